This design comes from an exercise in tuning for small area on the open sky130 flow, not from production work. Only simulation tests tie the RTL to the original design; equivalence was not proved. Order is by start time. A run may have started before the one above it ended, and the first run may already hold edits. The series may have gaps, and a smaller design here may also do less where the tests do not look. Power and IR drop assume default switching activity.

`flow/run.sh`:
```
#!/bin/bash
# synth_recipe.tcl (not shown) runs the flow's synth.tcl, then flattens the netlist and writes it again
# the make line also repeats each setting of config.mk as NAME=value (left out here)
make -C /OpenROAD-flow-scripts/flow DESIGN_CONFIG=/design/flow/config.mk WORK_HOME=/design/flow/orfs CLKGATE_MAP_FILE= SYNTH_SCRIPT=/design/flow/synth_recipe.tcl finish
```
`flow/constraint.sdc`:
```
create_clock -name core_clock -period 12.0 [get_ports {clk}]
set_input_delay 2.4000 -clock core_clock [delete_from_list [all_inputs] [get_ports {clk}]]
set_output_delay 2.4000 -clock core_clock [all_outputs]
set_load 0.01 [all_outputs]
```
`flow/config.mk`:
```
export PLATFORM = sky130hd
export DESIGN_NAME = cpu
export DESIGN_NICKNAME = cpu
export VERILOG_FILES = /design/flow/design.v
export SDC_FILE = /design/flow/constraint.sdc
export NUM_CORES = 4
export LEC_CHECK = 0
export CAP_MARGIN = 40
export CORE_MARGIN = 2
export CORE_UTILIZATION = 40
export SLEW_MARGIN = 20
```
`flow/design.v`:
```
module ALU(
    input  [31:0] val_A,
    input  [31:0] val_B,
    input  [2:0]  ALU_op,
    output logic [31:0] ALU_out,
    output logic [7:0]  ALU_flags
);
    logic [31:0] sum_result;
    logic [31:0] diff_result;
    logic        overflow_add, overflow_sub;
    logic        signed_ge, signed_lt, signed_gt, signed_le;
    always_comb begin
        sum_result = $signed(val_A) + $signed(val_B);
        diff_result = $signed(val_A) - $signed(val_B);
        overflow_add = (val_A[31] == val_B[31]) && (val_A[31] != sum_result[31]);
        overflow_sub = (val_A[31] != val_B[31]) && (val_A[31] != diff_result[31]);
        signed_ge = ($signed(val_A) >= $signed(val_B));
        signed_lt = ($signed(val_A) < $signed(val_B));
        signed_gt = ($signed(val_A) > $signed(val_B));
        signed_le = ($signed(val_A) <= $signed(val_B));
        case(ALU_op)
            3'b000: begin  
                ALU_out = sum_result;
                ALU_flags[4] = overflow_add;
            end
            3'b001: begin  
                ALU_out = diff_result;
                ALU_flags[4] = overflow_sub;
            end
            3'b010: begin  
                ALU_out = val_A & val_B;
                ALU_flags[4] = 1'b0;
            end
            3'b011: begin  
                ALU_out = val_A | val_B;
                ALU_flags[4] = 1'b0;
            end
            3'b100: begin  
                ALU_out = val_A ^ val_B;
                ALU_flags[4] = 1'b0;
            end
            3'b101: begin  
                ALU_out = ~val_A;
                ALU_flags[4] = 1'b0;
            end
            default: begin  
                ALU_out = 32'b0;
                ALU_flags[4] = 1'b0;
            end
        endcase
        ALU_flags[7] = ALU_out[31];                     
        ALU_flags[6] = (ALU_out == 32'b0);              
        ALU_flags[5] = 1'b0;                            
        ALU_flags[3] = signed_ge;                       
        ALU_flags[2] = signed_lt;                       
        ALU_flags[1] = signed_gt;                       
        ALU_flags[0] = signed_le;                       
    end
endmodule
module shifter(
    input  [31:0] shift_in,     
    input  [1:0]  shift_op,     
    input  [4:0]  shift_amt,    
    output logic [31:0] shift_out   
);
    logic [4:0] valid_shift_amt;
    logic [31:0] rotate_amount;
    assign valid_shift_amt = (shift_amt > 5'd31) ? 5'd31 : shift_amt;
    assign rotate_amount = 32 - valid_shift_amt;
    always_comb begin
        case (shift_op)
            2'b00: begin  
                shift_out = shift_in << valid_shift_amt;
            end
            2'b01: begin  
                shift_out = shift_in >> valid_shift_amt;
            end
            2'b10: begin  
                shift_out = $signed(shift_in) >>> valid_shift_amt;
            end
            2'b11: begin  
                if (valid_shift_amt == 5'd0) begin
                    shift_out = shift_in;   
                end else begin
                    shift_out = (shift_in >> valid_shift_amt) | 
                               (shift_in << rotate_amount);
                end
            end
            default: begin  
                shift_out = shift_in;
            end
        endcase
    end
endmodule
module status_reg_block(
    input  clk,
    input  rst_n,
    input         en_status,     
    input         status_rdy,    
    input  [31:0] status_in,     
    output logic [31:0] status_out   
);
    logic [31:0] status_reg;
    assign status_out = status_rdy ? status_in : status_reg;
    always_ff @(posedge clk or negedge rst_n) begin
        if (!rst_n) begin
            status_reg <= 32'b0;   
        end else if (en_status) begin
            status_reg <= status_in;
        end
    end
endmodule
module regfile(
    input  clk,
    input  [31:0] w_data1,
    input  [3:0]  w_addr1,
    input         w_en1,
    input  [31:0] w_data2,
    input  [3:0]  w_addr2,
    input         w_en2,
    input  [31:0] w_data_ldr,
    input  [3:0]  w_addr_ldr,
    input         w_en_ldr,
    input  [3:0]  A_addr,
    input  [3:0]  B_addr,
    input  [3:0]  shift_addr,
    input  [3:0]  str_addr,
    input  [3:0]  reg_addr,
    input  [1:0]  sel_pc,
    input         load_pc,
    input  [10:0] start_pc,
    input  [10:0] dp_pc,
    output logic [31:0] A_data,
    output logic [31:0] B_data,
    output logic [31:0] shift_data,
    output logic [31:0] str_data,
    output logic [10:0] pc_out,
    output logic [31:0] reg_output
);
    logic [31:0] registers[1:15];   
    logic [10:0] pc_in;
    assign A_data      = (A_addr == 4'd0)     ? 32'b0 : registers[A_addr];
    assign B_data      = (B_addr == 4'd0)     ? 32'b0 : registers[B_addr];
    assign shift_data  = (shift_addr == 4'd0) ? 32'b0 : registers[shift_addr];
    assign str_data    = (str_addr == 4'd0)   ? 32'b0 : registers[str_addr];
    assign reg_output  = (reg_addr == 4'd0)   ? 32'b0 : registers[reg_addr];
    assign pc_out      = registers[4'd15][10:0];   
    assign pc_in       = pc_out + 1'b1;
    always_ff @(posedge clk) begin
        if (w_en1 && w_addr1 != 4'd0) begin
            registers[w_addr1] <= w_data1;
        end else if (w_en2 && w_addr2 != 4'd0) begin
            registers[w_addr2] <= w_data2;
        end else if (w_en_ldr && w_addr_ldr != 4'd0) begin
            registers[w_addr_ldr] <= w_data_ldr;
        end
        if (load_pc) begin
            case (sel_pc)
                2'b01: registers[4'd15] <= {21'b0, start_pc};
                2'b11: registers[4'd15] <= {21'b0, dp_pc};
                default: registers[4'd15] <= {21'b0, pc_in};
            endcase
        end
    end
endmodule
module idecoder(
    input  [31:0] instr,      
    output logic [3:0]  cond,       
    output logic [6:0]  opcode,     
    output logic        en_status,  
    output logic [3:0]  rn,         
    output logic [3:0]  rd,         
    output logic [3:0]  rs,         
    output logic [3:0]  rm,         
    output logic [1:0]  shift_op,   
    output logic [4:0]  imm5,       
    output logic [11:0] imm12,      
    output logic [23:0] imm24,      
    output logic        P,          
    output logic        U,          
    output logic        W           
);
    logic type_I;    
    logic type_RS;   
    assign cond = instr[31:28];       
    assign type_I = instr[25];        
    assign P = instr[24];             
    assign U = instr[23];             
    assign W = instr[21];             
    assign en_status = instr[20];     
    assign rn = instr[19:16];         
    assign rd = instr[15:12];         
    assign rs = instr[11:8];          
    assign rm = instr[3:0];           
    assign shift_op = instr[6:5];     
    assign imm5 = instr[11:7];        
    assign imm12 = instr[11:0];       
    assign imm24 = instr[23:0];       
    assign type_RS = ~type_I & (instr[4] == 1'b1);
    always_comb begin
        case (instr[27:26])
            2'b00: begin  
                if (instr[27:21] == 7'b0011001) begin  
                    opcode = 7'b0000000;
                end else if (instr[27:21] == 7'b0001000) begin  
                    opcode = 7'b0000001;
                end else if (instr[27:21] == 7'b0001001) begin  
                    if (instr[5] == 1'b0) begin   
                        opcode = 7'b1001001;
                    end else begin               
                        opcode = 7'b1001101;
                    end
                end else begin
                    if (type_I) begin
                        case (instr[24:21])
                            4'b0100: opcode = 7'b0000100;  
                            4'b0010: opcode = 7'b0001001;  
                            4'b1010: opcode = 7'b0001010;  
                            4'b0000: opcode = 7'b0001011;  
                            4'b1100: opcode = 7'b0001100;  
                            4'b0001: opcode = 7'b0001101;  
                            4'b1101: opcode = 7'b0000000;  
                            default: opcode = 7'b0000001;  
                        endcase
                    end else if (type_RS) begin
                        case (instr[24:21])
                            4'b0100: opcode = 7'b0111000;  
                            4'b0010: opcode = 7'b0111001;  
                            4'b1010: opcode = 7'b0111010;  
                            4'b0000: opcode = 7'b0111011;  
                            4'b1100: opcode = 7'b0111100;  
                            4'b0001: opcode = 7'b0111101;  
                            4'b1101: opcode = 7'b0110000;  
                            default: opcode = 7'b0000001;  
                        endcase
                    end else begin
                        case (instr[24:21])
                            4'b0100: opcode = 7'b0011000;  
                            4'b0010: opcode = 7'b0011001;  
                            4'b1010: opcode = 7'b0011010;  
                            4'b0000: opcode = 7'b0011011;  
                            4'b1100: opcode = 7'b0011100;  
                            4'b0001: opcode = 7'b0011101;  
                            4'b1101: opcode = 7'b0010000;  
                            default: opcode = 7'b0000001;  
                        endcase
                    end
                end
            end
            2'b01: begin  
                if (instr[20] == 1'b1) begin  
                    if (instr[25] == 1'b0) begin  
                        if (instr[19:16] == 4'b1111) begin  
                            opcode = 7'b1000000;
                        end else begin  
                            opcode = 7'b1100000;
                        end
                    end else begin  
                        opcode = 7'b1101000;
                    end
                end else begin  
                    if (instr[25] == 1'b0) begin  
                        opcode = 7'b1110000;
                    end else begin  
                        opcode = 7'b1111000;
                    end
                end
            end
            2'b10: begin  
                if (instr[25:24] == 2'b10) begin  
                    opcode = 7'b1001000;
                end else begin  
                    opcode = 7'b1001100;
                end
            end
            default: begin  
                opcode = 7'b0000001;  
            end
        endcase
    end
endmodule
module controller(
    input  clk,
    input  rst_n,
    input  [6:0]  opcode,
    input  [31:0] status_reg,
    input  [3:0]  cond,
    input         P,
    input         U,
    input         W,
    input         en_status_decode,
    output logic         waiting,
    output logic         w_en1,
    output logic         w_en2,
    output logic         w_en_ldr,
    output logic         sel_load_LR,
    output logic [1:0]   sel_A_in,
    output logic [1:0]   sel_B_in,
    output logic [1:0]   sel_shift_in,
    output logic         en_A,
    output logic         en_B,
    output logic         en_C,
    output logic         en_S,
    output logic         sel_A,
    output logic         sel_B,
    output logic         sel_post_indexing,
    output logic [2:0]   ALU_op,
    output logic         en_status,
    output logic         status_rdy,
    output logic         load_ir,
    output logic         load_pc,
    output logic [1:0]   sel_pc,
    output logic         ram_w_en1,
    output logic         ram_w_en2
);
    localparam [3:0] RESET = 4'd0;
    localparam [3:0] FETCH = 4'd1;
    localparam [3:0] FETCH_WAIT = 4'd2;
    localparam [3:0] DECODE = 4'd3;
    localparam [3:0] EXECUTE = 4'd4;
    localparam [3:0] MEMORY_INCREMENT_PC = 4'd5;
    localparam [3:0] MEMORY_WAIT = 4'd6;
    localparam [3:0] WRITE_BACK = 4'd7;
    localparam [3:0] LOAD_PC_START = 4'd8;
    localparam [6:0] NOP = 7'b0000000;
    localparam [6:0] HLT = 7'b0000001;
    localparam [6:0] MOV_I = 7'b0001000;
    localparam [3:0] CMP = 4'b1010;
    localparam [2:0] ALU_ADD = 3'b000;
    localparam [2:0] ALU_SUB = 3'b001;
    localparam [2:0] ALU_AND = 3'b010;
    localparam [2:0] ALU_ORR = 3'b011;
    localparam [2:0] ALU_XOR = 3'b100;
    logic N, Z, C, V;
    assign N = status_reg[31];
    assign Z = status_reg[30];
    assign C = status_reg[29];
    assign V = status_reg[28];
    logic [3:0] state;
    always_ff @(posedge clk or negedge rst_n) begin
        if (!rst_n) begin
            state <= RESET;
        end else begin
            case (state)
                RESET: begin
                    state <= LOAD_PC_START;
                end
                LOAD_PC_START: begin
                    state <= FETCH;
                end
                FETCH: begin
                    state <= FETCH_WAIT;
                end
                FETCH_WAIT: begin
                    state <= DECODE;
                end
                DECODE: begin
                    state <= EXECUTE;
                end
                EXECUTE: begin
                    state <= MEMORY_INCREMENT_PC;
                end
                MEMORY_INCREMENT_PC: begin
                    state <= MEMORY_WAIT;
                end
                MEMORY_WAIT: begin
                    state <= WRITE_BACK;
                end
                WRITE_BACK: begin
                    state <= FETCH;
                end
                default: begin
                    state <= RESET;
                end
            endcase
        end
    end
    always_comb begin
        waiting = 1'b1;
        w_en1 = 1'b0;
        w_en2 = 1'b0;
        w_en_ldr = 1'b0;
        sel_load_LR = 1'b0;
        sel_A_in = 2'b00;
        sel_B_in = 2'b00;
        sel_shift_in = 2'b00;
        en_A = 1'b0;
        en_B = 1'b0;
        en_C = 1'b0;
        en_S = 1'b0;
        sel_A = 1'b0;
        sel_B = 1'b0;
        sel_post_indexing = 1'b0;
        ALU_op = ALU_ADD;
        en_status = 1'b0;
        status_rdy = 1'b0;
        load_ir = 1'b0;
        load_pc = 1'b0;
        sel_pc = 2'b00;
        ram_w_en1 = 1'b0;
        ram_w_en2 = 1'b0;
        case (state)
            RESET: begin
                waiting = 1'b1;
            end
            LOAD_PC_START: begin
                waiting = 1'b1;
                load_pc = 1'b1;
                sel_pc = 2'b01;
            end
            FETCH: begin
                waiting = 1'b1;
            end
            FETCH_WAIT: begin
                waiting = 1'b1;
            end
            DECODE: begin
                waiting = 1'b1;
                load_ir = 1'b1;
            end
            EXECUTE: begin
                waiting = 1'b1;
                if (opcode[6] == 1'b0 && cond != 4'b1111) begin
                    if (opcode[3]) begin
                        en_A = 1'b1;
                    end
                    if (opcode[4]) begin
                        en_B = 1'b1;
                    end
                    en_S = 1'b1;
                    if (opcode[4]) begin
                        sel_shift_in = 2'b00;
                    end else begin
                        sel_shift_in = 2'b00;
                    end
                end 
                else if (opcode[6:5] == 2'b11 || opcode[6:3] == 4'b1000) begin
                    if (opcode[3] == 1'b0) begin
                        if (opcode[6:4] == 3'b100) begin  
                            sel_A_in = 2'b11;  
                        end
                        sel_B_in = 2'b00;  
                        en_A = 1'b1;
                        en_B = 1'b0;
                        en_S = 1'b0;
                        sel_shift_in = 2'b00;
                    end 
                    else begin
                        sel_A_in = 2'b00;  
                        sel_B_in = 2'b00;  
                        en_A = 1'b1;
                        en_B = 1'b1;
                        en_S = 1'b1;
                        sel_shift_in = 2'b00;
                    end
                end 
                else if (opcode[6:3] == 4'b1001) begin
                    en_A = 1'b0;
                    if (opcode[1]) begin
                        en_B = 1'b1;
                    end
                    en_S = 1'b1;
                    sel_shift_in = 2'b11;
                end
            end
            MEMORY_INCREMENT_PC: begin
                waiting = 1'b1;
                en_C = 1'b1;
                if (opcode[6] == 1'b0 && cond != 4'b1111) begin
                    sel_pc = 2'b00;
                    load_pc = 1'b1;
                    case (opcode[2:0])
                        3'b000: ALU_op = ALU_ADD;
                        3'b001: ALU_op = ALU_SUB;
                        3'b010: ALU_op = ALU_AND;
                        3'b011: ALU_op = ALU_ORR;
                        3'b100: ALU_op = ALU_XOR;
                        default: ALU_op = ALU_ADD;
                    endcase
                    if (opcode[3] == 1'b0) begin
                        sel_A = 1'b1;
                    end
                    if (opcode[4] == 1'b0) begin
                        sel_B = 1'b1;
                    end
                    sel_post_indexing = 1'b0;
                    sel_load_LR = 1'b0;
                    en_status = en_status_decode;
                    if (opcode[3:0] != CMP) begin
                        w_en1 = 1'b1;
                    end
                    ram_w_en2 = 1'b0;
                end 
                else if (opcode[6:5] == 2'b11 || opcode[6:3] == 4'b1000) begin
                    sel_pc = 2'b00;
                    load_pc = 1'b1;
                    if (U == 1'b0) begin
                        ALU_op = ALU_SUB;
                    end else begin
                        ALU_op = ALU_ADD;
                    end
                    sel_A = 1'b0;  
                    sel_post_indexing = ~P;
                    if (opcode[3] == 1'b1) begin
                        sel_B = 1'b0;  
                    end else begin
                        sel_B = 1'b1;  
                    end
                    sel_load_LR = 1'b0;
                    en_status = en_status_decode;
                    w_en1 = 1'b0;
                    w_en2 = ~P | W;
                    if (opcode[4] == 1'b1) begin  
                        ram_w_en2 = 1'b1;
                    end else begin  
                        ram_w_en2 = 1'b0;
                    end
                end 
                else if (opcode[6:3] == 4'b1001) begin
                    if ((cond == 4'b0000 && Z) || 
                        (cond == 4'b0001 && ~Z) || 
                        (cond == 4'b0010 && C) || 
                        (cond == 4'b0011 && ~C) || 
                        (cond == 4'b0100 && N) || 
                        (cond == 4'b0101 && ~N) || 
                        (cond == 4'b0110 && V) || 
                        (cond == 4'b0111 && ~V) || 
                        (cond == 4'b1000 && C && ~Z) || 
                        (cond == 4'b1001 && (~C || Z)) || 
                        (cond == 4'b1010 && (N == V)) || 
                        (cond == 4'b1011 && (N != V)) || 
                        (cond == 4'b1100 && (~Z && (N == V))) || 
                        (cond == 4'b1101 && (Z || (N != V))) || 
                        (cond == 4'b1110)) begin
                        sel_pc = 2'b11;
                        load_pc = 1'b1;
                    end else begin
                        sel_pc = 2'b00;
                        load_pc = 1'b1;
                    end
                    if (opcode[2] == 1'b1) begin
                        w_en1 = 1'b1;
                        sel_load_LR = 1'b0;
                    end
                    ALU_op = ALU_ADD;
                    sel_A = 1'b1;
                    if (opcode[1] == 1'b1) begin
                        sel_B = 1'b0;
                    end else begin
                        sel_B = 1'b1;
                    end
                    sel_post_indexing = 1'b0;
                    en_status = 1'b0;
                end
            end
            MEMORY_WAIT: begin
                waiting = 1'b1;
                status_rdy = 1'b1;
            end
            WRITE_BACK: begin
                waiting = 1'b1;
                if (opcode[6:4] == 3'b110 || opcode[6:3] == 4'b1000) begin
                    w_en_ldr = 1'b1;
                end
            end
            default: begin
                waiting = 1'b1;
            end
        endcase
    end
endmodule
module datapath(
    input  clk,
    input  rst_n,
    input  [3:0]  w_addr1,
    input         w_en1,
    input  [3:0]  w_addr2,
    input         w_en2,
    input  [3:0]  w_addr_ldr,
    input         w_en_ldr,
    input  [31:0] w_data_ldr,
    input  [3:0]  A_addr,
    input  [3:0]  B_addr,
    input  [3:0]  shift_addr,
    input  [3:0]  str_addr,
    input  [3:0]  reg_addr,       
    input  [1:0]  sel_pc,
    input         load_pc,
    input  [10:0] start_pc,
    input  [1:0]  sel_A_in,
    input  [1:0]  sel_B_in,
    input  [1:0]  sel_shift_in,
    input         en_A,
    input         en_B,
    input         en_S,
    input  [31:0] shift_imme,
    input         sel_shift,
    input  [1:0]  shift_op,
    input         sel_A,
    input         sel_B,
    input         sel_post_indexing,
    input  [31:0] imme_data,
    input  [2:0]  ALU_op,
    input         en_status,
    input         status_rdy,
    input  [31:0] LR_in,
    input         sel_load_LR,
    output logic [31:0] datapath_out,
    output logic [31:0] status_out,
    output logic [31:0] str_data,
    output logic [10:0] PC,
    output logic [31:0] reg_output
);  
    logic [31:0] A_data, B_data, shift_data, str_data_rf;
    logic [10:0] pc_out;
    logic [31:0] reg_output_rf;
    logic [31:0] shift_out;
    logic [31:0] val_A, val_B, ALU_out, shift_amt, status_in;
    logic [7:0]  ALU_flags;
    logic [31:0] A_in, B_in, shift_in;
    logic [31:0] A_reg, B_reg, S_reg, status_out_reg;
    logic [31:0] w_data1;
    logic [3:0]  w_addr1_in;
    assign PC = pc_out;
    assign reg_output = reg_output_rf;
    assign status_out = status_out_reg;
    assign str_data = str_data_rf;
    regfile regfile(
        .clk(clk),
        .w_data1(w_data1),
        .w_addr1(w_addr1_in),
        .w_en1(w_en1),
        .w_data2(ALU_out),
        .w_addr2(w_addr2),
        .w_en2(w_en2),
        .w_data_ldr(w_data_ldr),
        .w_addr_ldr(w_addr_ldr),
        .w_en_ldr(w_en_ldr),
        .sel_pc(sel_pc),
        .load_pc(load_pc),
        .start_pc(start_pc),
        .dp_pc(ALU_out[10:0]),
        .A_addr(A_addr),
        .B_addr(B_addr),
        .shift_addr(shift_addr),
        .str_addr(str_addr),
        .A_data(A_data),
        .B_data(B_data),
        .shift_data(shift_data),
        .str_data(str_data_rf),
        .pc_out(pc_out),
        .reg_output(reg_output_rf),
        .reg_addr(reg_addr)
    );
    shifter shifter(
        .shift_in(B_reg),
        .shift_op(shift_op),
        .shift_amt(S_reg[4:0]),
        .shift_out(shift_out)
    );
    ALU alu(
        .val_A(val_A),
        .val_B(val_B),
        .ALU_op(ALU_op),
        .ALU_out(ALU_out),
        .ALU_flags(ALU_flags)
    );
    status_reg_block status_reg(
        .clk(clk),
        .rst_n(rst_n),
        .en_status(en_status),
        .status_rdy(status_rdy),
        .status_in(status_in),
        .status_out(status_out_reg)
    );
    assign status_in = {24'b0, ALU_flags};
    assign datapath_out = sel_post_indexing ? val_A : ALU_out;
    assign w_data1 = sel_load_LR ? LR_in : ALU_out;
    assign w_addr1_in = sel_load_LR ? 4'd14 : w_addr1;   
    assign val_A = sel_A ? 32'b0 : A_reg;
    assign val_B = sel_B ? imme_data : shift_out; 
    assign shift_amt = sel_shift ? shift_in : shift_imme;
    always_comb begin
        case (sel_A_in)
            2'b00: A_in = A_data;         
            2'b01: A_in = ALU_out;        
            2'b11: A_in = {21'b0, pc_out};  
            default: A_in = A_data;
        endcase
    end
    always_comb begin
        case (sel_B_in)
            2'b00: B_in = B_data;         
            2'b01: B_in = ALU_out;        
            2'b11: B_in = val_B;          
            default: B_in = B_data;
        endcase
    end
    always_comb begin
        case (sel_shift_in)
            2'b00: shift_in = shift_data;  
            2'b01: shift_in = ALU_out;     
            2'b11: shift_in = 32'b0;       
            default: shift_in = shift_data;
        endcase
    end
    always_ff @(posedge clk or negedge rst_n) begin
        if (!rst_n) begin
            A_reg <= 32'b0;
        end else if (en_A) begin
            A_reg <= A_in;
        end
    end
    always_ff @(posedge clk or negedge rst_n) begin
        if (!rst_n) begin
            B_reg <= 32'b0;
        end else if (en_B) begin
            B_reg <= B_in;
        end
    end
    always_ff @(posedge clk or negedge rst_n) begin
        if (!rst_n) begin
            S_reg <= 32'b0;
        end else if (en_S) begin
            S_reg <= shift_amt;
        end
    end
endmodule
module cpu (
    input  clk,
    input  rst_n,
    input  [31:0] instr,
    input  [31:0] ram_data2,
    input  [10:0] start_pc,
    input  [3:0]  reg_addr,   
    output logic         waiting,
    output logic         ram_w_en1,
    output logic         ram_w_en2,
    output logic [10:0]  ram_addr2,
    output logic [31:0]  ram_in2,
    output logic [31:0]  status_out,
    output logic [31:0]  datapath_out,
    output logic [10:0]  pc_out,
    output logic [31:0]  reg_output
);
    logic [31:0] instr_reg;
    logic [3:0]  cond;            
    logic [6:0]  opcode;          
    logic        en_status_decode;  
    logic [3:0]  rn, rd, rs, rm;  
    logic [1:0]  shift_op;        
    logic [4:0]  imm5;            
    logic [11:0] imm12;           
    logic [23:0] imm24;           
    logic        P, U, W;         
    logic [3:0] rt;
    assign rt = rd;
    logic [31:0] status_out_dp;
    logic [31:0] datapath_out_dp;
    logic [31:0] str_data_dp;
    logic [10:0] pc_out_dp;
    logic [31:0] reg_output_dp;
    logic        waiting_ctrl;
    logic        w_en1, w_en2, w_en_ldr, sel_load_LR;
    logic [1:0]  sel_A_in, sel_B_in, sel_shift_in;
    logic        en_A, en_B, en_C, en_S;
    logic        sel_A, sel_B, sel_post_indexing;
    logic [2:0]  ALU_op;
    logic        en_status, status_rdy_ctrl;
    logic        load_ir, load_pc_ctrl;
    logic [1:0]  sel_pc_ctrl;
    logic        ram_w_en1_ctrl, ram_w_en2_ctrl;
    assign waiting = waiting_ctrl;
    assign status_out = status_out_dp;
    assign datapath_out = datapath_out_dp;
    assign pc_out = pc_out_dp;
    assign reg_output = reg_output_dp;
    assign ram_addr2 = datapath_out_dp[10:0];
    assign ram_in2 = str_data_dp;
    assign ram_w_en1 = ram_w_en1_ctrl;
    assign ram_w_en2 = ram_w_en2_ctrl;
    idecoder idecoder(
        .instr(instr_reg),
        .cond(cond),
        .opcode(opcode),
        .en_status(en_status_decode),
        .rn(rn),
        .rd(rd),
        .rs(rs),
        .rm(rm),
        .shift_op(shift_op),
        .imm5(imm5),
        .imm12(imm12),
        .imm24(imm24),
        .P(P),
        .U(U),
        .W(W)
    );
    datapath datapath(
        .clk(clk),
        .rst_n(rst_n),
        .LR_in(ram_data2),
        .sel_load_LR(sel_load_LR),
        .w_addr1(rd),
        .w_en1(w_en1),
        .w_addr2(rn),
        .w_en2(w_en2),
        .w_addr_ldr(rt),            
        .w_en_ldr(w_en_ldr),
        .w_data_ldr(ram_data2),     
        .A_addr(rn),
        .B_addr(rm),
        .shift_addr(rs),
        .str_addr(rt),
        .reg_addr(reg_addr),        
        .sel_pc(sel_pc_ctrl),
        .load_pc(load_pc_ctrl),
        .start_pc(start_pc),
        .sel_A_in(sel_A_in),
        .sel_B_in(sel_B_in),
        .sel_shift_in(sel_shift_in),
        .en_A(en_A),
        .en_B(en_B),
        .en_S(en_S),
        .shift_imme({27'd0, imm5}),
        .sel_shift(1'b0),           
        .shift_op(shift_op),
        .sel_A(sel_A),
        .sel_B(sel_B),
        .sel_post_indexing(sel_post_indexing),
        .imme_data({20'd0, imm12}),
        .ALU_op(ALU_op),
        .en_status(en_status),
        .status_rdy(status_rdy_ctrl),
        .datapath_out(datapath_out_dp),
        .status_out(status_out_dp),
        .str_data(str_data_dp),
        .PC(pc_out_dp),
        .reg_output(reg_output_dp)
    );
    controller controller(
        .clk(clk),
        .rst_n(rst_n),
        .opcode(opcode),
        .status_reg(status_out_dp),
        .cond(cond),
        .P(P),
        .U(U),
        .W(W),
        .en_status_decode(en_status_decode),
        .waiting(waiting_ctrl),
        .w_en1(w_en1),
        .w_en2(w_en2),
        .w_en_ldr(w_en_ldr),
        .sel_load_LR(sel_load_LR),
        .sel_A_in(sel_A_in),
        .sel_B_in(sel_B_in),
        .sel_shift_in(sel_shift_in),
        .en_A(en_A),
        .en_B(en_B),
        .en_C(en_C),
        .en_S(en_S),
        .sel_A(sel_A),
        .sel_B(sel_B),
        .sel_post_indexing(sel_post_indexing),
        .ALU_op(ALU_op),
        .en_status(en_status),
        .status_rdy(status_rdy_ctrl),
        .load_ir(load_ir),
        .load_pc(load_pc_ctrl),
        .sel_pc(sel_pc_ctrl),
        .ram_w_en1(ram_w_en1_ctrl),
        .ram_w_en2(ram_w_en2_ctrl)
    );
    always_ff @(posedge clk or negedge rst_n) begin
        if (!rst_n) begin
            instr_reg <= 32'b0;
        end else if (load_ir) begin
            instr_reg <= instr;
        end
    end
endmodule
```
==> results of run 1 <==
## Yosys cell counts, drive strengths merged (11+ instances only)
| library cell | number |
|---|---|
| inv | 107 |
| or3 | 13 |
| a31oi | 37 |
| o21a | 20 |
| nand3 | 58 |
| nor2b | 24 |
| and2 | 14 |
| nand2b | 30 |
| o211ai | 80 |
| a22oi | 81 |
| nor4 | 18 |
| clkbuf | 304 |
| a21oi | 297 |
| a2111oi | 40 |
| dfxtp | 21 |
| a221oi | 16 |
| nor2 | 400 |
| dfrtp | 112 |
| o311ai | 20 |
| ha | 115 |
| o221ai | 25 |
| mux4 | 417 |
| a21o | 53 |
| xor2 | 11 |
| o31ai | 24 |
| edfxtp | 459 |
| a211oi | 172 |
| nand2 | 427 |
| o21bai | 23 |
| buf | 154 |
| nor3 | 44 |
| mux2 | 147 |
| xnor2 | 26 |
| o22ai | 25 |
| or2 | 20 |
| o21ai | 256 |
| mux2i | 247 |
## stage by stage
step / hold WS (ps) / util / setup WS, ps / power [mW] / cell area, um2
floorplan: 450 / - / 2890 / 5.76 / 48100
CTS: 484 / 0.458 / 83.5 / 10.2 / 54700
finish: 481 / 0.459 / 344 / 10.4 / 54800
global route: 503 / 0.459 / 47.0 / 10.8 / 54800
detailed placement: 470 / 0.437 / 779 / 7.91 / 52200
global placement: 462 / 0.433 / 964 / 7.86 / 51800
## power groups by stage
stage | combinational [mW] | sequential, mW | clock [mW]
detailed placement | 4.83 | 3.08 | 0
floorplan | 2.82 | 2.94 | 0
global placement | 4.77 | 3.09 | 0
finish | 5.01 | 3.06 | 2.32
CTS | 4.85 | 3.04 | 2.34
global route | 5.27 | 3.07 | 2.43
## cell type report
cell class,instances,area [um2]
multi-input cells,3361,29000
well taps,1612,2020
repair buffers,414,3840
fillers,11000,64700
clock buffers,95,1990
diodes,3,7.51
inverters,110,413
clock inverters,35,472
flip-flops and latches,592,17100
## path summary, 6_finish.rpt
check                                    from                           endpoint  slack [ps]  depth (start not counted)
max                         datapath.S_reg[1]                      status_out[6]         340                         26
min                        datapath.A_reg[20]                 datapath.A_reg[20]         480                          2
max reg2reg                 datapath.S_reg[1]  datapath.regfile.registers[8][31]        3940                         25
min reg2reg                datapath.A_reg[20]                 datapath.A_reg[20]         480                          2
max in group asynchronous               rst_n                      instr_reg[12]        9170                          3
min in group asynchronous               rst_n  datapath.status_reg.status_reg[3]        1730                          1
## cells in the final DEF, fill, tap and decap left out, types with 22 or more instances in the layout
cell type        netlist  final
edfxtp_1             459    459
nand2_1              425    425
mux4_2               417    417
nor2_1               399    382
a21oi_1              296    292
o21ai_0              248    247
mux2i_1              247    247
clkdlybuf4s50_1        0    201
buf_4                 59    171
a211oi_1             170    170
mux2_2               147    147
ha_1                 115    115
inv_1                104    103
dfrtp_1              112     97
o211ai_1              80     80
a22oi_1               80     80
clkbuf_16              0     74
nand3_1               56     56
a21o_1                52     51
nor3_1                43     40
a31oi_1               35     34
nand2b_1              29     29
conb_1                 2     27
o22ai_1               25     25
xnor2_1               26     25
a2111oi_0             35     24
o221ai_1              24     24
nor2b_1               24     22
o31ai_1               22     22
o21bai_1              23     22
## per-layer routing
layer,global-route usage,vias up,wire [um],share of wire
met1,0.439,21200,77800,0.37
met2,0.506,3014,91700,0.44
li1,-,17600,-,-
met4,0.183,12,13400,0.064
met3,0.0833,610,25300,0.12
met5,0,-,82,0.00039
## kinds of logic after synthesis
kind of cell,synth area share
compound gates,0.176
simple gates,0.100
mux,0.281
flops,0.354
buf+inv,0.0502
fa+ha+maj,0.0310
xor+xnor,0.00675
other cells,0.000156
## repair_timing
action / CTS / global route
setup buffers: 0 / 0
resized for setup: 0 / 5
endpoints found under the setup margin: 0 / 4
## worst register-to-register path, delay by kind of cell, from the launching register on
family / cells / cell delay [ps]
adder cells (fa/ha/maj): 2 / 650
AND/OR/NAND/NOR: 6 / 1930
flip-flops: 1 / 670
buffers and inverters: 4 / 830
AO/OA/AOI/OAI: 13 / 3700
==> run summary, run 1 <==
- Status: complete, no violations
- Synth area leaders: edfxtp_1, mux4_2, dfrtp_1
- Hold Vio Cnt, Final: 0
- Clock root cell: clkbuf_16
- Yosys reg bits: between 500 and 600
- Clock tree buffer depth: 3
- Clock Skews: 31.1 ps
- Setup_tns: 0 ps
- Routed WL: about 210 mm
- Critical Path AT: between 9000 and 10,000 ps
- DP HPWL: between 100 and 150 mm
- # setup viols final: 0
- Top reg by flops: datapath.regfile.registers
- FP Rows: 127
- Yosys warns: 8
- Die ar.: 123,000 um2
- Layout cells sized above 1: 0.218
- Crit Path Class: reg2out
- Combinational power share: 0.482
- CTS Buf Count: about 70
- Tcrit/Tclk final: 0.971
- CP Max Fanout: 37
- Buffers on Ports: 206
- Total track usage: 0.334
- Synth top area share: 0.287
- MaxCap Viol Count: 0
- Dominant cell type by area after synthesis: edfxtp_1
- Total gr overflow: 0
- Synth Flop Type: edfxtp_1
- Critical path startpoint category: flip-flop
- Die span in x: around 350 um
- Worst path top cell family by delay: compound AO/OA/AOI/OAI gates
- Worst VDD drop: between 0.1 and 0.15 mV
- Post-DR vias/cell: roughly 6.8
- Avg Cell Area, Syn: ~11 um2
- H-tree depth: 3
- Die Span Y: roughly 350 um
- Post-synth cell types: approximately 120
- Clk Latency, worst-skew pair: 670 ps
- Area added between synthesis and finish: 14.1%
- Final Critical Period: 11,660 ps
- Critical path buffer and inverter count: 4
- Drt pass-1 iters: 7
- Global-route wire length before repair: approximately 300 mm
- Initial antenna violation count: 11
- F_max: 0.0858 GHz
- Nets: around 4,700
- I/O pin cnt: between 200 and 250
- DR WL/cell: roughly 33 um
- CTS Hold Bufs: 0
- Initial Utilization: 0.402
- Sw frac: 0.428
- Slew headroom: 0.307
- Cell Pwr Density: 190 nW/um2
- Worst Max-Slew Pin Slew: slightly above 1000 ps
- Iter 0 DRT Violations: about 6,300
- Clock power frac: 0.223
- Core area: between 100,000 and 150,000 um2
- Post-synth ARST share: 0.189
- Placed Cells: roughly 6,100
- Mapped Area: 48,000 um2
- Non-filler instance count after layout: ~6,200
- NetSw: around 4.5 mW
- Clock-pin transition on the worst setup and hold timing paths: around 60 ps
- Post-Synthesis Cells: between 4,000 and 5,000
- Post-synth EDFFs: approximately 460
- Seq pwr share: 0.294
- RSZ-0062 raised after global routing: no
- DR DRC count: 0
- Largest net degree at the start of global routing: around 120
- LEAKAGE: approximately 20 nW
- GPL Wtd Cong: 1.06
- Sink Count: 592
- Vias: between 40,000 and 50,000
- CTS tree: yes
- Slowest cell on crit path: dfrtp_4
- CP peak stage delay: 670 ps
- Post-route ant nets: 0
- Pint: just under 6 mW
- Max FFs per register: 480
- Hold Crit Class: reg2reg
- CP required: 9600 ps
- Critical path's most frequent cell: o31ai_1
- Setup crit end kind: primary output
- Slew Limit Fails: 0
- Seq/Total Area, Yosys: 0.354
- Number of global-route vias before repair: between 40,000 and 50,000
==> run 2, diff against run 1 <==
==> flow/design.v (replaced) <==
module ALU(
    input  [31:0] val_A,
    input  [31:0] val_B,
    input  [2:0]  ALU_op,
    output logic [31:0] ALU_out,
    output logic [7:0]  ALU_flags
);
    logic        sub, arith;
    logic [31:0] d, p, s;
    logic [32:0] c;
    assign sub   = (ALU_op == 3'b001);
    assign arith = (ALU_op[2:1] == 2'b00);
    assign d     = val_A ^ val_B;
    assign p     = d ^ {32{sub}};           
    always_comb begin
        c[0] = sub;
        for (int b = 0; b < 8; b++) begin
            logic r;
            r = c[4*b];
            for (int i = 4*b; i < 4*b + 4; i++) begin
                r = p[i] ? r : val_A[i];
                if (i < 4*b + 3) c[i+1] = r;
            end
            c[4*b+4] = (&p[4*b +: 4]) ? c[4*b] : r;
        end
    end
    assign s = p ^ c[31:0];
    always_comb begin
        case (ALU_op)
            3'b010:  ALU_out = val_A & ~d;      
            3'b011:  ALU_out = val_A | d;       
            3'b100:  ALU_out = d;               
            default: ALU_out = s;
        endcase
    end
    logic [31:0] l;
    always_comb begin
        l = val_B;
        l[31] = val_A[31];
    end
    logic [31:0] td [0:5];
    logic [31:0] tl [0:5];
    always_comb begin
        td[0] = d;
        tl[0] = l;
        for (int k = 1; k < 6; k++) begin
            td[k] = 32'd0;
            tl[k] = 32'd0;
            for (int j = 0; j < (32 >> k); j++) begin
                td[k][j] = td[k-1][2*j+1] | td[k-1][2*j];
                tl[k][j] = td[k-1][2*j+1] ? tl[k-1][2*j+1] : tl[k-1][2*j];
            end
        end
    end
    logic lt, gt;
    assign lt = td[5][0] & tl[5][0];
    assign gt = td[5][0] & ~tl[5][0];
    assign ALU_flags[7] = ALU_out[31];
    assign ALU_flags[6] = ~|ALU_out;
    assign ALU_flags[5] = 1'b0;
    assign ALU_flags[4] = arith & ~p[31] & (s[31] != val_A[31]);
    assign ALU_flags[3] = ~lt;
    assign ALU_flags[2] = lt;
    assign ALU_flags[1] = gt;
    assign ALU_flags[0] = ~gt;
endmodule
module shifter(
    input  [31:0] shift_in,
    input  [1:0]  shift_op,
    input  [4:0]  shift_amt,
    input         zero,
    output logic [31:0] shift_out
);
    logic lsl, ror, fill, in_rev, in_fwd;
    assign lsl    = (shift_op == 2'b00);
    assign ror    = (shift_op == 2'b11);
    assign fill   = (shift_op == 2'b10) & shift_in[31] & ~zero;
    assign in_rev = lsl & ~zero;
    assign in_fwd = ~lsl & ~zero;
    logic [31:0] x [0:5];
    always_comb begin
        for (int j = 0; j < 32; j++)
            x[0][j] = (in_rev & shift_in[31-j]) | (in_fwd & shift_in[j]);
        for (int k = 0; k < 5; k++) begin
            for (int j = 0; j < 32; j++) begin
                if (j + (1 << k) < 32)
                    x[k+1][j] = shift_amt[k] ? x[k][j + (1 << k)] : x[k][j];
                else
                    x[k+1][j] = shift_amt[k] ? ((ror & x[k][j + (1 << k) - 32]) | fill) : x[k][j];
            end
        end
        for (int j = 0; j < 32; j++)
            shift_out[j] = lsl ? x[5][31-j] : x[5][j];
    end
endmodule
module cpu (
    input  clk,
    input  rst_n,
    input  [31:0] instr,
    input  [31:0] ram_data2,
    input  [10:0] start_pc,
    input  [3:0]  reg_addr,
    output logic         waiting,
    output logic         ram_w_en1,
    output logic         ram_w_en2,
    output logic [10:0]  ram_addr2,
    output logic [31:0]  ram_in2,
    output logic [31:0]  status_out,
    output logic [31:0]  datapath_out,
    output logic [10:0]  pc_out,
    output logic [31:0]  reg_output
);
    localparam [3:0] RESET = 4'd0, FETCH = 4'd1, FETCH_WAIT = 4'd2, DECODE = 4'd3,
                     EXECUTE = 4'd4, MEM_INC_PC = 4'd5, MEM_WAIT = 4'd6,
                     WRITE_BACK = 4'd7, LOAD_PC_START = 4'd8;
    logic [3:0] state;
    always_ff @(posedge clk or negedge rst_n) begin
        if (!rst_n) state <= RESET;
        else case (state)
            RESET:         state <= LOAD_PC_START;
            LOAD_PC_START: state <= FETCH;
            FETCH:         state <= FETCH_WAIT;
            FETCH_WAIT:    state <= DECODE;
            DECODE:        state <= EXECUTE;
            EXECUTE:       state <= MEM_INC_PC;
            MEM_INC_PC:    state <= MEM_WAIT;
            MEM_WAIT:      state <= WRITE_BACK;
            WRITE_BACK:    state <= FETCH;
            default:       state <= RESET;
        endcase
    end
    logic st_dec, st_exe, st_mem, st_mwait, st_wb, st_ldpc;
    assign st_dec   = (state == DECODE);
    assign st_exe   = (state == EXECUTE);
    assign st_mem   = (state == MEM_INC_PC);
    assign st_mwait = (state == MEM_WAIT);
    assign st_wb    = (state == WRITE_BACK);
    assign st_ldpc  = (state == LOAD_PC_START);
    logic [31:0] ir;
    always_ff @(posedge clk) if (st_dec) ir <= instr;
    logic [6:0] opcode;
    always_comb begin
        case (ir[27:26])
            2'b00: begin
                if (ir[27:21] == 7'b0011001)      opcode = 7'b0000000;
                else if (ir[27:21] == 7'b0001000) opcode = 7'b0000001;
                else if (ir[27:21] == 7'b0001001) opcode = ir[5] ? 7'b1001101 : 7'b1001001;
                else if (ir[25]) begin
                    case (ir[24:21])
                        4'b0100: opcode = 7'b0000100;
                        4'b0010: opcode = 7'b0001001;
                        4'b1010: opcode = 7'b0001010;
                        4'b0000: opcode = 7'b0001011;
                        4'b1100: opcode = 7'b0001100;
                        4'b0001: opcode = 7'b0001101;
                        4'b1101: opcode = 7'b0000000;
                        default: opcode = 7'b0000001;
                    endcase
                end else if (ir[4]) begin
                    case (ir[24:21])
                        4'b0100: opcode = 7'b0111000;
                        4'b0010: opcode = 7'b0111001;
                        4'b1010: opcode = 7'b0111010;
                        4'b0000: opcode = 7'b0111011;
                        4'b1100: opcode = 7'b0111100;
                        4'b0001: opcode = 7'b0111101;
                        4'b1101: opcode = 7'b0110000;
                        default: opcode = 7'b0000001;
                    endcase
                end else begin
                    case (ir[24:21])
                        4'b0100: opcode = 7'b0011000;
                        4'b0010: opcode = 7'b0011001;
                        4'b1010: opcode = 7'b0011010;
                        4'b0000: opcode = 7'b0011011;
                        4'b1100: opcode = 7'b0011100;
                        4'b0001: opcode = 7'b0011101;
                        4'b1101: opcode = 7'b0010000;
                        default: opcode = 7'b0000001;
                    endcase
                end
            end
            2'b01: begin
                if (ir[20]) begin
                    if (!ir[25]) opcode = (ir[19:16] == 4'b1111) ? 7'b1000000 : 7'b1100000;
                    else         opcode = 7'b1101000;
                end else         opcode = ir[25] ? 7'b1111000 : 7'b1110000;
            end
            2'b10:   opcode = (ir[25:24] == 2'b10) ? 7'b1001000 : 7'b1001100;
            default: opcode = 7'b0000001;
        endcase
    end
    logic [3:0] cond;
    logic is_dp, is_mem, is_br, is_lit, is_ldr, is_str, taken;
    assign cond   = ir[31:28];
    assign is_dp  = ~opcode[6] & (cond != 4'b1111);
    assign is_mem = (opcode[6:5] == 2'b11) | (opcode[6:3] == 4'b1000);
    assign is_br  = (opcode[6:3] == 4'b1001);
    assign is_lit = (opcode == 7'b1000000);
    assign is_ldr = is_mem & ~opcode[4];
    assign is_str = is_mem & opcode[4];
    assign taken  = cond[3] ? (cond[2:0] == 3'b001 || cond[2:0] == 3'b010 ||
                               cond[2:0] == 3'b100 || cond[2:0] == 3'b110)
                            : cond[0];
    logic en_A, en_B, en_S;
    assign en_A = st_exe & ((is_dp & opcode[3]) | is_mem);
    assign en_B = st_exe & ((is_dp & opcode[4]) | (is_mem & opcode[3]));
    assign en_S = st_exe & (is_dp | (is_mem & opcode[3]) | is_br);
    logic [2:0] alu_op;
    logic sel_A, sel_B, post_idx, en_status, load_pc, wen;
    always_comb begin
        alu_op = 3'b000;
        sel_A = 1'b0;
        sel_B = 1'b0;
        if (st_mem) begin
            if (is_dp) begin
                case (opcode[2:0])
                    3'b001: alu_op = 3'b001;
                    3'b010: alu_op = 3'b010;
                    3'b011: alu_op = 3'b011;
                    3'b100: alu_op = 3'b100;
                    default: alu_op = 3'b000;
                endcase
                sel_A = ~opcode[3];
                sel_B = ~opcode[4];
            end else if (is_mem) begin
                alu_op = ir[23] ? 3'b000 : 3'b001;
                sel_B = ~opcode[3];
            end else if (is_br) begin
                sel_A = 1'b1;
                sel_B = 1'b1;
            end
        end
    end
    assign post_idx  = st_mem & is_mem & ~ir[24];
    assign en_status = st_mem & (is_dp | is_mem) & ir[20];
    assign load_pc   = st_ldpc | (st_mem & (is_dp | is_mem | is_br));
    assign wen       = (st_mem & ((is_dp & (opcode[3:0] != 4'b1010)) |
                                  (is_br & opcode[2]) |
                                  (is_mem & (~ir[24] | ir[21])))) |
                       (st_wb & is_ldr);
    logic [31:0] rf [1:14];
    logic [31:0] r15;
    logic [3:0]  waddr;
    logic [31:0] wdata;
    logic [31:0] alu_out;
    assign waddr = (st_mem & is_mem) ? ir[19:16] : ir[15:12];
    assign wdata = st_wb ? ram_data2 : alu_out;
    always_ff @(posedge clk) begin
        for (int i = 1; i < 15; i++)
            if (wen && waddr == i[3:0]) rf[i] <= wdata;
    end
    always_ff @(posedge clk) begin
        if (load_pc) begin
            if (st_ldpc)               r15 <= {21'd0, start_pc};
            else if (is_br && taken)   r15 <= {21'd0, ir[10:0]};
            else                       r15 <= {21'd0, r15[10:0] + 11'd1};
        end else if (st_wb && is_ldr && ir[15:12] == 4'd15) begin
            r15 <= ram_data2;
        end
    end
    function automatic logic [31:0] rd_reg(input logic [3:0] a);
        if (a == 4'd0)       rd_reg = 32'd0;
        else if (a == 4'd15) rd_reg = r15;
        else                 rd_reg = rf[a];
    endfunction
    logic [3:0]  paddr;
    logic [31:0] pdata;
    assign paddr = st_dec ? instr[3:0] : st_exe ? ir[19:16] : ir[15:12];
    assign pdata = rd_reg(paddr);
    assign reg_output = rd_reg(reg_addr);
    assign ram_in2    = pdata;
    assign pc_out     = r15[10:0];
    logic [31:0] t_reg, A_reg, B_reg;
    logic [4:0]  S_reg;
    logic        ldA, ldB;
    always_ff @(posedge clk) t_reg <= pdata;
    always_ff @(posedge clk) begin
        if (en_A) A_reg <= is_lit ? {21'd0, pdata[10:0]} : pdata;
        if (en_B) B_reg <= t_reg;
        if (en_S) S_reg <= ir[11:7];
    end
    always_ff @(posedge clk or negedge rst_n) begin
        if (!rst_n) begin
            ldA <= 1'b0;
            ldB <= 1'b0;
        end else begin
            if (en_A) ldA <= 1'b1;
            if (en_B) ldB <= 1'b1;
        end
    end
    logic [31:0] shift_out, val_A, val_B;
    logic [7:0]  flags;
    shifter shifter(.shift_in(B_reg), .shift_op(ir[6:5]), .shift_amt(S_reg), .zero(~ldB), .shift_out(shift_out));
    assign val_A = (sel_A | ~ldA) ? 32'd0 : A_reg;
    assign val_B = sel_B ? {20'd0, ir[11:0]} : shift_out;
    ALU alu(.val_A(val_A), .val_B(val_B), .ALU_op(alu_op), .ALU_out(alu_out), .ALU_flags(flags));
    assign datapath_out = post_idx ? val_A : alu_out;
    assign ram_addr2    = datapath_out[10:0];
    logic [7:0] status_reg;
    always_ff @(posedge clk or negedge rst_n) begin
        if (!rst_n) status_reg <= 8'd0;
        else if (en_status) status_reg <= flags;
    end
    assign status_out = {24'd0, st_mwait ? flags : status_reg};
    assign waiting   = 1'b1;
    assign ram_w_en1 = 1'b0;
    assign ram_w_en2 = st_mem & is_str;
endmodule
--- a/flow/config.mk
+++ b/flow/config.mk
@@ -5,6 +5,7 @@
 export SDC_FILE = /design/flow/constraint.sdc
 export NUM_CORES = 4
 export LEC_CHECK = 0
+export ABC_AREA = 1
 export CAP_MARGIN = 40
 export CORE_MARGIN = 2
 export CORE_UTILIZATION = 40
==> run 2 against run 1 <==
  * Total power down 49%
  * Count of clock-buffer cells in the layout unchanged
  * Die area down 27%
  * Global-route usage down 1.7 points
  * Final cell count down 15%
  * Synthesized area down 27%
  * Sequential power down 21%
  * Critical path depth up 52
  * Via count down 26%
  * Sequential cell count up 34
  * Critical path type unchanged
  * Highest routed layer unchanged
==> run summary, run 2 <==
- Sink Count: about 630
- Slew headroom: 0.334
- Avg Cell Area, Syn: ~9 um2
- Post-synth ARST share: 0.0208
- Post-Synthesis Cells: about 3,800
- Crit Path Class: reg2out
- Worst Max-Slew Pin Slew: approximately 970 ps
- Top-count cell post-synth: nand2_1
- Buffers on Ports: 206
- Initial Utilization: 0.403
- Combinational power share: 0.102
- Routed WL: approximately 150 mm
- Post-synth cell types: 64
- DP HPWL: between 100 and 150 mm
- Critical Path AT: roughly 9000 ps
- FP Rows: 108
- Cell Pwr Density: ~130 nW/um2
- Layout cells sized above 1: 0.112
- Global-route wire length before repair: 205 mm
- CP Max Fanout: 13
- Seq. cell area: around 18,000 um2
- I/O pin cnt: approximately 230
- Sw frac: 0.253
- GPL Wtd Cong: approximately 1
- Top cells by count, synth: nand2_1, edfxtp_1, inv_1
- Critical path's most frequent cell: nand2_2
- Pint: a little under 4 mW
- Setup crit end kind: primary output
- # fillers: 8,191
- Drt pass-1 iters: 6
- Core area: slightly below 90,000 um2
- Hold Vio Cnt, Final: 0
- Hold Crit Class: reg2reg
- Nets: between 4,000 and 5,000
- Status: complete, no violations
- Worst VDD drop: just over 0.09 mV
- Die span in x: roughly 300 um
- Slew Limit Fails: 0
- Area of the multi-input gates: ~13,000 um2
- Area added between synthesis and finish: 18.9%
- Critical path startpoint category: flip-flop
- Setup_tns: 0 ps
- Clock root cell: clkbuf_16
- Synth Flop Type: edfxtp_1
- Total gr overflow: 0
- Yosys reg bits: about 630
- Dominant cell type by area after synthesis: edfxtp_1
- Clock Skews: approximately 60 ps
- Mapped Area: 34,800 um2
- Commonest non-fill, non-tap cell in the layout: nand2_1
- LEAKAGE: ~17 nW
- Pre-CTS setup slack: 782 ps
- Number of global-route vias before repair: a little under 30,000
- Seq pwr share: 0.463
- Seq/Total Area, Yosys: 0.529
- Top reg by flops: rf
- Iter 0 DRT Violations: 4,331
- Clk Latency, worst-skew pair: roughly 660 ps
- Yosys warns: 39
- Die Span Y: around 300 um
- Total track usage: 0.317
- Post-DR vias/cell: ~6.0
- CP required: around 9600 ps
- Post-route ant nets: 0
- Clock-pin transition on the worst setup and hold timing paths: 60 ps
- Most frequent cells in the layout: nand2_1, edfxtp_1, inv_1, nand3_1, o21ai_0
- Largest net degree at the start of global routing: 65
- F_max: between 0.08 and 0.09 GHz
- Final worst slack: around 720 ps
- CTS Buf Count: 73
- NetSw: 1.33 mW
- H-tree depth: 3
- Vias: ~31,000
- Die ar.: slightly below 90,000 um2
- CTS tree: yes
- Slowest cell on crit path: clkdlybuf4s50_1
- Placed Instance Area: around 39,000 um2
- Final Total Pwr: around 5.3 mW
- MaxCap Viol Count: 0
- Synth area leaders: edfxtp_1, nand2_1, inv_1
- Synth top area share: 0.501
- Clock tree buffer depth: 3
- Clock power frac: 0.434
- Initial antenna violation count: 7
- DR WL/cell: about 28 um
- RSZ-0062 raised after global routing: no
- Final Critical Period: 11,280 ps
- Tcrit/Tclk final: 0.940
- # setup viols final: 0
- DR DRC count: 0
- CP peak stage delay: 570 ps
- Post-synth EDFFs: between 500 and 600
- Max FFs per register: 448
- Final Instance Area: between 40,000 and 50,000 um2
run 2: cell types whose count changed in the layout (fill, tap and decap cells not counted), sizes merged, moves of 55 or more:
| cell | change |
|---|---|
| nand4 | +55 |
| mux2 | -147 |
| a21oi | -177 |
| inv | +461 |
| mux2i | -241 |
| nand3 | +289 |
| nand2 | +299 |
| dfrtp | -99 |
| mux4 | -417 |
| o22ai | +180 |
| edfxtp | +122 |
| nor2 | -201 |
| a211oi | -140 |
| a22oi | -79 |
run 2: power by group through the flow:
stage | Clock [mW] | Sequential, mW | Combinational (mW)
after floorplan | 0 | 2.48 | 0.261
after global placement | 0 | 2.48 | 0.516
after detailed placement | 0 | 2.48 | 0.519
after CTS | 2.30 | 2.43 | 0.522
after global routing | 2.38 | 2.43 | 0.570
final | 2.28 | 2.43 | 0.538
run 2: worst max-delay path: cells and delay by family (launching register included):
family	cells	cell delay [ps]
compound gates	8	1510
xor+xnor	1	250
buf+inv	2	740
simple gates	66	4820
flops	1	480
fa+ha+maj	1	400
run 2: worst paths after layout:
| check | start | slack (ps) | to | cells after the start |
|---|---|---|---|---|
| setup / recovery | ir[5] | 720 | datapath_out[29] | 78 |
| hold / removal | t_reg[13] | 400 | B_reg[13] | 0 |
| setup reg to reg | ir[5] | 3580 | rf[4][31] | 82 |
| hold reg to reg | t_reg[13] | 400 | B_reg[13] | 0 |
| max in group asynchronous | rst_n | 9490 | status_reg[6] | 2 |
| min in group asynchronous | rst_n | 2070 | state[2] | 1 |
run 2: area by class of cell:
cell class              instances  share of cell area
flip-flops and latches        626               0.445
clock inverters                38              0.0116
well taps                    1155              0.0349
repair buffers                371              0.0834
inverters                     580              0.0526
multi-input cells            2412               0.325
clock buffers                  95              0.0476
diodes                          2            0.000121
run 2: through the flow:
stage                     hold WS [ps]  cells   util
after floorplan                    386   3849      -
after global placement             386   5124  0.446
after detailed placement           389   5136  0.449
after CTS                          399   5269  0.477
after global routing               405   5278  0.479
final                              400   5279  0.479
run 2: what timing repair did:
| action | 4_1_cts | 5_1_grt |
|---|---|---|
| hold buffers | 0 | 0 |
| endpoints found under the setup margin | 0 | 10 |
| buffers inserted | 0 | 6 |
| hold endpoints to repair | 0 | 0 |
| gates resized for setup | 0 | 37 |
run 2: cells by family (layout without fill, tap and decap cells):
family | after synthesis | in the layout | synth area share
compound gates | 833 | 833 | 0.151
xor+xnor | 38 | 38 | 0.00955
fa+ha+maj | 75 | 75 | 0.0269
buf+inv | 812 | 1084 | 0.0948
flops | 626 | 626 | 0.529
mux | 6 | 6 | 0.00172
other cells | 2 | 29 | 0.000216
simple gates | 1432 | 1433 | 0.187
run 2: metal layers:
| layer | GRT usage | share of wire | wire [um] | vias to the layer above |
|---|---|---|---|---|
| li1 | - | - | - | 13900 |
| met1 | 0.407 | 0.37 | 54500 | 15000 |
| met2 | 0.495 | 0.45 | 64900 | 2116 |
| met3 | 0.0794 | 0.12 | 17400 | 482 |
| met4 | 0.165 | 0.061 | 8820 | 10 |
| met5 | 0 | 0.00047 | 68 | - |
==> run 3, diff against run 2 <==
--- a/flow/design.v
+++ b/flow/design.v
@@ -1,98 +1,3 @@
-module ALU(
-    input  [31:0] val_A,
-    input  [31:0] val_B,
-    input  [2:0]  ALU_op,
-    output logic [31:0] ALU_out,
-    output logic [7:0]  ALU_flags
-);
-    logic        sub, arith;
-    logic [31:0] d, p, s;
-    logic [32:0] c;
-    assign sub   = (ALU_op == 3'b001);
-    assign arith = (ALU_op[2:1] == 2'b00);
-    assign d     = val_A ^ val_B;
-    assign p     = d ^ {32{sub}};           
-    always_comb begin
-        c[0] = sub;
-        for (int b = 0; b < 8; b++) begin
-            logic r;
-            r = c[4*b];
-            for (int i = 4*b; i < 4*b + 4; i++) begin
-                r = p[i] ? r : val_A[i];
-                if (i < 4*b + 3) c[i+1] = r;
-            end
-            c[4*b+4] = (&p[4*b +: 4]) ? c[4*b] : r;
-        end
-    end
-    assign s = p ^ c[31:0];
-    always_comb begin
-        case (ALU_op)
-            3'b010:  ALU_out = val_A & ~d;      
-            3'b011:  ALU_out = val_A | d;       
-            3'b100:  ALU_out = d;               
-            default: ALU_out = s;
-        endcase
-    end
-    logic [31:0] l;
-    always_comb begin
-        l = val_B;
-        l[31] = val_A[31];
-    end
-    logic [31:0] td [0:5];
-    logic [31:0] tl [0:5];
-    always_comb begin
-        td[0] = d;
-        tl[0] = l;
-        for (int k = 1; k < 6; k++) begin
-            td[k] = 32'd0;
-            tl[k] = 32'd0;
-            for (int j = 0; j < (32 >> k); j++) begin
-                td[k][j] = td[k-1][2*j+1] | td[k-1][2*j];
-                tl[k][j] = td[k-1][2*j+1] ? tl[k-1][2*j+1] : tl[k-1][2*j];
-            end
-        end
-    end
-    logic lt, gt;
-    assign lt = td[5][0] & tl[5][0];
-    assign gt = td[5][0] & ~tl[5][0];
-    assign ALU_flags[7] = ALU_out[31];
-    assign ALU_flags[6] = ~|ALU_out;
-    assign ALU_flags[5] = 1'b0;
-    assign ALU_flags[4] = arith & ~p[31] & (s[31] != val_A[31]);
-    assign ALU_flags[3] = ~lt;
-    assign ALU_flags[2] = lt;
-    assign ALU_flags[1] = gt;
-    assign ALU_flags[0] = ~gt;
-endmodule
-module shifter(
-    input  [31:0] shift_in,
-    input  [1:0]  shift_op,
-    input  [4:0]  shift_amt,
-    input         zero,
-    output logic [31:0] shift_out
-);
-    logic lsl, ror, fill, in_rev, in_fwd;
-    assign lsl    = (shift_op == 2'b00);
-    assign ror    = (shift_op == 2'b11);
-    assign fill   = (shift_op == 2'b10) & shift_in[31] & ~zero;
-    assign in_rev = lsl & ~zero;
-    assign in_fwd = ~lsl & ~zero;
-    logic [31:0] x [0:5];
-    always_comb begin
-        for (int j = 0; j < 32; j++)
-            x[0][j] = (in_rev & shift_in[31-j]) | (in_fwd & shift_in[j]);
-        for (int k = 0; k < 5; k++) begin
-            for (int j = 0; j < 32; j++) begin
-                if (j + (1 << k) < 32)
-                    x[k+1][j] = shift_amt[k] ? x[k][j + (1 << k)] : x[k][j];
-                else
-                    x[k+1][j] = shift_amt[k] ? ((ror & x[k][j + (1 << k) - 32]) | fill) : x[k][j];
-            end
-        end
-        for (int j = 0; j < 32; j++)
-            shift_out[j] = lsl ? x[5][31-j] : x[5][j];
-    end
-endmodule
 module cpu (
     input  clk,
     input  rst_n,
@@ -291,10 +196,90 @@
     end
     logic [31:0] shift_out, val_A, val_B;
     logic [7:0]  flags;
-    shifter shifter(.shift_in(B_reg), .shift_op(ir[6:5]), .shift_amt(S_reg), .zero(~ldB), .shift_out(shift_out));
+    logic [1:0]  sh_op;
+    logic [4:0]  sh_n, sh_r;
+    logic        sh_lsl, sh_ror, sh_fill;
+    logic [31:0] sh_ge, sh_valid;
+    logic [31:0] rot [0:5];
+    assign sh_op   = ir[6:5];
+    assign sh_n    = S_reg;
+    assign sh_lsl  = (sh_op == 2'b00);
+    assign sh_ror  = (sh_op == 2'b11);
+    assign sh_r    = sh_lsl ? (5'd0 - sh_n) : sh_n;
+    assign sh_fill = ldB & (sh_op == 2'b10) & B_reg[31];
+    always_comb begin
+        rot[0] = B_reg;
+        for (int k = 0; k < 5; k++)
+            for (int j = 0; j < 32; j++)
+                rot[k+1][j] = sh_r[k] ? rot[k][(j + (1 << k)) % 32] : rot[k][j];
+        for (int j = 0; j < 32; j++)
+            sh_ge[j] = (j[4:0] >= sh_n);
+        for (int j = 0; j < 32; j++)
+            sh_valid[j] = ldB & (sh_ror | (sh_lsl ? sh_ge[j] : sh_ge[31 - j]));
+        for (int j = 0; j < 32; j++)
+            shift_out[j] = sh_valid[j] ? rot[5][j] : sh_fill;
+    end
     assign val_A = (sel_A | ~ldA) ? 32'd0 : A_reg;
     assign val_B = sel_B ? {20'd0, ir[11:0]} : shift_out;
-    ALU alu(.val_A(val_A), .val_B(val_B), .ALU_op(alu_op), .ALU_out(alu_out), .ALU_flags(flags));
+    logic        sub, arith;
+    logic [31:0] d, p, g, s;
+    logic [32:0] c;
+    logic [7:0]  bg, bp;
+    assign sub   = (alu_op == 3'b001);
+    assign arith = (alu_op[2:1] == 2'b00);
+    assign d     = val_A ^ val_B;
+    assign p     = d ^ {32{sub}};           
+    assign g     = val_A & ~p;              
+    always_comb begin
+        for (int b = 0; b < 8; b++) begin
+            bg[b] = g[4*b+3] | (p[4*b+3] & (g[4*b+2] | (p[4*b+2] & (g[4*b+1] | (p[4*b+1] & g[4*b])))));
+            bp[b] = &p[4*b +: 4];
+        end
+        c[0] = sub;
+        for (int b = 0; b < 8; b++) begin
+            c[4*b+1] = g[4*b]   | (p[4*b]   & c[4*b]);
+            c[4*b+2] = g[4*b+1] | (p[4*b+1] & c[4*b+1]);
+            c[4*b+3] = g[4*b+2] | (p[4*b+2] & c[4*b+2]);
+            c[4*b+4] = bg[b] | (bp[b] & c[4*b]);
+        end
+    end
+    assign s = p ^ c[31:0];
+    always_comb begin
+        case (alu_op)
+            3'b010:  alu_out = val_A & ~d;      
+            3'b011:  alu_out = val_A | d;       
+            3'b100:  alu_out = d;               
+            default: alu_out = s;
+        endcase
+    end
+    logic [31:0] cl;
+    logic [31:0] td [0:5];
+    logic [31:0] tl [0:5];
+    logic        lt, gt;
+    always_comb begin
+        cl = val_B;
+        cl[31] = val_A[31];
+        td[0] = d;
+        tl[0] = cl;
+        for (int k = 1; k < 6; k++) begin
+            td[k] = 32'd0;
+            tl[k] = 32'd0;
+            for (int j = 0; j < (32 >> k); j++) begin
+                td[k][j] = td[k-1][2*j+1] | td[k-1][2*j];
+                tl[k][j] = td[k-1][2*j+1] ? tl[k-1][2*j+1] : tl[k-1][2*j];
+            end
+        end
+    end
+    assign lt = td[5][0] & tl[5][0];
+    assign gt = td[5][0] & ~tl[5][0];
+    assign flags[7] = alu_out[31];
+    assign flags[6] = ~|alu_out;
+    assign flags[5] = 1'b0;
+    assign flags[4] = arith & ~p[31] & (s[31] != val_A[31]);
+    assign flags[3] = ~lt;
+    assign flags[2] = lt;
+    assign flags[1] = gt;
+    assign flags[0] = ~gt;
     assign datapath_out = post_idx ? val_A : alu_out;
     assign ram_addr2    = datapath_out[10:0];
     logic [7:0] status_reg;
--- a/flow/config.mk
+++ b/flow/config.mk
@@ -9,4 +9,7 @@
 export CAP_MARGIN = 40
 export CORE_MARGIN = 2
 export CORE_UTILIZATION = 40
+export CTS_BUF_LIST = sky130_fd_sc_hd__clkbuf_8
+export CTS_CLUSTER_DIAMETER = 60
+export CTS_CLUSTER_SIZE = 14
 export SLEW_MARGIN = 20
==> run 3 against run 2 <==
  * Combinational power rose by 93%
  * Highest routed layer unchanged
  * Clock power down 41%
  * Still clean on timing, DRC and antenna
  * Sequential power increased by 5%
  * Non-clock buffer count fell by 34
  * Clock skew shrank 29 ps
  * Maximum frequency up 8.1%
  * Register-to-register slack better by 1300 ps
==> run summary, run 3 <==
- Clk Latency, worst-skew pair: between 700 and 800 ps
- Clock-pin transition on the worst setup and hold timing paths: ~90 ps
- # setup viols final: 0
- Core area: between 80,000 and 90,000 um2
- Dominant cell type by area after synthesis: edfxtp_1
- I/O pin cnt: around 230
- Synth Flop Type: edfxtp_1
- Status: complete, no violations
- Seq/Total Area, Yosys: 0.522
- Avg Cell Area, Syn: slightly below 9 um2
- Clock root cell: clkbuf_8
- Routed WL: ~140 mm
- Slew Limit Fails: 0
- Critical Path AT: between 8000 and 9000 ps
- CP Max Fanout: 28
- Most frequent cells in the layout: nand2_1, inv_1, edfxtp_1, o21ai_0, nor2_1
- Post-synth cell types: 64
- Total track usage: 0.309
- Vias: ~32,000
- Nets: about 4,400
- # fillers: between 8,000 and 9,000
- Commonest non-fill, non-tap cell in the layout: nand2_1
- Yosys reg bits: roughly 630
- DR WL/cell: between 20 and 30 um
- Clock Skews: 30.8 ps
- DR DRC count: 0
- H-tree depth: 2
- Hold Vio Cnt, Final: 0
- Post-CTS sizing: 0
- Worst VDD drop: between 0.08 and 0.09 mV
- Hold Crit Class: reg2reg
- RSZ-0062 raised after global routing: no
- Buffers on Ports: between 200 and 250
- Final Critical Period: approximately 10,000 ps
- LEAKAGE: roughly 16 nW
- CP peak stage delay: roughly 530 ps
- Die Span Y: 301 um
- Critical Path Start: S_reg[0]
- Slowest cell on crit path: clkdlybuf4s50_1
- Post-DR vias/cell: about 6
- Setup_tns: 0 ps
- Total gr overflow: 0
- Top-count cell post-synth: nand2_1
- CTS Hold Bufs: 0
- Area added between synthesis and finish: 14.6%
- Max FFs per register: between 400 and 500
- HP Start: t_reg[19]
- CTS tree: yes
- Initial Utilization: 0.405
- Die ar.: 90,600 um2
- Drt pass-1 iters: 6
- CP required: 9600 ps
- Post-Synthesis Cells: 4,002
- Layout cells sized above 1: 0.0800
- Die span in x: 301 um
- Yosys warns: 37
- Largest net degree at the start of global routing: between 60 and 70
- Slew headroom: 0.403
- Global-route wire length before repair: 202 mm
- Critical register-to-register path startpoint: ir[5]
- Critical path's most frequent cell: nand2_1
- Synth area leaders: edfxtp_1, nand2_1, inv_1
- Mapped Area: between 30,000 and 40,000 um2
- FP Rows: around 110
- Cell Pwr Density: between 100 and 150 nW/um2
- Crit Path Class: reg2out
- Final Total Pwr: around 4.9 mW
- F_max: between 0.09 and 0.1 GHz
- Iter 0 DRT Violations: roughly 4,200
- Sink Count: 626
- Post-synth EDFFs: 581
- MaxCap Viol Count: 0
- Critical path startpoint category: flip-flop
- Tcrit/Tclk final: 0.869
- Top reg by flops: rf
- Post-route ant nets: 0
- Post-synth ARST share: 0.0208
- Number of global-route vias before repair: approximately 29,000
- Synth top area share: 0.494
- GPL Wtd Cong: 1.01
- Top cells by count, synth: nand2_1, inv_1, edfxtp_1
- Post-CTS setup buffers: 0
- Initial antenna violation count: 3
- Worst Max-Slew Pin Slew: ~890 ps
- CTS Buf Count: 60
- Clock tree buffer depth: 3
- DP HPWL: roughly 100 mm
- Setup crit end kind: primary output
==> run 3: cell count changes after synthesis, sizes merged, moves of 11 or more <==
cell     change
a31oi       +11
nor2        +43
o21ai       +97
nand2      +165
inv         +59
a211oi      -21
nand3      -191
o2111ai     +11
buf         -20
o22ai       -29
a21oi       +13
==> run 3: worst max-delay path, delay by kind of cell (launching register included) <==
family                   cells  cell delay (ps)
AO/OA/AOI/OAI                4              830
XOR/XNOR                     1              170
adder cells (fa/ha/maj)      2              710
buffers and inverters        8             2150
flip-flops                   1              360
AND/OR/NAND/NOR             28             3060
==> run 3: report_power, final <==
part	internal, mW	leakage [nW]	switching [mW]	total, mW
clock	0.532	0.577	0.811	1.34
sequential	2.54	5.68	0.0139	2.56
combinational	0.353	10.0	0.683	1.04
==> run 3: layer usage <==
metal / track usage / share of wire / up-vias
met2: 0.492 / 0.45 / 1942
li1: - / - / 14200
met4: 0.150 / 0.056 / 2
met1: 0.404 / 0.39 / 15100
met3: 0.0578 / 0.10 / 436
met5: 0 / 0.000091 / -
==> run 3: layout make-up <==
class / count / area, um2 / area share
Sequential cell: 626 / 18400 / 0.456
Multi-Input combinational cell: 2536 / 13700 / 0.339
Timing Repair Buffer: 337 / 3300 / 0.0816
Inverter: 644 / 2420 / 0.0598
Tap cell: 1155 / 1450 / 0.0358
Clock buffer: 61 / 840 / 0.0208
Clock inverter: 31 / 284 / 0.00703
Antenna cell: 3 / 7.51 / 0.000186
==> run 3: per-stage QoR <==
step | hold WS [ps] | cell area, um2 | setup slack (ps) | utilization | instances
after global placement | 387 | 38800 | 2200 | 0.446 | 5271
after CTS | 407 | 40300 | 1570 | 0.462 | 5384
after floorplan | 386 | 35400 | 4370 | - | 4027
after detailed placement | 389 | 39200 | 2440 | 0.450 | 5292
final | 407 | 40400 | 1570 | 0.464 | 5393
after global routing | 415 | 40400 | 809 | 0.464 | 5391
==> run 3: final timing paths <==
| kind | to | slack, ps | cells past startpoint |
|---|---|---|---|
| hold / removal | B_reg[19] | 410 | 0 |
| min in group asynchronous | state[2] | 1860 | 1 |
| setup reg to reg | rf[12][30] | 4850 | 42 |
| setup / recovery | status_out[6] | 1570 | 43 |
| hold reg to reg | B_reg[19] | 410 | 0 |
| max in group asynchronous | status_reg[2] | 9720 | 2 |
==> run 3: kinds of logic after synthesis <==
logic type                 after synthesis  share of synthesized area
buffers and inverters                  865                     0.0983
muxes                                    6                    0.00170
xor gates and xnor gates                37                     0.0100
adders and majority gates               79                     0.0280
AOI/OAI and AO/OA                      946                      0.166
and+or+nand+nor                       1441                      0.174
other                                    2                   0.000213
DFF                                    626                      0.522
==> run 4, diff against run 3 <==
--- a/flow/design.v
+++ b/flow/design.v
@@ -165,14 +165,20 @@
         end
     end
     function automatic logic [31:0] rd_reg(input logic [3:0] a);
-        if (a == 4'd0)       rd_reg = 32'd0;
-        else if (a == 4'd15) rd_reg = r15;
-        else                 rd_reg = rf[a];
+        rd_reg = {32{a == 4'd15}} & r15;
+        for (int i = 1; i < 15; i++)
+            rd_reg = rd_reg | ({32{a == i[3:0]}} & rf[i]);
     endfunction
     logic [3:0]  paddr;
     logic [31:0] pdata;
-    assign paddr = st_dec ? instr[3:0] : st_exe ? ir[19:16] : ir[15:12];
-    assign pdata = rd_reg(paddr);
+    logic        p15_hi;
+    assign paddr  = st_dec ? instr[3:0] : st_exe ? ir[19:16] : ir[15:12];
+    assign p15_hi = (paddr == 4'd15) & ~(st_exe & is_lit);
+    always_comb begin
+        pdata = {{21{p15_hi}} & r15[31:11], {11{paddr == 4'd15}} & r15[10:0]};
+        for (int i = 1; i < 15; i++)
+            pdata = pdata | ({32{paddr == i[3:0]}} & rf[i]);
+    end
     assign reg_output = rd_reg(reg_addr);
     assign ram_in2    = pdata;
     assign pc_out     = r15[10:0];
@@ -181,7 +187,7 @@
     logic        ldA, ldB;
     always_ff @(posedge clk) t_reg <= pdata;
     always_ff @(posedge clk) begin
-        if (en_A) A_reg <= is_lit ? {21'd0, pdata[10:0]} : pdata;
+        if (en_A) A_reg <= pdata;
         if (en_B) B_reg <= t_reg;
         if (en_S) S_reg <= ir[11:7];
     end
==> flow/flow/run.sh (new file) <==
#!/bin/bash
# Own layout flow: the standard synthesis, then the combinational logic
# (never the registers) is mapped again with ABC's &nf mapper, then the standard flow's
# standard layout on that netlist with small port buffers and a leaner
# clock tree.  Each tool's output goes to a log file in this folder.
set -euo pipefail
W=$(pwd)
R=$W/orfs/results/$FLOW_PLATFORM/cpu/base
LIB=$FLOW_HOME/platforms/$FLOW_PLATFORM/lib/sky130_fd_sc_hd__tt_025C_1v80.lib

# 1. standard synthesis
bash standard.sh synth > synth.log 2>&1

# 2. map the logic between the registers again
cp $R/1_2_yosys.v $W/std_1_2_yosys.v
python3 flow/gen_cells.py $LIB > $W/cells_comb.v 2> gen_cells.log
DU=$(grep -o -- "-dont_use [A-Za-z0-9_]*" $W/orfs/logs/$FLOW_PLATFORM/cpu/base/1_2_yosys.log | sort -u | tr '\n' ' ')
printf 'set_driving_cell sky130_fd_sc_hd__buf_1\nset_load 5\n' > $W/abc.constr
cat > $W/remap.ys <<EOS
read_verilog $W/cells_comb.v
read_liberty -lib -ignore_redef $LIB
read_verilog $W/std_1_2_yosys.v
hierarchy -top $FLOW_TOP
flatten
simplemap
opt -purge
abc -script $W/flow/remap.abc -liberty $LIB $DU -constr $W/abc.constr -D ${ABC_D:-12000}
opt_clean -purge
hilomap -singleton -hicell sky130_fd_sc_hd__conb_1 HI -locell sky130_fd_sc_hd__conb_1 LO
splitnets
opt_clean -purge
tee -o $W/remap_stat.txt stat -liberty $LIB
write_verilog -noattr -noexpr -nohex -nodec $W/remap.v
EOS
YOSYS=$(command -v yosys || echo $FLOW_HOME/../tools/install/yosys/bin/yosys)
$YOSYS -s $W/remap.ys > remap.log 2>&1
cp $W/remap.v $R/1_2_yosys.v
rm -f $R/1_synth.odb $R/1_synth.sdc

# 3. standard layout from the new netlist
bash standard.sh \
  "BUFFER_PORTS_ARGS=-buffer_cell sky130_fd_sc_hd__buf_1" \
  "CTS_ARGS=-sink_clustering_enable -repair_clock_nets -buf_list sky130_fd_sc_hd__clkbuf_8 -dont_use_dummy_load -sink_clustering_size 14 -sink_clustering_max_diameter 60" \
  finish > layout.log 2>&1
==> flow/flow/gen_cells.py (new file) <==
#!/usr/bin/env python3
"""Write Verilog models of the combinational cells of a Liberty file (one
assign per output pin, from its function), so Yosys can flatten a mapped
netlist's logic back into gates and map it again."""
import re, sys

def conv(f):
    f = f.strip().strip('"')
    f = re.sub(r'([A-Za-z_][A-Za-z0-9_]*)\s*\'', r'(!\1)', f)   # postfix '
    f = f.replace('!', '~').replace('+', '|').replace('*', '&')
    # juxtaposition means AND: "A B" -> "A & B"
    f = re.sub(r'([A-Za-z0-9_)])\s+(?=[A-Za-z_(~])', r'\1 & ', f)
    return f

text = open(sys.argv[1]).read()
out = []
for m in re.finditer(r'\n\s*cell\s*\(\s*"?([A-Za-z0-9_]+)"?\s*\)\s*\{', text):
    name = m.group(1)
    start = m.end()
    depth, i = 1, start
    while depth:
        c = text[i]
        if c == '{': depth += 1
        elif c == '}': depth -= 1
        i += 1
    body = text[start:i]
    if re.search(r'\b(ff|latch|statetable)\s*\(', body):
        continue
    pins = []
    for pm in re.finditer(r'\n\s*pin\s*\(\s*"?([A-Za-z0-9_]+)"?\s*\)\s*\{', body):
        ps = pm.end(); d, j = 1, ps
        while d:
            c = body[j]
            if c == '{': d += 1
            elif c == '}': d -= 1
            j += 1
        pb = body[ps:j]
        dm = re.search(r'direction\s*:\s*"?(\w+)"?', pb)
        fm = re.search(r'\bfunction\s*:\s*"([^"]*)"', pb)
        pins.append((pm.group(1), dm.group(1) if dm else None, fm.group(1) if fm else None))
    outs = [p for p in pins if p[1] == 'output']
    if not outs or any(p[2] is None for p in outs):
        continue
    ins = [p for p in pins if p[1] == 'input']
    ports = [p[0] for p in ins] + [p[0] for p in outs]
    lines = [f'module {name}({", ".join(ports)});']
    lines += [f'  input {p[0]};' for p in ins]
    lines += [f'  output {p[0]};' for p in outs]
    lines += [f'  assign {p[0]} = {conv(p[2])};' for p in outs]
    lines.append('endmodule')
    out.append('\n'.join(lines))
print('\n'.join(out))
==> flow/flow/remap.abc (new file) <==
&get -n
&st
&dch
&nf
&put
==> flow/standard.sh (new file) <==
#!/bin/bash
# synth_recipe.tcl (not shown) runs the flow's synth.tcl, then flattens the netlist and writes it again
# the make line also repeats each setting of config.mk as NAME=value (left out here)
make -C /OpenROAD-flow-scripts/flow DESIGN_CONFIG=/design/flow/config.mk WORK_HOME=/design/flow/orfs CLKGATE_MAP_FILE= SYNTH_SCRIPT=/design/flow/synth_recipe.tcl "${@:-finish}"
removed: flow/run.sh
==> run 4 against run 3 <==
  * Still clean
  * Synthesized area fell by 11%
  * Non-clock buffer count rose by 8
  * Count of clock-buffer cells in the layout fell by 1
  * Routed wire length fell by 0.89%
  * Total power fell by 17%
  * Maximum frequency fell by 9.2%
  * Setup slack got worse by 1100 ps
  * Register-to-register slack got worse by 1100 ps
  * Utilization fell by 0.17 points
  * Via count fell by 8.4%
  * Critical path type unchanged
==> run summary, run 4 <==
- Status: complete, no violations
- Yosys warns: 5
- Total gr overflow: 0
- Number of global-route vias before repair: between 20,000 and 30,000
- Die Span Y: roughly 280 um
- Setup_tns: 0 ps
- Commonest non-fill, non-tap cell in the layout: edfxtp_1
- GPL Wtd Cong: 0.989
- Crit Path Class: reg2out
- Post-Synthesis Cells: between 2,000 and 3,000
- Post-DR vias/cell: ~7.1
- Sink Count: between 600 and 700
- Worst VDD drop: 0.0875 mV
- Drt pass-1 iters: 9
- Area added between synthesis and finish: 14.2%
- Clock root cell: clkbuf_8
- Top reg by flops: rf
- Worst setup path end: status_out[6]
- CTS Hold Bufs: 0
- Critical path, cell by cell: nor2_2 > nand3_1 > nand2_1 > mux2_1 > a211o_1 > a31oi_1 > mux2i_1 > xor2_1 > a2111oi_0 > a32oi_1 > a21oi_1 > o21ai_0 > a21oi_1 > o21ai_0 > a211oi_1 > o21ai_0 > a21oi_1 > xor2_1 > o211ai_1 > nor4bb_1 > nand4_1 > o31ai_1 > buf_1
- Pre-CTS setup slack: just over 1000 ps
- RSZ-0062 raised after global routing: no
- DP HPWL: approximately 90 mm
- CP peak stage delay: 670 ps
- Clock-pin transition on the worst setup and hold timing paths: roughly 80 ps
- Clock tree buffer depth: 3
- CP required: 9600 ps
- Global-route wire length before repair: roughly 200 mm
- R2R Setup Slk: about 3700 ps
- Slew Limit Fails: 0
- Buffers on Ports: 206
- CP Max Fanout: 14
- Post-route ant nets: 0
- Nets: roughly 3,100
- Critical Path AT: between 9000 and 10,000 ps
- Critical register-to-register path startpoint: ir[5]
- Final Critical Period: 11,480 ps
- Hold Vio Cnt, Final: 0
- Initial antenna violation count: 9
- Worst r2r dst: rf[12][31]
- # setup viols final: 0
- Critical Path Start: ir[5]
- FP Rows: just over 100
- Tcrit/Tclk final: 0.957
- Mapped Area: about 31,000 um2
- Iter 0 DRT Violations: just under 5,000
- LEAKAGE: between 10 and 15 nW
- Initial Utilization: 0.405
- Cell Pwr Density: 115 nW/um2
- Routed WL: between 100 and 150 mm
- CTS Buf Count: 60
- Setup crit end kind: primary output
- MaxCap Viol Count: 0
- Critical path startpoint category: flip-flop
- # fillers: around 7,100
- I/O pin cnt: around 230
- Largest net degree at the start of global routing: roughly 80
- Layout cells sized above 1: 0.0858
- Die ar.: just over 80,000 um2
- Vias: about 29,000
- Worst Max-Slew Pin Slew: just under 1000 ps
- DR DRC count: 0
- Clock Skews: 159 ps
- Avg Cell Area, Syn: about 12 um2
- Hold Crit Class: reg2reg
- DR WL/cell: about 35 um
- Die span in x: 284 um
- Slew headroom: 0.333
- Slowest cell on crit path: edfxtp_1
- Reg2reg path depth: 24
- H-tree depth: 2
- F_max: around 0.087 GHz
- Core area: around 77,000 um2
- Total track usage: 0.340
- Max FFs per register: approximately 450
- CTS tree: yes
- Final worst slack: between 500 and 600 ps
- Most frequent cells in the layout: edfxtp_1, nand2_1, buf_1, a21oi_1, o21ai_0
- Clk Latency, worst-skew pair: a little under 800 ps
==> run 4: layout make-up <==
cell class,count,area (um2),area share
sequential,626,18400,0.514
multi-input combinational,2001,13300,0.372
timing repair buffer,345,1850,0.0517
tap,1040,1300,0.0364
clock buffer,60,826,0.0231
inverter,20,75.1,0.00210
antenna,10,25.0,0.000699
==> run 4: worst min path at each step <==
stage / start / endpoint / slack, ps / depth (start not counted)
after global placement: t_reg[9] / B_reg[9] / 390 / 0
final: t_reg[22] / B_reg[22] / 400 / 0
after global routing: t_reg[24] / B_reg[24] / 400 / 0
after CTS: t_reg[24] / B_reg[24] / 400 / 0
after detailed placement: t_reg[10] / B_reg[10] / 390 / 0
after floorplan: t_reg[0] / B_reg[0] / 390 / 0
==> run 4: repair_timing <==
| action | 4_1_cts | 5_1_grt |
|---|---|---|
| setup endpoints to repair | 0 | 4 |
| setup buffers | 0 | 6 |
| gates resized for setup | 0 | 4 |
==> run 4: critical path, delay by kind of cell (launching register included) <==
kind	cells	cell delay, ps
multiplexers	2	650
flip-flops	1	670
XOR/XNOR	2	440
AO/OA/AOI/OAI	13	4000
buffers and inverters	1	200
AND/OR/NAND/NOR	5	2440
==> run 4: stage by stage <==
step | hold WS, ps | util | std cells | cell area (um2) | total power [mW]
global route | 401 | 0.462 | 4094 | 35800 | 4.23
CTS | 402 | 0.460 | 4075 | 35600 | 4.10
floorplan | 386 | - | 2647 | 31400 | 2.77
finish | 403 | 0.462 | 4102 | 35800 | 4.11
global placement | 387 | 0.446 | 3989 | 34600 | 2.97
detailed placement | 389 | 0.449 | 4015 | 34800 | 2.99
==> run 4: power by group <==
group          internal [mW]  switching, mW
Combinational          0.148          0.354
Sequential              2.45         0.0131
Clock                  0.441          0.706
==> run 4: metal layers <==
metal	share of wire	vias up	track usage
li1	-	11900	-
met2	0.45	2435	0.542
met4	0.059	6	0.170
met5	0.00024	-	0
met3	0.13	548	0.0860
met1	0.36	14100	0.430
==> run 5, diff against run 4 <==
--- a/flow/design.v
+++ b/flow/design.v
@@ -41,8 +41,17 @@
     assign st_mwait = (state == MEM_WAIT);
     assign st_wb    = (state == WRITE_BACK);
     assign st_ldpc  = (state == LOAD_PC_START);
-    logic [31:0] ir;
-    always_ff @(posedge clk) if (st_dec) ir <= instr;
+    logic [27:0] ir;
+    logic        cond_nv, taken;
+    always_ff @(posedge clk) begin
+        if (st_dec) begin
+            ir      <= instr[27:0];
+            cond_nv <= (instr[31:28] == 4'b1111);
+            taken   <= instr[31] ? (instr[30:28] == 3'b001 || instr[30:28] == 3'b010 ||
+                                    instr[30:28] == 3'b100 || instr[30:28] == 3'b110)
+                                 : instr[28];
+        end
+    end
     logic [6:0] opcode;
     always_comb begin
         case (ir[27:26])
@@ -95,18 +104,13 @@
             default: opcode = 7'b0000001;
         endcase
     end
-    logic [3:0] cond;
-    logic is_dp, is_mem, is_br, is_lit, is_ldr, is_str, taken;
-    assign cond   = ir[31:28];
-    assign is_dp  = ~opcode[6] & (cond != 4'b1111);
+    logic is_dp, is_mem, is_br, is_lit, is_ldr, is_str;
+    assign is_dp  = ~opcode[6] & ~cond_nv;
     assign is_mem = (opcode[6:5] == 2'b11) | (opcode[6:3] == 4'b1000);
     assign is_br  = (opcode[6:3] == 4'b1001);
     assign is_lit = (opcode == 7'b1000000);
     assign is_ldr = is_mem & ~opcode[4];
     assign is_str = is_mem & opcode[4];
-    assign taken  = cond[3] ? (cond[2:0] == 3'b001 || cond[2:0] == 3'b010 ||
-                               cond[2:0] == 3'b100 || cond[2:0] == 3'b110)
-                            : cond[0];
     logic en_A, en_B, en_S;
     assign en_A = st_exe & ((is_dp & opcode[3]) | is_mem);
     assign en_B = st_exe & ((is_dp & opcode[4]) | (is_mem & opcode[3]));
--- a/flow/config.mk
+++ b/flow/config.mk
@@ -6,10 +6,10 @@
 export NUM_CORES = 4
 export LEC_CHECK = 0
 export ABC_AREA = 1
-export CAP_MARGIN = 40
+export CAP_MARGIN = 15
 export CORE_MARGIN = 2
-export CORE_UTILIZATION = 40
+export CORE_UTILIZATION = 50
 export CTS_BUF_LIST = sky130_fd_sc_hd__clkbuf_8
 export CTS_CLUSTER_DIAMETER = 60
 export CTS_CLUSTER_SIZE = 14
-export SLEW_MARGIN = 20
+export SLEW_MARGIN = 10
==> run 5 against run 4 <==
  * Still clean on timing, DRC and antenna
  * Sequential share of layout area grew 0.99 points
  * Utilization grew 11 points
  * Final cell count shrank 6.6%
  * Non-clock buffer count shrank 34
  * Clock power shrank 4%
  * Global-route usage grew 7.6 points
  * Register-to-register slack lost 260 ps
  * Sequential power is essentially flat
  * Largest cell class unchanged
  * Largest power group unchanged
  * Highest routed layer unchanged
==> run summary, run 5 <==
- Status: complete, no violations
- Drt pass-1 iters: 10
- Sink Count: 624
- Initial antenna violation count: 12
- Hold Crit Class: reg2reg
- Hold Vio Cnt, Final: 0
- Reg2reg path depth: 21
- H-tree depth: 2
- Clock Skews: 134 ps
- F_max: between 0.08 and 0.09 GHz
- DP HPWL: roughly 86 mm
- Initial Utilization: 0.505
- Clock-pin transition on the worst setup and hold timing paths: roughly 100 ps
- Slew Limit Fails: 0
- Final Critical Period: roughly 12,000 ps
- Die ar.: 64,200 um2
- Slew headroom: 0.239
- Nets: slightly above 3,000
- Met2 Track Usage GR: 0.645
- Hold Path End: B_reg[22]
- Mapped Area: a little over 30,000 um2
- Busiest metal layer after global routing: met2
- Final Core Density: 0.568
- Area added between synthesis and finish: 12.6%
- Avg Cell Area, Syn: 12.0 um2
- RSZ-0062 raised after global routing: no
- Placed Cells: approximately 3,800
- Pre-CTS setup slack: between 500 and 600 ps
- Die Span Y: about 250 um
- Max FFs per register: 448
- Critical register-to-register path startpoint: ir[24]
- Number of global-route vias before repair: ~27,000
- HP Start: t_reg[22]
- Most frequent cells in the layout: edfxtp_1, nand2_1, buf_1, a21oi_1, a22oi_1
- DR DRC count: 0
- Met1 usage: 0.527
- Post-Synthesis Cells: 2,593
- CTS Buf Count: 55
- Global-route wire length before repair: ~190 mm
- Placed Instance Area: around 34,000 um2
- Layout cells sized above 1: 0.0754
- Worst r2r dst: rf[9][30]
- I/O pin cnt: roughly 230
- Clock tree buffer depth: 3
- Final Total Pwr: 4.04 mW
- Final Instance Area: ~35,000 um2
- Crit Path Class: reg2out
- Clk Latency, worst-skew pair: 740 ps
- LEAKAGE: around 11 nW
- Hold Path Stages: 0
- Iter 0 DRT Violations: between 4,000 and 5,000
- Critical path startpoint category: flip-flop
- GPL Wtd Cong: ~1
- Commonest non-fill, non-tap cell in the layout: edfxtp_1
- Core area: slightly above 60,000 um2
- CTS Hold Bufs: 0
- Total track usage: 0.416
- CP Max Fanout: 12
- Top reg by flops: rf
- Die span in x: 253 um
- Post-DR vias/cell: between 7 and 8
- Setup_tns: 0 ps
- Min Hold Slack: between 300 and 400 ps
- CTS tree: yes
- R2R Setup Slk: roughly 3400 ps
- Vias: about 29,000
- Tcrit/Tclk final: 0.967
- Routed WL: ~140 mm
- Worst VDD drop: between 0.1 and 0.15 mV
- Largest net degree at the start of global routing: 65
- Total gr overflow: 0
- Worst Max-Slew Pin Slew: around 1100 ps
- Cell Pwr Density: approximately 120 nW/um2
- Yosys warns: 5
- Setup crit end kind: primary output
- MaxCap Viol Count: 0
- Grt met3 use: 0.115
- Non-filler instance count after layout: approximately 3,800
- Final worst slack: between 400 and 500 ps
- Post-route ant nets: 0
- # setup viols final: 0
- Buffers on Ports: just over 200
- CP required: around 9600 ps
- DR WL/cell: 35.5 um
- Critical Path AT: 9200 ps
- FP Rows: 91
- Clock root cell: clkbuf_8
## run 5: changes by cell type in the layout (fill, tap and decap cells not counted), moves of 13 or more
cell,before,now
o221ai_1,9,28
mux2i_1,31,50
a221oi_1,64,45
o2111ai_1,7,21
buf_4,122,104
a22o_1,58,37
nand2_1,217,239
a211oi_1,51,34
a22oi_1,133,161
o22ai_1,22,9
## run 5: cell type report
| type | instances | area (um2) |
|---|---|---|
| clock buffers | 55 | 757 |
| fillers | 5171 | 26600 |
| diodes | 11 | 27.5 |
| flip-flops and latches | 624 | 18400 |
| repair buffers | 311 | 1560 |
| inverters | 24 | 90.1 |
| well taps | 837 | 1050 |
| multi-input cells | 1971 | 13200 |
## run 5: routing by layer
layer  routed length [um]  vias up
met4                 8840        8
met1                47600    13800
met5                   60        -
met3                19000      580
met2                60400     2528
li1                     -    11700
## run 5: how the worst max path moves through the flow
| stage | depth (start not counted) | start | endpoint |
|---|---|---|---|
| floorplan | 22 | S_reg[0] | status_out[6] |
| global placement | 23 | ir[24] | status_out[6] |
| detailed placement | 23 | ir[5] | status_out[6] |
| CTS | 25 | S_reg[1] | status_out[6] |
| global route | 23 | ir[5] | status_out[6] |
| finish | 23 | ir[24] | status_out[6] |
## run 5: timing repair
action                                  CTS  global route
cloned                                    0             1
resized for setup                         2             6
pin swaps                                 0             2
buffers inserted                          0             5
endpoints found under the setup margin    1             5
## run 5: report_power, final
part	internal, mW	total [mW]	switching, mW
clock	0.405	1.10	0.690
combinational	0.135	0.483	0.349
sequential	2.45	2.46	0.0118
total	2.99	4.04	1.05
## run 5: critical path, cell delays in order, from the launching register on
cell      delay, ps
edfxtp_1        570
nor4bb_1        530
a211oi_1        200
nor2b_1         210
a31oi_1         500
a211o_1         630
o221ai_1        460
a21o_1          320
nand2_1         160
nor3b_1         310
a2bb2o_1        220
o21ai_0         180
o221a_1         390
o221a_1         350
o21ai_1         380
a31oi_1         250
o41a_1          550
o311ai_0        430
a21oi_1         200
o31ai_1         410
and4b_1         260
nand4_1         270
o31ai_2         480
buf_1           220
==> run 6, diff against run 5 <==
==> flow/flow/remap.abc (replaced) <==
&get -n
&st
&dch
&nf -F 8 -A 4 -a
&put
--- a/flow/config.mk
+++ b/flow/config.mk
@@ -8,7 +8,7 @@
 export ABC_AREA = 1
 export CAP_MARGIN = 15
 export CORE_MARGIN = 2
-export CORE_UTILIZATION = 50
+export CORE_UTILIZATION = 60
 export CTS_BUF_LIST = sky130_fd_sc_hd__clkbuf_8
 export CTS_CLUSTER_DIAMETER = 60
 export CTS_CLUSTER_SIZE = 14
==> run 6 against run 5 <==
  * Setup slack got worse by 170 ps
  * Utilization rose by 11 points
  * Clock skew is 6.8 ps higher
  * Still clean
  * Highest routed layer unchanged
  * Critical path type unchanged
==> run summary, run 6 <==
- Status: complete, no violations
- Non-filler instance count after layout: roughly 3,700
- Worst path top cell family by delay: compound AO/OA/AOI/OAI gates
- Commonest non-fill, non-tap cell in the layout: edfxtp_1
- Die Span Y: about 230 um
- Drt pass-1 iters: 13
- Die span in x: between 200 and 250 um
- # fillers: about 3,800
- Reg2reg path depth: 23
- R2R Setup Slk: 3050 ps
- Yosys warns: 5
- Mapped Area: between 30,000 and 40,000 um2
- I/O pin cnt: around 230
- Final Core Density: 0.677
- MaxCap Viol Count: 0
- CP required: ~9600 ps
- Critical path buffer and inverter count: 3
- Final Critical Period: around 12,000 ps
- # setup viols final: 0
- Area added between synthesis and finish: 11.8%
- Buffers on Ports: between 200 and 250
- CTS tree: yes
- Post-DR vias/cell: between 8 and 9
- DP HPWL: 79.9 mm
- Slew Limit Fails: 0
- Critical register-to-register path startpoint: ir[6]
- FP Rows: 83
- Routed WL: approximately 130 mm
- Number of global-route vias before repair: 27,600
- Initial Utilization: 0.606
- Crit Path Class: reg2out
- Clock root cell: clkbuf_8
- Most frequent cells in the layout: edfxtp_1, nand2_1, buf_1, a21oi_1, a22oi_1
- Critical path's most frequent cell: a211oi_1
- Top reg by flops: rf
- Vias: between 20,000 and 30,000
- Final Total Pwr: a little over 4 mW
- Seq. cell area: 18,400 um2
- CP peak stage delay: 620 ps
- Slowest cell on crit path: a211oi_1
- Global-route wire length before repair: approximately 180 mm
- Cell Pwr Density: approximately 120 nW/um2
- Hold Vio Cnt, Final: 0
- Nets: about 3,000
- Post-route ant nets: 0
- Layout cells sized above 1: 0.0753
- Total track usage: 0.471
- F_max: around 0.085 GHz
- LEAKAGE: 11.1 nW
- Setup crit end kind: primary output
- Sink Count: 624
- Hold Crit Class: reg2reg
- Avg Cell Area, Syn: between 10 and 15 um2
- CTS Buf Count: 55
- Die ar.: 53,500 um2
- H-tree depth: 2
- Core area: 51,200 um2
- Critical Path AT: around 9400 ps
- Clock Skews: about 140 ps
- Clock-pin transition on the worst setup and hold timing paths: 90 ps
- Largest net degree at the start of global routing: between 60 and 70
- Hold Path End: B_reg[13]
- Worst r2r dst: rf[2][30]
- Worst VDD drop: 0.138 mV
- CP Max Fanout: 16
- Worst Max-Slew Pin Slew: 1260 ps
- Hold Path Stages: 0
- Iter 0 DRT Violations: slightly above 6,000
- HP Start: t_reg[13]
- Total gr overflow: 0
- Area of the multi-input gates: approximately 13,000 um2
- Max FFs per register: 448
- Placed Cells: roughly 3,600
- Clock tree buffer depth: 3
- Initial antenna violation count: 7
- Post-Synthesis Cells: about 2,600
- DR DRC count: 0
- Tcrit/Tclk final: 0.981
- GPL Wtd Cong: ~1.1
- Slew headroom: 0.163
- Post-CTS setup buffers: 0
- Clk Latency, worst-skew pair: between 700 and 800 ps
- DR WL/cell: between 30 and 40 um
- Critical path startpoint category: flip-flop
## run 6: how the worst max path moves through the flow
stage | start | endpoint | cells past startpoint
3_5_place_dp | ir[6] | status_out[6] | 23
5_1_grt | ir[6] | status_out[6] | 24
3_3_place_gp | ir[6] | status_out[6] | 23
6_report | ir[6] | status_out[6] | 25
2_1_floorplan | S_reg[0] | status_out[6] | 22
4_1_cts | ir[6] | status_out[6] | 23
## run 6: final cells by class
cell class | count | area share
Inverter | 26 | 0.00281
Multi-Input combinational cell | 1959 | 0.376
Timing Repair Buffer | 311 | 0.0456
Antenna cell | 3 | 0.000217
Tap cell | 680 | 0.0245
Sequential cell | 624 | 0.529
Clock buffer | 55 | 0.0218
## run 6: power breakdown
part	switching [mW]	internal, mW
Clock	0.697	0.406
Combinational	0.353	0.132
Sequential	0.0122	2.45
Total	1.06	2.99
## run 6: per-stage QoR
stage               cell area [um2]  setup TNS (ps)  setup slack [ps]  hold WS (ps)
floorplan                     31100               0               338           386
global placement              33800               0               929           386
detailed placement            33800               0               810           389
CTS                           34600               0              14.0           399
global route                  34700           -2.31             -2.31           399
finish                        34700               0               233           400
## run 6: what timing repair did
item	CTS	global route
endpoints found under the setup margin	0	6
hold buffers	0	0
gates resized for setup	0	12
## run 6: metal layers
layer  track usage  up-vias  part of all wire
met5        0.0184        -            0.0019
met4         0.297       14             0.081
met3         0.166      823              0.18
met2         0.689     3101              0.42
met1         0.599    13700              0.32
li1              -    11600                 -

## re-timing with driven ports
No port has a modelled driver above. Below, the same layouts with a new extraction and two added sets of constraints.
Step 1, drivers: a clkbuf_16 drives clk and a buf_2 each remaining input, both assumed.
Step 2, shift: input delay + t, output delay - t, t = (earliest + latest rising clock arrival at the registers) / 2. This alone moves slack from input paths to output paths.
Slacks: no drivers / after step 1 / after step 2; pairs: no drivers / after step 1.
| run | t, ns | setup slack, ns | cell pins on the clock port's net |
|---|---|---|---|
| run 1 | 0.738 | 0.344 / 0.261 / 0.999 | 1 |
| run 2 | 0.703 | 0.725 / 0.652 / 1.355 | 1 |
| run 3 | 0.820 | 1.572 / 1.499 / 2.319 | 1 |
| run 4 | 0.761 | 0.518 / 0.454 / 1.215 | 1 |
| run 5 | 0.736 | 0.401 / 0.342 / 1.078 | 1 |
| run 6 | 0.739 | 0.233 / 0.177 / 0.915 | 1 |
After both steps setup and hold are still met in every run listed.
